What follows belongs to an exercise in optimizing a design on an open flow for a short achievable clock period and few clock cycles; a production flow would make more cautious choices.
At most, simulation tests tie the RTL to the original design; equivalence was not proved.
The runs stand in the order in which they began. Some may have run side by side, so a run need not build on the results above it, and the first need not be the original design.
Not every run is shown, and edits may drop behaviour that the tests do not exercise.
No functional check of the RTL was part of runs 2 to 4.
Power and IR drop assume default switching activity.

## constraint.sdc

```tcl
create_clock -name core_clock -period 18.0 [get_ports {clk}]
set_input_delay 3.6000 -clock core_clock [delete_from_list [all_inputs] [get_ports {clk}]]
set_output_delay 3.6000 -clock core_clock [all_outputs]
set_load 0.01 [all_outputs]
```

## config.mk

```make
export PLATFORM = sky130hd
export DESIGN_NAME = mips
export DESIGN_NICKNAME = mips
export VERILOG_FILES = /design/flow/design.v
export SDC_FILE = /design/flow/constraint.sdc
export NUM_CORES = 4
export LEC_CHECK = 0
export CAP_MARGIN = 20
export CORE_MARGIN = 2
export CORE_UTILIZATION = 40
export SLEW_MARGIN = 20
```

## run.sh

```bash
#!/bin/bash
# synth_recipe.tcl (not shown) runs the flow's synth.tcl, then flattens the netlist and writes it again
# the make line also repeats each setting of config.mk as NAME=value (left out here)
make -C /OpenROAD-flow-scripts/flow DESIGN_CONFIG=/design/flow/config.mk WORK_HOME=/design/flow/orfs CLKGATE_MAP_FILE= SYNTH_SCRIPT=/design/flow/synth_recipe.tcl finish
```

## design.v

```verilog
module adder(
        input logic a, b, cin,
        output logic s, cout);
    logic p, g;
    assign p = a ^ b;
    assign g = a & b;
    assign s = p ^ cin;
    assign cout = g | (p & cin);
endmodule
module mux2_1(
    input logic s,
    input logic d0, d1,
    output logic y);
    assign y = s ? d1 : d0;
endmodule
module mux4_1(
    input logic [1:0] s,
    input logic d0, d1, d2, d3,
    output logic y);
    logic y0, y1;
    mux2_1 m0(s[0], d0, d1, y0);
    mux2_1 m1(s[0], d2, d3, y1);
    mux2_1 m2(s[1], y0, y1, y);
endmodule
module mux8_1(
    input logic [2:0] s,
    input logic d0, d1, d2, d3, d4, d5, d6, d7,
    output logic y);
    logic y0, y1;
    mux4_1 m0(s[1:0], d0, d1, d2, d3, y0);
    mux4_1 m1(s[1:0], d4, d5, d6, d7, y1);
    mux2_1 m2(s[2], y0, y1, y);
endmodule
module ula(
        input logic [2:0] ULAcontrole,
        input logic a, b,
        input logic cin, addsub, less,
        output logic set, cout,
        output logic ULAsaida
        );
    logic saidaAND, saidaOR, saidaNOR, saidaXOR, saidaADD, saidaSUB, saidaDEF, bAux;
    logic cout0, cout1;
    assign saidaDEF = 1'b0;  
    and ULAand(saidaAND,a,b);                  
    or ULAor(saidaOR,a,b);                     
    nor ULAnor(saidaNOR,a,b);                  
    xor ULAxor(saidaXOR,a,b);                  
	 xor ULAaddsub(bAux, b, addsub);
	 adder ULAadd(.a(a), .b(bAux), .cin(cin), .s(saidaADD), .cout(cout));
    assign set = saidaADD;
	 mux8_1 ULAmux(.s(ULAcontrole), .d0(saidaAND), .d1(saidaOR), .d2(saidaADD), .d3(saidaNOR), .d4(saidaDEF)
		, .d5(saidaXOR), .d6(saidaADD), .d7(less), .y(ULAsaida));
endmodule
module ula32(
    input logic [2:0] ULAcontrole,
    input logic [31:0] SrcA, SrcB,
    output logic [31:0] ULAsaida,
    output logic overflow, zero
    );
    logic [31:0] cout, set;
	 logic addSub;
	 assign addSub = (ULAcontrole == 3'b110 || ULAcontrole == 3'b111) ? 1'b1 : 1'b0;
    ula ula0(.ULAcontrole(ULAcontrole), .a(SrcA[0]), .b(SrcB[0]), .cin(addSub), .addsub(addSub)
		, .less(set[31]), .set(set[0]), .cout(cout[0]), .ULAsaida(ULAsaida[0]));
    genvar j;
    generate
        for (j = 1; j < 32; j++) begin: ula
            ula ula(.ULAcontrole(ULAcontrole), .a(SrcA[j]), .b(SrcB[j]), .cin(cout[j-1]), .addsub(addSub)
					, .less(1'b0), .set(set[j]), .cout(cout[j]), .ULAsaida(ULAsaida[j]));
        end
    endgenerate
    xor of(overflow, cout[31], cout[30]);
    nor z(zero, ULAsaida[31], ULAsaida[30], ULAsaida[29], ULAsaida[28], ULAsaida[27], ULAsaida[26],
        ULAsaida[25], ULAsaida[24], ULAsaida[23], ULAsaida[22], ULAsaida[21], ULAsaida[20], ULAsaida[19],
        ULAsaida[18], ULAsaida[17], ULAsaida[16], ULAsaida[15], ULAsaida[14], ULAsaida[13], ULAsaida[12],
        ULAsaida[11], ULAsaida[10], ULAsaida[9], ULAsaida[8], ULAsaida[7], ULAsaida[6], ULAsaida[5], 
		  ULAsaida[4], ULAsaida[3], ULAsaida[2], ULAsaida[1], ULAsaida[0]);
endmodule
module mux2_5(
    input logic s,
    input logic [4:0] d0, d1,
    output logic [4:0] y);
    assign y = s ? d1 : d0;
endmodule
module mux2_32(
    input logic s,
    input logic [31:0] d0, d1,
    output logic [31:0] y);
    assign y = s ? d1 : d0;
endmodule
module mux4_32(
    input logic [1:0] s,
    input logic [31:0] d0, d1, d2, d3,
    output logic [31:0] y);
    logic [31:0] y0, y1;
    mux2_32 m0(s[0], d0, d1, y0);
    mux2_32 m1(s[0], d2, d3, y1);
    mux2_32 m2(s[1], y0, y1, y);
endmodule
module signext(
    input logic [15:0] a,
    output logic [31:0] y);
    assign y = {{16{a[15]}}, a[15:0]};
endmodule
module sl2(
    input logic [31:0] a,
    output logic [31:0] y);
    assign y = {a[29:0], 2'b00};
endmodule
module flopenr(
    input logic clk_in,
    input logic en,
    input logic rst_in,
    input logic d,
    output logic q);
    always_ff @(posedge clk_in, posedge rst_in)
        if (rst_in) q <= 1'b0;
        else if (en) q <= d;
endmodule
module flopenr32(
    input logic clk_in, en, rst_in,
    input logic [31:0]d,
    output logic [31:0]q
	 );
    genvar j;
    generate for (j = 0; j < 32; j++) begin: registers
        flopenr registers(
                .clk_in(clk_in),
                .en(en),
                .rst_in(rst_in),
                .d(d[j]),
                .q(q[j])
				);
		end
	endgenerate
endmodule
module flopr(
    input logic clk_in, rst_in,
    input logic d,
    output logic q
    );
    always_ff @(posedge clk_in, posedge rst_in)
        if (rst_in) q <= 1'b0;
        else q <= d;
endmodule
module flopr32(
    input logic clk_in, rst_in,
    input logic [31:0] d,
    output logic [31:0] q
    );
    genvar j;
    generate for (j = 0; j < 32; j++) begin: registers
        flopr registers(
            .clk_in(clk_in),
            .rst_in(rst_in),
            .d(d[j]),
            .q(q[j])
				);
		end
	endgenerate
endmodule
module decoder(
    input logic [4:0] a,
    output logic [31:0] y);
    assign y = 32'd1 << a;
endmodule
module flopenr32_regbank(
    input logic clk_in, en, rst_in, regWrite,
    input logic [31:0] d,
    output logic [31:0] q
	 );
    logic write_s;
    assign write_s = regWrite & en;
    flopenr32 register(.clk_in(clk_in), .en(write_s), .rst_in(rst_in), .d(d), .q(q));
endmodule
module mux32_1(
    input logic [31:0][31:0] a,
    input logic [4:0] sel,
    output logic [31:0] y);
always_comb begin
    y = a[sel];
    end
endmodule
module regbank(
	input logic [4:0] a1, a2, a3,
	input logic [31:0] wd3,
	input logic clk, rst, we3,
	output logic [31:0] rd1, rd2
	);
	logic [31:0] decoder_s;
	logic [31:0][31:0] registers_s;
	decoder decoder(a3, decoder_s);
	assign registers_s[0] = 32'd0;  
	genvar j;
	generate for(j = 1; j < 32; j++) begin: registers
			flopenr32_regbank reg32(.clk_in(clk), .en(decoder_s[j]), .rst_in(rst), .regWrite(we3), .d(wd3), .q(registers_s[j]));
		end
	endgenerate
	mux32_1 mux1(.sel(a1), .a(registers_s), .y(rd1));
	mux32_1 mux2(.sel(a2), .a(registers_s), .y(rd2));
endmodule
module datapath(
    input logic clk, reset,
    input logic IorD, RegDst, MemtoReg, IRWrite, WE3, ALUSrcA, Branch, PCWrite,
    input logic [1:0] ALUSrcB, PCSrc,
    input logic [2:0] ALUControl,
    input logic [31:0] RD,
    output logic [31:0] Adr, WD,
    output logic Overflow,
	 output [5:0] Op, Funct
    );
    logic Zero, outputAND_PC, PCEn;
    logic [31:0] inputPC, outputPC, outRegInstr, outRegData, outRegA, outRegB, WD3, RD1, RD2;
    logic [31:0] SrcA, SrcB, SignImm, outShift2, ALUOut, ALUResult;
    logic [31:0] inShift2, outShiftJump, jumpADDR;
    logic [4:0] A3;
    and andPC(outputAND_PC, Zero, Branch);
    or orPC(PCEn, outputAND_PC, PCWrite);
    flopenr32 reg_pc(.clk_in(clk), .en(PCEn), .rst_in(reset), .d(inputPC), .q(outputPC));
	 mux2_32 mux__1(.s(IorD), .d0(outputPC), .d1(ALUOut), .y(Adr));
    flopenr32 reg_instructions(.clk_in(clk), .en(IRWrite), .rst_in(reset), .d(RD), .q(outRegInstr));
    flopr32 reg_data(.clk_in(clk), .rst_in(reset), .d(RD), .q(outRegData));
    mux2_5 mux__2(.s(RegDst), .d0(outRegInstr[20:16]), .d1(outRegInstr[15:11]), .y(A3));
    mux2_32 mux__3(.s(MemtoReg), .d0(ALUOut), .d1(outRegData), .y(WD3));
    regbank register_bank(.a1(outRegInstr[25:21]), .a2(outRegInstr[20:16]), .a3(A3), .wd3(WD3), .clk(clk)
		, .rst(reset), .we3(WE3), .rd1(RD1), .rd2(RD2));
	 flopr32 reg_A(.clk_in(clk), .rst_in(reset), .d(RD1), .q(outRegA));
    flopr32 reg_B(.clk_in(clk), .rst_in(reset), .d(RD2), .q(outRegB));
    mux2_32 mux__4(.s(ALUSrcA), .d0(outputPC), .d1(outRegA), .y(SrcA));
    signext sign_extend(.a(outRegInstr[15:0]), .y(SignImm));
    sl2 shift_2(.a(SignImm), .y(outShift2));
    mux4_32 mux__5(.s(ALUSrcB), .d0(outRegB), .d1(32'd4), .d2(SignImm), .d3(outShift2), .y(SrcB));
    ula32 ula32(.ULAcontrole(ALUControl), .SrcA(SrcA), .SrcB(SrcB), .ULAsaida(ALUResult), .overflow(Overflow), .zero(Zero));
    flopr32 reg_ALUResult(.clk_in(clk), .rst_in(reset), .d(ALUResult), .q(ALUOut));
    assign inShift2[25:0] = outRegInstr[25:0];
    assign inShift2[31:26] = 6'b000000;
    sl2 shift_2_2(.a(inShift2), .y(outShiftJump));
    assign jumpADDR = {outputPC[31:28], outShiftJump[27:0]};
    mux4_32 mux__6(.s(PCSrc), .d0(ALUResult), .d1(ALUOut), .d2(jumpADDR), .d3(32'd0), .y(inputPC));
	 assign WD = outRegB;
	 assign Op = outRegInstr[31:26];
	 assign Funct = outRegInstr[5:0];
endmodule
module ula_decoder(
    input logic [5:0] Funct,
    input logic [1:0] ULAOp,
    output logic [2:0] ULAControle);
    always_comb begin
		case (ULAOp)
			2'b00: begin
				ULAControle = 3'b010;  
			end
			2'b01: begin
				ULAControle = 3'b110;  
			end
			2'b10: begin
				case (Funct)
					6'b100000: begin
						ULAControle = 3'b010;  
					end
					6'b100010: begin
						ULAControle = 3'b110;  
					end
					6'b100100: begin
						ULAControle = 3'b000;  
					end
					6'b100101: begin
						ULAControle = 3'b001;  
					end
					6'b101010: begin
						ULAControle = 3'b111;  
					end
					6'b100111: begin
                        ULAControle = 3'b011;  
                    end
                    6'b100110: begin
                        ULAControle = 3'b101;  
                    end
					default: ULAControle = 3'b010;  
				endcase
			end
			2'b11: begin
				case (Funct)
					6'b100000: begin
						ULAControle = 3'b010;  
					end
					6'b100010: begin
						ULAControle = 3'b110;  
					end
					6'b100100: begin
						ULAControle = 3'b000;  
					end
					6'b100101: begin
						ULAControle = 3'b001;  
					end
					6'b101010: begin
						ULAControle = 3'b111;  
					end
					6'b100111: begin
                        ULAControle = 3'b011;  
                    end
                    6'b100110: begin
                        ULAControle = 3'b101;  
                    end
					default: ULAControle = 3'b010;  
				endcase
			end
			default: ULAControle = 3'b010;  
		endcase
    end
endmodule
module fsm(
    input logic [5:0] Opcode,
    input logic clk, reset,
    output logic MemtoReg, RegDst, IorD, ALUSrcA, IRWrite, MemWrite, PCWrite, Branch, RegWrite,
    output logic [1:0] ULAOp, ALUSrcB, PCSrc);
    typedef enum logic [3:0]{S0,S1,S2,S3,S4,S5,S6,S7,S8,S9,S10,S11} State;
    State current_state, next_state;
    always_ff @(posedge clk, posedge reset) begin
        if(reset)begin
            current_state <= S0;
            end
        else
            current_state <= next_state;
    end
    always_comb begin
        case(current_state)
            S0: begin   
                IorD = 1'b0;
                ALUSrcA = 1'b0;
                ALUSrcB = 2'b01;
                ULAOp = 2'b00;
                PCSrc = 2'b00;
                IRWrite = 1'b1;
                PCWrite = 1'b1;
                MemtoReg = 1'b0;
                RegDst = 1'b0;
                MemWrite = 1'b0;
                Branch = 1'b0;
                RegWrite = 1'b0;
                next_state = S1;
            end
            S1: begin  
                ALUSrcA = 1'b0;
                ALUSrcB = 2'b11;
                ULAOp = 2'b00;
                MemtoReg = 1'b0;
                RegDst = 1'b0;
                MemWrite = 1'b0;
                Branch = 1'b0;
                RegWrite = 1'b0;
                IorD = 1'b0;
                PCSrc = 2'b00;
                IRWrite = 1'b0;
                PCWrite = 1'b0;
                case(Opcode)
                    6'd0: begin
                        next_state = S6;  
                    end
                    6'd35: begin
                        next_state = S2;  
                    end
                    6'd43: begin
                        next_state = S2;  
                    end
                    6'd4: begin
                        next_state = S8;  
                    end
                    6'd8: begin
                        next_state = S9;  
                    end
                    6'd2: begin
                        next_state = S11;  
                    end
                    default: next_state = S0;
                endcase
            end
            S2: begin  
                ALUSrcA = 1'b1;
                ALUSrcB = 2'b10;
                ULAOp = 2'b00;
                MemtoReg = 1'b0;
                RegDst = 1'b0;
                MemWrite = 1'b0;
                Branch = 1'b0;
                RegWrite = 1'b0;
                IorD = 1'b0;
                PCSrc = 2'b00;
                IRWrite = 1'b0;
                PCWrite = 1'b0;
                case(Opcode)
                    6'd35: begin
                        next_state = S3;  
                    end
                    6'd43: begin
                        next_state = S5;  
                    end
                    default: next_state= S0;
                endcase
            end
            S3: begin  
                IorD = 1'b1;
                MemtoReg = 1'b0;
                RegDst = 1'b0;
                MemWrite = 1'b0;
                Branch = 1'b0;
                RegWrite = 1'b0;
                ALUSrcA = 1'b0;
                ALUSrcB = 2'b00;
                ULAOp = 2'b00;
                PCSrc = 2'b00;
                IRWrite = 1'b0;
                PCWrite = 1'b0;
                next_state = S4;
            end
            S4: begin  
                RegDst = 1'b0;
                MemtoReg = 1'b1;
                RegWrite = 1'b1;
                MemWrite = 1'b0;
                Branch = 1'b0;
                IorD = 1'b0;
                ALUSrcA = 1'b0;
                ALUSrcB = 2'b00;
                ULAOp = 2'b00;
                PCSrc = 2'b00;
                IRWrite = 1'b0;
                PCWrite = 1'b0;
                next_state = S0;
            end
            S5: begin  
                IorD = 1'b1;
                MemWrite = 1'b1;
                MemtoReg = 1'b0;
                RegDst = 1'b0;
                Branch = 1'b0;
                RegWrite = 1'b0;
                ALUSrcA = 1'b0;
                ALUSrcB = 2'b00;
                ULAOp = 2'b00;
                PCSrc = 2'b00;
                IRWrite = 1'b0;
                PCWrite = 1'b0;
                next_state = S0;
            end
            S7: begin  
                RegDst   = 1'b1;
                MemtoReg = 1'b0;
                RegWrite = 1'b1;
                MemWrite = 1'b0;
                Branch = 1'b0;
                IorD = 1'b0;
                ALUSrcA = 1'b0;
                ALUSrcB = 2'b00;
                ULAOp = 2'b00;
                PCSrc = 2'b00;
                IRWrite = 1'b0;
                PCWrite = 1'b0;
                next_state = S0;
            end
            S8: begin  
                ALUSrcA = 1'b1;
                ALUSrcB = 2'b00;
                PCSrc = 2'b01;
                ULAOp = 2'b01;
                Branch = 1'b1;
                MemtoReg = 1'b0;
                RegDst = 1'b0;
                MemWrite = 1'b0;
                RegWrite = 1'b0;
                IorD = 1'b0;
                IRWrite = 1'b0;
                PCWrite = 1'b0;
                next_state = S0;
            end
            S10: begin  
                RegDst = 1'b0;
                MemtoReg = 1'b0;
                RegWrite = 1'b1;
                MemWrite = 1'b0;
                Branch = 1'b0;
                IorD = 1'b0;
                ALUSrcA = 1'b0;
                ALUSrcB = 2'b00;
                ULAOp = 2'b00;
                PCSrc = 2'b00;
                IRWrite = 1'b0;
                PCWrite = 1'b0;
                next_state = S0;
            end
            S11: begin  
                PCSrc = 2'b10;
                PCWrite = 1'b1;
                MemtoReg = 1'b0;
                RegDst = 1'b0;
                MemWrite = 1'b0;
                Branch = 1'b0;
                RegWrite = 1'b0;
                IorD = 1'b0;
                ALUSrcA = 1'b0;
                ALUSrcB = 2'b00;
                ULAOp = 2'b00;
                IRWrite = 1'b0;
                next_state = S0;
            end
            S9: begin  
                ALUSrcA = 1'b1;
                ALUSrcB = 2'b10;
                ULAOp = 2'b00;
                MemtoReg = 1'b0;
                RegDst = 1'b0;
                MemWrite = 1'b0;
                Branch = 1'b0;
                RegWrite = 1'b0;
                IorD = 1'b0;
                PCSrc = 2'b00;
                IRWrite = 1'b0;
                PCWrite = 1'b0;
                next_state = S10;
            end
            S6: begin  
                ALUSrcA = 1'b1;
                ALUSrcB = 2'b00;
                MemtoReg = 1'b0;
                RegDst = 1'b0;
                MemWrite = 1'b0;
                Branch = 1'b0;
                RegWrite = 1'b0;
                IorD = 1'b0;
                PCSrc = 2'b00;
                IRWrite = 1'b0;
                PCWrite = 1'b0;
                ULAOp = 2'b10;  
                next_state = S7;
            end
            default: begin
                MemtoReg = 1'b0;
                RegDst = 1'b0;
                MemWrite = 1'b0;
                Branch = 1'b0;
                RegWrite = 1'b0;
                IorD = 1'b0;
                ALUSrcA = 1'b0;
                ALUSrcB = 2'b00;
                ULAOp = 2'b00;
                PCSrc = 2'b00;
                IRWrite = 1'b0;
                PCWrite = 1'b0;
                next_state = S0;
            end
        endcase
    end
endmodule
module controller(
    input logic [5:0] Opcode, Funct,
    input logic clk, reset,
    output logic MemtoReg, RegDst, IorD, ALUSrcA, IRWrite, MemWrite, PCWrite, Branch, RegWrite,
    output logic [1:0] ALUSrcB, PCSrc,
    output logic [2:0] ULAControle
    );
    logic [1:0]ULAOp;
    fsm fsm(.Opcode(Opcode), .clk(clk), .reset(reset), .MemtoReg(MemtoReg), .RegDst(RegDst), .IorD(IorD)
		, .ALUSrcA(ALUSrcA), .IRWrite(IRWrite), .MemWrite(MemWrite), .PCWrite(PCWrite), .Branch(Branch)
		,.RegWrite(RegWrite), .ULAOp(ULAOp), .ALUSrcB(ALUSrcB), .PCSrc(PCSrc));
    ula_decoder ula_decoder(.ULAOp(ULAOp), .Funct(Funct), .ULAControle(ULAControle));
endmodule
module mips(input logic clk,reset,input logic [31:0]rd,output logic [31:0] wd, adr,output logic MemWrite);
logic IorD,MemtoReg,IRWrite,RegWrite,PCWrite,Branch,ALUSrcA,RegDst;
logic [1:0] ALUSrcB,PCSrc;
logic [2:0] ALUControl;
logic [5:0]Opcode,Funct;
datapath datapath(.clk(clk), .reset(reset), .IorD(IorD), .MemtoReg(MemtoReg), .IRWrite(IRWrite)
	, .Branch(Branch), .ALUSrcA(ALUSrcA), .RegDst(RegDst), .ALUSrcB(ALUSrcB), .PCSrc(PCSrc)
	, .ALUControl(ALUControl), .Op(Opcode), .Funct(Funct), .Adr(adr), .WD(wd), .RD(rd), .PCWrite(PCWrite)
	, .WE3(RegWrite));
controller controller(.clk(clk), .reset(reset), .IorD(IorD), .MemtoReg(MemtoReg), .IRWrite(IRWrite)
	, .Branch(Branch), .ALUSrcA(ALUSrcA), .RegDst(RegDst), .ALUSrcB(ALUSrcB), .PCSrc(PCSrc)
	, .ULAControle(ALUControl), .Opcode(Opcode), .Funct(Funct), .MemWrite(MemWrite), .PCWrite(PCWrite)
	, .RegWrite(RegWrite));
endmodule
```

==> summary.txt, run 1 <==
Timing
  • Final hold violations: 0
  • Max-slew violation count: 0
  • RSZ-0062 raised after global routing: no
  • Setup_tns: 0 ns
  • Slew HR: 17.7%
  • Final Skew: 0.0265 ns
  • Final period utilization: 96.3%
  • Fin crit period: 17.34 ns
  • FMAX: 57.7 MHz
  • Worst setup margin: 0.660 ns
  • Worst-margin pin slew: 1.22 ns
  • Setup Viol. Count Final: 0

Critical path
  • WP data required: 18.67 ns
  • Cell mode on critical path: fa_1
  • Critical path class: flop to flop
  • Crit path to: datapath.reg_pc.registers[14].registers.q$_DFFE_PP0P_
  • Critical path arrival: 18.01 ns
  • Startpoint class of the critical path: flop
  • CP peak stage delay: 0.65 ns
  • Critical path's slowest cell: dfrtp_1
  • Critical Path Source: controller.fsm.current_state[3]$_DFF_PP0_
  • RR Startpoint: controller.fsm.current_state[3]$_DFF_PP0_
  • Crit path max fanout: 35
  • Setup crit end kind: flop
  • Worst reg2reg path depth: 46
  • Reg2reg end: datapath.reg_pc.registers[14].registers.q$_DFFE_PP0P_
  • Reg2reg setup slack: 0.66 ns

Floorplan
  • Core Rows: 145
  • Die area: 0.160 sq mm
  • Die X: 400 um
  • # IOs: 99
  • CORE AREA: 0.156 sq mm
  • Die height: 400 um
  • Starting density of the core: 40.2%

Yosys
  • Synth top area share: 47.4%
  • Post-synth EDFFs: 0
  • Commonest cells post-synth: 1188 x dfrtp_1, 689 x nand2_1, 596 x nor2_1, 576 x mux4_2, 554 x o21ai_0
  • YS warnings: 5
  • Syn nets: 5648
  • Netlist cell types: 75
  • Leading register cell type out of synthesis: dfrtp_1
  • Sequential share of the synthesized area: 47.4%
  • Post-synthesis instance total: 5520
  • Syn Std Cell Area: 0.0627 sq mm
  • Post-synth ARST share: 100%
  • Mapped Avg Cell Area: 11.4 sq um
  • Synth Register Bits: 1188
  • Largest cells by area after synthesis: dfrtp_1 47%, mux4_2 21%, o21ai_0 4.4%
  • Area leader, netlist: dfrtp_1
  • Count leader, synth: dfrtp_1

Cells and area
  • Post-route cell area: 0.0700 sq mm
  • Share of cells above drive strength 1: 21.6%
  • Layout Nets: 5439
  • Number of non-filler instances in the completed layout: 7466
  • Core Util, Final: 44.9%
  • Area Overhead vs Synth: 11.6%

Route
  • Antenna viol nets, final: 0
  • Via density: 5.99
  • Drt first-iter violations: 4530
  • Routed WL: 206000 um
  • DR vias: 44.8k
  • TritonRoute pass-1 iters: 8
  • Wire length per cell: 27.6 um
  • DRC: 0

Pwr
  • Lkg Pwr: 30.4 nW
  • VDD IR-drop max: 163 uV
  • PD cells: 205 mW/mm^2

Run
  • Max-cap viol count: 0

GRT
  • First-pass GRT wire length: 306000 um
  • Number of antenna violations at the first check in global routing: 16
  • GRT overflow: 0
  • Largest net degree at the start of global routing: 176
  • GRT Overall Usage: 26.1%
  • Number of global-route vias before repair: 44.4k

Place
  • Post-placement setup slack: 0.816 ns
  • DPL Wire Length: 121000 um
  • Buffers on Ports: 98
  • Placed cell areas: 0.0654 sq mm
  • Inst Count DP: 7234
  • Final Wtd Congestion: 0.960

Outcome
  • Status: no timing/DRC/antenna violations

CTS
  • CTS Root Cell: clkbuf_16
  • H-Tree Depth: 4
  • Longest Clk Path Bufs: 3
  • Worst-path clk slew: 0.06 ns
  • Worst-Skew Late Latency: 0.78 ns
  • Post-CTS Setup Bufs: 0
  • TritonCTS clock tree: yes
  • Num CTS Buffers: 132
  • Total clock sinks: 1188

Hold path
  • Worst hold path type: flop to flop
[stage by stage]
step,total power (W),hold WS [ns]
6_report,0.0144,0.497
5_1_grt,0.0152,0.519
4_1_cts,0.0143,0.500
3_5_place_dp,0.0114,0.485
3_3_place_gp,0.0113,0.473
2_1_floorplan,0.00906,0.460
[layout by cell type (no fill, tap or decap), drive strengths merged, types with 16 or more instances in the layout]
| cell | synthesis | layout |
|---|---|---|
| a21oi | 534 | 534 |
| a22o | 67 | 67 |
| buf | 120 | 114 |
| clkbuf | 435 | 180 |
| clkdlybuf4s50 | 0 | 98 |
| clkinv | 1 | 19 |
| dfrtp | 1188 | 1188 |
| fa | 30 | 30 |
| ha | 64 | 64 |
| inv | 89 | 96 |
| mux2 | 162 | 162 |
| mux2i | 96 | 96 |
| mux4 | 576 | 576 |
| nand2 | 689 | 689 |
| nand3 | 16 | 16 |
| nor2 | 597 | 597 |
| nor3 | 18 | 18 |
| nor3b | 21 | 21 |
| nor4 | 24 | 24 |
| o21ai | 559 | 559 |
| o22ai | 21 | 21 |
| or3 | 21 | 21 |
| xnor2 | 33 | 33 |
[repair_timing]
action                                  CTS  global route
hold buffers                              0             0
endpoints found under the setup margin    0             1
hold endpoints to repair                  0             0
gates resized for setup                   0             1
[layer usage]
metal / GRT usage (%) / up-vias / wire length (um)
met5: 0 / - / 122
met4: 8.89 / 18 / 7100
met3: 5.59 / 409 / 18700
met2: 39.3 / 1854 / 92600
met1: 37.4 / 23000 / 87300
li1: - / 19500 / -
[worst min path at each step]
| stage | slack [ns] | cells past startpoint | endpoint | startpoint |
|---|---|---|---|---|
| 2_1_floorplan | 0.46 | 2 | flop | flop |
| 3_3_place_gp | 0.47 | 2 | flop | flop |
| 3_5_place_dp | 0.49 | 2 | flop | flop |
| 4_1_cts | 0.50 | 2 | flop | flop |
| 5_1_grt | 0.52 | 2 | flop | flop |
| 6_report | 0.50 | 2 | flop | flop |
[worst max-delay path: cells and delay by family (launching register included)]
kind,cells,cell delay [ns]
DFF,1,0.65
AOI/OAI and AO/OA,5,1.52
buffers and inverters,2,0.58
adders and majority gates,30,11.91
xor gates and xnor gates,3,0.63
and+or+nand+nor,6,1.92
[final cells by class]
class / instances / area [sq um]
fillers: 14300 / 86000
multi-input cells: 3687 / 30800
flip-flops and latches: 1188 / 29800
clock buffers: 180 / 3820
well taps: 2058 / 2570
repair buffers: 212 / 1940
clock inverters: 50 / 723
inverters: 90 / 347
diodes: 1 / 2.50
[cells by family (layout without fill, tap and decap cells)]
family | count (synthesis) | count (layout) | share of synthesized area (%)
other | 0 | 1 | 0
buffers and inverters | 645 | 532 | 4.14
AO/OA/AOI/OAI | 1277 | 1277 | 11.2
multiplexers | 834 | 834 | 25.1
AND/OR/NAND/NOR | 1442 | 1442 | 9.37
XOR/XNOR | 40 | 40 | 0.559
flip-flops | 1188 | 1188 | 47.4
adder cells (fa/ha/maj) | 94 | 94 | 2.23
[where the power goes]
group,internal [W],switching (W)
combinational,0.00296,0.00409
clock,0.00170,0.00116
sequential,0.00358,0.000865
Testbench counts, summed over its fixed seeds: cycles 265,263.
==> run 2, diff against run 1 <==
==> design.v (replaced) <==
module mips(input logic clk, reset, input logic [31:0] rd,
            output logic [31:0] wd, adr, output logic MemWrite);
  localparam int NL = 64;            
  localparam int IB = $clog2(NL);    
  localparam int TB = 10 - IB;
  localparam int W = 32;             
  function automatic logic [31:0] add32(input logic [31:0] a, b, input logic ci);
    logic [31:0] p, g, p0, g0;
    p0 = a ^ b;
    g0 = a & b;
    g0[0] = g0[0] | (p0[0] & ci);
    p = p0;
    g = g0;
    for (int d = 1; d < 32; d = d * 2) begin
      for (int i = 31; i >= d; i--) begin
        g[i] = g[i] | (p[i] & g[i - d]);
        p[i] = p[i] & p[i - d];
      end
    end
    add32 = p0 ^ {g[30:0], ci};
  endfunction
  function automatic logic [4:0] f_dst(input logic [31:0] x);
    case (x[31:26])
      6'd0: f_dst = x[15:11];
      6'd8, 6'd35: f_dst = x[20:16];
      default: f_dst = 5'd0;
    endcase
  endfunction
  function automatic logic f_usrs(input logic [31:0] x);
    f_usrs = x[31:26] == 6'd0 || x[31:26] == 6'd8 || x[31:26] == 6'd35 ||
             x[31:26] == 6'd43 || x[31:26] == 6'd4;
  endfunction
  function automatic logic f_usrt(input logic [31:0] x);
    f_usrt = x[31:26] == 6'd0 || x[31:26] == 6'd43 || x[31:26] == 6'd4;
  endfunction
  function automatic logic f_mem(input logic [31:0] x);
    f_mem = x[31:26] == 6'd35 || x[31:26] == 6'd43;
  endfunction
  logic [31:0] adr_q, wd_q;
  logic        mw_q;                 
  logic        pf_q;                 
  logic        ld_q;                 
  logic [4:0]  ldrt_q;
  logic [13:2] pp;                   
  logic [13:2] fpc;                  
  logic [31:0] ir0, ir1;             
  logic        ir0_v, ir1_v;
  logic [13:2] ir_pc;                
  logic        ir_pt;                
  logic        fb_v;                 
  logic [31:0] fb_d;
  logic [13:2] fb_a;
  logic [31:0] rf [1:31];
  logic [31:1] rf_v;                 
  logic [31:0] c_d   [0:NL-1];
  logic [TB-1:0] c_tag [0:NL-1];
  logic [NL-1:0] c_v;
  logic [NL-1:0] c_bp;               
  logic [13:2] c_tgt [0:NL-1];       
  logic [4:0]  c_dst [0:NL-1];
  logic [NL-1:0] c_usrs, c_usrt, c_mem, c_j, c_b;
  assign adr = adr_q;
  assign wd = wd_q;
  assign MemWrite = mw_q;
  logic [5:0]  op0, op1, fn0, fn1;
  logic [4:0]  rs0, rt0, rd0, rs1, rt1, rd1;
  logic [31:0] a0, b0, a1, b1, se0, se1;
  assign op0 = ir0[31:26]; assign rs0 = ir0[25:21]; assign rt0 = ir0[20:16];
  assign rd0 = ir0[15:11]; assign fn0 = ir0[5:0];
  assign op1 = ir1[31:26]; assign rs1 = ir1[25:21]; assign rt1 = ir1[20:16];
  assign rd1 = ir1[15:11]; assign fn1 = ir1[5:0];
  assign se0 = {{16{ir0[15]}}, ir0[15:0]};
  assign se1 = {{16{ir1[15]}}, ir1[15:0]};
  function automatic logic [31:0] rread(input logic [4:0] r);
    rread = (r != 5'd0 && rf_v[r]) ? rf[r] : 32'd0;
  endfunction
  assign a0 = rread(rs0);
  assign b0 = rread(rt0);
  assign a1 = rread(rs1);
  assign b1 = rread(rt1);
  function automatic logic [31:0] alu(input logic [5:0] fn, input logic [31:0] a, b);
    logic sub;
    logic [31:0] sum;
    sub = (fn == 6'h22) || (fn == 6'h2a);
    sum = add32(a, b ^ {32{sub}}, sub);
    case (fn)
      6'h24: alu = a & b;
      6'h25: alu = a | b;
      6'h26: alu = a ^ b;
      6'h27: alu = ~(a | b);
      6'h2a: alu = {31'd0, sum[31]};
      default: alu = sum;
    endcase
  endfunction
  logic stall, ex, ex1;
  assign stall = ld_q && (ldrt_q != 5'd0) &&
                 ((f_usrs(ir0) && rs0 == ldrt_q) || (f_usrt(ir0) && rt0 == ldrt_q) ||
                  (ir1_v && ((f_usrs(ir1) && rs1 == ldrt_q) || (f_usrt(ir1) && rt1 == ldrt_q))));
  assign ex = ir0_v && !stall;
  assign ex1 = ex && ir1_v;
  logic [31:0] ag0, ag1, res0, res1;
  assign ag0 = add32(a0, se0, 1'b0);
  assign ag1 = add32(a1, se1, 1'b0);
  assign res0 = (op0 == 6'd0) ? alu(fn0, a0, b0) : ag0;
  assign res1 = (op1 == 6'd0) ? alu(fn1, a1, b1) : ag1;
  logic [4:0] wa0, wa1;
  logic we0, we1;
  assign wa0 = (op0 == 6'd0) ? rd0 : rt0;
  assign wa1 = (op1 == 6'd0) ? rd1 : rt1;
  assign we0 = ex && (op0 == 6'd0 || op0 == 6'd8) && wa0 != 5'd0;
  assign we1 = ex1 && (op1 == 6'd0 || op1 == 6'd8) && wa1 != 5'd0;
  logic        bsl, isb, tk, e_redir;
  logic [31:0] ba, bb;
  logic [15:0] bimm;
  logic [13:2] bpc, e_tgt;
  assign bsl = ir1_v && op1 == 6'd4;
  assign isb = bsl || op0 == 6'd4;
  assign ba = bsl ? a1 : a0;
  assign bb = bsl ? b1 : b0;
  assign bimm = bsl ? ir1[15:0] : ir0[15:0];
  assign bpc = bsl ? ir_pc + 12'd1 : ir_pc;
  assign tk = ba == bb;
  always_comb begin
    e_redir = 1'b0;
    e_tgt = bpc + 12'd1 + bimm[11:0];
    if (ex && isb && tk != ir_pt) begin
      e_redir = 1'b1;
      if (!tk) e_tgt = bpc + 12'd1;
    end else if (ex && op0 == 6'd2 && !ir_pt) begin
      e_redir = 1'b1;
      e_tgt = ir0[11:0];
    end
  end
  logic msl, e_mem;
  assign msl = ir1_v && f_mem(ir1);
  assign e_mem = ex && (f_mem(ir0) || msl);
  logic [IB-1:0] i0;
  logic [TB-1:0] ft, ft1;
  logic        wrap, hit0, hit1, fbh0, rdh0, f_avail, slot_free, f_take;
  logic [31:0] c_d1 [0:NL-1];
  logic [TB-1:0] c_tag1 [0:NL-1];
  logic [NL-1:0] c_v1, c_bp1, c_usrs1, c_usrt1, c_mem1, c_j1, c_b1;
  logic [13:2] c_tgt1 [0:NL-1];
  logic [4:0]  c_dst1 [0:NL-1];
  always_comb
    for (int k = 0; k < NL; k++) begin
      c_d1[k] = c_d[(k + 1) % NL];
      c_tag1[k] = c_tag[(k + 1) % NL];
      c_tgt1[k] = c_tgt[(k + 1) % NL];
      c_dst1[k] = c_dst[(k + 1) % NL];
      c_v1[k] = c_v[(k + 1) % NL];
      c_bp1[k] = c_bp[(k + 1) % NL];
      c_usrs1[k] = c_usrs[(k + 1) % NL];
      c_usrt1[k] = c_usrt[(k + 1) % NL];
      c_mem1[k] = c_mem[(k + 1) % NL];
      c_j1[k] = c_j[(k + 1) % NL];
      c_b1[k] = c_b[(k + 1) % NL];
    end
  assign i0 = fpc[IB+1:2];
  assign ft = fpc[11:IB+2];
  assign ft1 = ft + 1'b1;
  assign wrap = &i0;
  assign hit0 = fpc[13:12] == 2'b00 && c_v[i0] && c_tag[i0] == ft;
  assign hit1 = fpc[13:12] == 2'b00 && c_v1[i0] &&
                (wrap ? (ft != '1 && c_tag1[i0] == ft1) : c_tag1[i0] == ft);
  assign fbh0 = fb_v && fb_a == fpc;
  assign rdh0 = pf_q && pp == fpc;
  assign f_avail = hit0 | fbh0 | rdh0;
  assign slot_free = !ir0_v || ex;
  assign f_take = f_avail && slot_free && !e_redir;
  logic [31:0] x0, x1;
  assign x0 = hit0 ? c_d[i0] : fbh0 ? fb_d : rd;
  assign x1 = c_d1[i0];
  logic pt0, pt1, raw, pair;
  assign pt0 = c_j[i0] | (c_b[i0] & c_bp[i0]);
  assign pt1 = c_j1[i0] | (c_b1[i0] & c_bp1[i0]);
  assign raw = c_dst[i0] != 5'd0 &&
               ((c_usrs1[i0] && x1[25:21] == c_dst[i0]) || (c_usrt1[i0] && x1[20:16] == c_dst[i0]) ||
                (c_mem[i0] && c_dst1[i0] == c_dst[i0]));    
  assign pair = hit0 && hit1 && !pt0 &&
                (c_b[i0] ? c_j1[i0] : (!(c_mem[i0] && c_mem1[i0]) && !raw));
  logic        f_pt;
  logic [13:2] fpc_n;
  always_comb begin
    f_pt = 1'b0;
    if (e_redir) fpc_n = e_tgt;
    else if (!f_take) fpc_n = fpc;
    else if (pair) begin
      f_pt = c_b1[i0] & c_bp1[i0];
      fpc_n = pt1 ? c_tgt1[i0] : fpc + 12'd2;
    end else if (hit0) begin
      f_pt = pt0;
      fpc_n = pt0 ? c_tgt[i0] : fpc + 12'd1;
    end else fpc_n = fpc + 12'd1;
  end
  logic [11:0] dpp;
  logic behind, far;
  logic [13:2] pp_n;
  assign dpp = pp - fpc;
  assign behind = dpp[11];
  assign far = !behind && dpp >= 12'(W - 1);
  always_comb begin
    if (e_redir) pp_n = e_tgt;
    else if (!f_avail || behind) pp_n = fpc;
    else if (pf_q && !far) pp_n = pp + 12'd1;
    else pp_n = pp;
  end
  always_ff @(posedge clk, posedge reset) begin
    if (reset) begin
      adr_q <= 32'd0;
      mw_q <= 1'b0;
      pf_q <= 1'b1;
      ld_q <= 1'b0;
      pp <= 12'd0;
      fpc <= 12'd0;
      ir0_v <= 1'b0;
      ir1_v <= 1'b0;
      ir_pt <= 1'b0;
      fb_v <= 1'b0;
    end else begin
      fpc <= fpc_n;
      pp <= pp_n;
      if (e_mem) begin
        adr_q <= msl ? ag1 : ag0;
        mw_q <= msl ? op1 == 6'd43 : op0 == 6'd43;
        ld_q <= msl ? op1 == 6'd35 : op0 == 6'd35;
        pf_q <= 1'b0;
      end else begin
        adr_q <= {18'd0, pp_n, 2'b00};
        mw_q <= 1'b0;
        ld_q <= 1'b0;
        pf_q <= 1'b1;
      end
      if (f_take) begin
        ir0_v <= 1'b1;
        ir1_v <= pair;
        ir_pt <= f_pt;
      end else if (ex || e_redir) begin
        ir0_v <= 1'b0;
        ir1_v <= 1'b0;
      end
      fb_v <= pf_q && pp[13:12] == 2'b00;
    end
  end
  always_ff @(posedge clk) begin
    if (e_mem) begin
      ldrt_q <= msl ? rt1 : rt0;
      wd_q <= msl ? b1 : b0;
    end
    if (f_take) begin
      ir0 <= x0;
      ir1 <= x1;
      ir_pc <= fpc;
    end
    fb_d <= rd;
    fb_a <= pp;
  end
  always_ff @(posedge clk, posedge reset) begin
    if (reset) rf_v <= '0;
    else begin
      for (int i = 1; i < 32; i++)
        if ((we1 && wa1 == 5'(i)) || (we0 && wa0 == 5'(i)) || (ld_q && ldrt_q == 5'(i)))
          rf_v[i] <= 1'b1;
    end
  end
  always_ff @(posedge clk) begin
    for (int i = 1; i < 32; i++) begin
      if (we1 && wa1 == 5'(i)) rf[i] <= res1;
      else if (we0 && wa0 == 5'(i)) rf[i] <= res0;
      else if (ld_q && ldrt_q == 5'(i)) rf[i] <= rd;
    end
  end
  logic inval, fill;
  logic [IB-1:0] fi;
  assign fi = fb_a[IB+1:2];
  assign inval = mw_q && adr_q[13:12] == 2'b00;
  assign fill = fb_v && !(c_v[fi] && c_tag[fi] == fb_a[11:IB+2]);
  always_ff @(posedge clk, posedge reset) begin
    if (reset) c_v <= '0;
    else if (inval) c_v <= '0;
    else if (fill) c_v[fi] <= 1'b1;
  end
  always_ff @(posedge clk) begin
    if (fill) begin
      c_d[fi] <= fb_d;
      c_tag[fi] <= fb_a[11:IB+2];
      c_tgt[fi] <= (fb_d[31:26] == 6'd2) ? fb_d[11:0] : fb_a + 12'd1 + fb_d[11:0];
      c_dst[fi] <= f_dst(fb_d);
      c_usrs[fi] <= f_usrs(fb_d);
      c_usrt[fi] <= f_usrt(fb_d);
      c_mem[fi] <= f_mem(fb_d);
      c_j[fi] <= fb_d[31:26] == 6'd2;
      c_b[fi] <= fb_d[31:26] == 6'd4;
    end
    for (int i = 0; i < NL; i++) begin
      if (ex && isb && bpc[IB+1:2] == IB'(i)) c_bp[i] <= tk;
      else if (fill && fi == IB'(i)) c_bp[i] <= fb_d[25:21] == fb_d[20:16];
    end
  end
endmodule
==> flow/run.sh (new file) <==
#!/bin/bash
set -euo pipefail
bash standard.sh SETUP_SLACK_MARGIN=13 finish > flow_standard.log 2>&1
==> standard.sh (new file) <==
#!/bin/bash
# synth_recipe.tcl (not shown) runs the flow's synth.tcl, then flattens the netlist and writes it again
# the make line also repeats each setting of config.mk as NAME=value (left out here)
make -C /OpenROAD-flow-scripts/flow DESIGN_CONFIG=/design/flow/config.mk WORK_HOME=/design/flow/orfs CLKGATE_MAP_FILE= SYNTH_SCRIPT=/design/flow/synth_recipe.tcl "${@:-finish}"
--- a/config.mk
+++ b/config.mk
@@ -7,5 +7,7 @@
 export LEC_CHECK = 0
+export ABC_CLOCK_PERIOD_IN_PS = 3000
 export CAP_MARGIN = 20
 export CORE_MARGIN = 2
-export CORE_UTILIZATION = 40
+export CORE_UTILIZATION = 50
 export SLEW_MARGIN = 20
+export TNS_END_PERCENT = 5
removed: run.sh
==> run 2 against run 1 <==
  * The run now fails in global routing
  * Area after synthesis increased to 4.6 times the previous value
  * Synthesized cell count increased to 4.3 times the previous value
==> summary.txt, run 2 <==
Yosys
  • Syn Std Cell Area: 0.288 sq mm
  • Leading register cell type out of synthesis: edfxtp_1
  • Post-synthesis instance total: 23.5k
  • Syn nets: 23.9k
  • Post-synth ARST share: 3.11%
  • Synth top area share: 50.9%
  • Mapped Avg Cell Area: 12.2 sq um
  • Synth Register Bits: 5083
  • Sequential share of the synthesized area: 52.6%
  • Largest cells by area after synthesis: edfxtp_1 51%, mux4_2 11%, a22oi_1 5.9%
  • Area leader, netlist: edfxtp_1
  • Commonest cells post-synth: 4881 x edfxtp_1, 2260 x a22oi_1, 1866 x nand2_1, 1633 x clkbuf_1, 1373 x mux4_2
  • Count leader, synth: edfxtp_1
  • YS warnings: 38
  • Post-synth EDFFs: 4881
  • Netlist cell types: 126

GRT
  • GRT overflow: 3113
  • Largest net degree at the start of global routing: 191
  • Number of global-route vias before repair: 322k
  • GRT Overall Usage: 88.5%
  • First-pass GRT wire length: 3500000 um

Place
  • Buffers on Ports: 98
  • Final Wtd Congestion: 1.38
  • DPL Wire Length: 1520000 um

Floorplan
  • Die height: 763 um
  • Starting density of the core: 50.2%
  • # IOs: 99
  • Core Rows: 278
  • Die X: 763 um

CTS
  • Total clock sinks: 5083
  • Longest Clk Path Bufs: 4
  • Num CTS Buffers: 552
  • CTS Root Cell: clkbuf_16
  • H-Tree Depth: 6
  • CTS Hold Buffers Added: 0

Outcome
  • Status: aborted with a tool error
  • Error message: [ERROR GRT-0116] Global routing finished with congestion. Check the congestion regions in the DRC Viewer.
  • Fail Step: global routing
## run 2: how the worst max path moves through the flow
stage | from | endpoint
floorplan | ir1[16]$_DFFE_PP_ | rf[5][28]$_DFFE_PP_
global placement | ir1[24]$_DFFE_PP_ | rf[22][31]$_DFFE_PP_
detailed placement | ir0[21]$_DFFE_PP_ | rf[3][30]$_DFFE_PP_
CTS | fpc[3]$_DFFE_PP0P_ | fpc[5]$_DFFE_PP0P_
## run 2: stage by stage
| stage | instances | cell area [sq um] | setup WS, ns | utilization, % | total power (W) |
|---|---|---|---|---|---|
| floorplan | 23500 | 289000 | 12.27 | - | 0.0287 |
| global placement | 30400 | 305000 | 7.47 | 53.2 | 0.0416 |
| detailed placement | 30400 | 305000 | 7.85 | 53.2 | 0.0419 |
| CTS | 31900 | 336000 | 10.87 | 58.6 | 0.0566 |
## run 2: timing repair
action / 4_1_cts
setup endpoints to repair: 6075
gates resized for setup: 1334
pin swaps: 283
cloned: 80
endpoints found under the hold margin: 0
buffers inserted: 419
## run 2: cell families after synthesis
| logic type | synth area share [%] |
|---|---|
| compound gates | 17.2 |
| simple gates | 9.89 |
| flops | 52.6 |
| buf+inv | 3.66 |
| mux | 14.1 |
| xor+xnor | 1.11 |
| fa+ha+maj | 1.44 |
## run 2: power groups by stage
stage               logic (W)  clock network, W  registers [W]
detailed placement     0.0261                 0         0.0158
global placement       0.0259                 0         0.0157
floorplan              0.0133                 0         0.0154
CTS                    0.0291            0.0119         0.0156
## run 2: routing by layer
layer / track usage [%] / GRT overflow
met5: 65.5 / 72
met4: 83.8 / 1122
met3: 83.5 / 395
met1: 90.0 / 333
met2: 95.2 / 1191
==> run 3, diff against run 2 <==
--- a/design.v
+++ b/design.v
@@ -2,6 +2,6 @@
             output logic [31:0] wd, adr, output logic MemWrite);
-  localparam int NL = 64;            
+  localparam int NL = 32;            
   localparam int IB = $clog2(NL);    
   localparam int TB = 10 - IB;
-  localparam int W = 32;             
+  localparam int W = 20;             
   function automatic logic [31:0] add32(input logic [31:0] a, b, input logic ci);
@@ -38,2 +38,11 @@
   endfunction
+  function automatic logic f_pairable(input logic [31:0] p, q);
+    logic [4:0] d;
+    d = f_dst(p);
+    f_pairable = p[31:26] != 6'd2 &&
+                 !(p[31:26] == 6'd4 && q[31:26] == 6'd4) &&
+                 !(f_mem(p) && f_mem(q)) &&
+                 !(d != 5'd0 && ((f_usrs(q) && q[25:21] == d) || (f_usrt(q) && q[20:16] == d))) &&
+                 !(p[31:26] == 6'd35 && d != 5'd0 && f_dst(q) == d);
+  endfunction
   logic [31:0] adr_q, wd_q;
@@ -50,4 +59,8 @@
   logic        fb_v;                 
+  logic        fb_in;                
   logic [31:0] fb_d;
   logic [13:2] fb_a;
+  logic        pv_v;                 
+  logic [31:0] pv_d;
+  logic [13:2] pv_a;
   logic [31:0] rf [1:31];
@@ -59,4 +72,3 @@
   logic [13:2] c_tgt [0:NL-1];       
-  logic [4:0]  c_dst [0:NL-1];
-  logic [NL-1:0] c_usrs, c_usrt, c_mem, c_j, c_b;
+  logic [NL-1:0] c_j, c_b, c_pb;     
   assign adr = adr_q;
@@ -94,3 +106,3 @@
   endfunction
-  logic stall, ex, ex1;
+  logic stall, ex, ex1, kill1;
   assign stall = ld_q && (ldrt_q != 5'd0) &&
@@ -99,3 +111,4 @@
   assign ex = ir0_v && !stall;
-  assign ex1 = ex && ir1_v;
+  assign kill1 = op0 == 6'd4 && a0 == b0;    
+  assign ex1 = ex && ir1_v && !kill1;
   logic [31:0] ag0, ag1, res0, res1;
@@ -135,25 +148,6 @@
   assign msl = ir1_v && f_mem(ir1);
-  assign e_mem = ex && (f_mem(ir0) || msl);
+  assign e_mem = ex && (f_mem(ir0) || (msl && !kill1));
   logic [IB-1:0] i0;
   logic [TB-1:0] ft, ft1;
-  logic        wrap, hit0, hit1, fbh0, rdh0, f_avail, slot_free, f_take;
-  logic [31:0] c_d1 [0:NL-1];
-  logic [TB-1:0] c_tag1 [0:NL-1];
-  logic [NL-1:0] c_v1, c_bp1, c_usrs1, c_usrt1, c_mem1, c_j1, c_b1;
-  logic [13:2] c_tgt1 [0:NL-1];
-  logic [4:0]  c_dst1 [0:NL-1];
-  always_comb
-    for (int k = 0; k < NL; k++) begin
-      c_d1[k] = c_d[(k + 1) % NL];
-      c_tag1[k] = c_tag[(k + 1) % NL];
-      c_tgt1[k] = c_tgt[(k + 1) % NL];
-      c_dst1[k] = c_dst[(k + 1) % NL];
-      c_v1[k] = c_v[(k + 1) % NL];
-      c_bp1[k] = c_bp[(k + 1) % NL];
-      c_usrs1[k] = c_usrs[(k + 1) % NL];
-      c_usrt1[k] = c_usrt[(k + 1) % NL];
-      c_mem1[k] = c_mem[(k + 1) % NL];
-      c_j1[k] = c_j[(k + 1) % NL];
-      c_b1[k] = c_b[(k + 1) % NL];
-    end
+  logic          fca, fca1;
   assign i0 = fpc[IB+1:2];
@@ -161,6 +155,28 @@
   assign ft1 = ft + 1'b1;
-  assign wrap = &i0;
-  assign hit0 = fpc[13:12] == 2'b00 && c_v[i0] && c_tag[i0] == ft;
-  assign hit1 = fpc[13:12] == 2'b00 && c_v1[i0] &&
-                (wrap ? (ft != '1 && c_tag1[i0] == ft1) : c_tag1[i0] == ft);
+  assign fca = fpc[13:12] == 2'b00;
+  assign fca1 = fca && ft != '1;       
+  logic [NL-1:0] h0, h1, h2, j1r, j2r, b1r, bp1r, pb1r;
+  logic [31:0]   d1r  [0:NL-1];
+  logic [13:2]   t1r  [0:NL-1];
+  logic [13:2]   t2r  [0:NL-1];
+  always_comb
+    for (int k = 0; k < NL; k++) begin
+      h0[k] = c_v[k] && c_tag[k] == ft;
+      h1[k] = c_v[(k + 1) % NL] &&
+              ((k + 1 >= NL) ? (fca1 && c_tag[(k + 1) % NL] == ft1) : c_tag[(k + 1) % NL] == ft);
+      h2[k] = c_v[(k + 2) % NL] &&
+              ((k + 2 >= NL) ? (fca1 && c_tag[(k + 2) % NL] == ft1) : c_tag[(k + 2) % NL] == ft);
+      j1r[k] = c_j[(k + 1) % NL];
+      j2r[k] = c_j[(k + 2) % NL];
+      b1r[k] = c_b[(k + 1) % NL];
+      bp1r[k] = c_bp[(k + 1) % NL];
+      pb1r[k] = c_pb[(k + 1) % NL];
+      d1r[k] = c_d[(k + 1) % NL];
+      t1r[k] = c_tgt[(k + 1) % NL];
+      t2r[k] = c_tgt[(k + 2) % NL];
+    end
+  logic hit0, hit1, hit2, fbh0, rdh0, f_avail, slot_free;
+  assign hit0 = fca && h0[i0];
+  assign hit1 = fca && h1[i0];
+  assign hit2 = fca && h2[i0];
   assign fbh0 = fb_v && fb_a == fpc;
@@ -169,14 +185,8 @@
   assign slot_free = !ir0_v || ex;
-  assign f_take = f_avail && slot_free && !e_redir;
-  logic [31:0] x0, x1;
-  assign x0 = hit0 ? c_d[i0] : fbh0 ? fb_d : rd;
-  assign x1 = c_d1[i0];
-  logic pt0, pt1, raw, pair;
+  logic pt0, pt1, pair, fold1, fold2;
   assign pt0 = c_j[i0] | (c_b[i0] & c_bp[i0]);
-  assign pt1 = c_j1[i0] | (c_b1[i0] & c_bp1[i0]);
-  assign raw = c_dst[i0] != 5'd0 &&
-               ((c_usrs1[i0] && x1[25:21] == c_dst[i0]) || (c_usrt1[i0] && x1[20:16] == c_dst[i0]) ||
-                (c_mem[i0] && c_dst1[i0] == c_dst[i0]));    
-  assign pair = hit0 && hit1 && !pt0 &&
-                (c_b[i0] ? c_j1[i0] : (!(c_mem[i0] && c_mem1[i0]) && !raw));
+  assign pt1 = j1r[i0] | (b1r[i0] & bp1r[i0]);
+  assign pair = hit0 && hit1 && pb1r[i0] && !pt0;
+  assign fold1 = hit1 && j1r[i0];      
+  assign fold2 = hit2 && j2r[i0];      
   logic        f_pt;
@@ -186,10 +196,10 @@
     if (e_redir) fpc_n = e_tgt;
-    else if (!f_take) fpc_n = fpc;
+    else if (!(f_avail && slot_free)) fpc_n = fpc;
     else if (pair) begin
-      f_pt = c_b1[i0] & c_bp1[i0];
-      fpc_n = pt1 ? c_tgt1[i0] : fpc + 12'd2;
+      f_pt = b1r[i0] & bp1r[i0];
+      fpc_n = pt1 ? t1r[i0] : fold2 ? t2r[i0] : fpc + 12'd2;
     end else if (hit0) begin
       f_pt = pt0;
-      fpc_n = pt0 ? c_tgt[i0] : fpc + 12'd1;
-    end else fpc_n = fpc + 12'd1;
+      fpc_n = pt0 ? c_tgt[i0] : fold1 ? t1r[i0] : fpc + 12'd1;
+    end else fpc_n = fold1 ? t1r[i0] : fpc + 12'd1;
   end
@@ -219,2 +229,3 @@
       fb_v <= 1'b0;
+      pv_v <= 1'b0;
     end else begin
@@ -233,7 +244,7 @@
       end
-      if (f_take) begin
-        ir0_v <= 1'b1;
-        ir1_v <= pair;
+      if (slot_free) begin
+        ir0_v <= f_avail && !e_redir;
+        ir1_v <= pair && !e_redir;
         ir_pt <= f_pt;
-      end else if (ex || e_redir) begin
+      end else if (e_redir) begin
         ir0_v <= 1'b0;
@@ -242,2 +253,3 @@
       fb_v <= pf_q && pp[13:12] == 2'b00;
+      if (fb_v) pv_v <= 1'b1;
     end
@@ -249,5 +261,5 @@
     end
-    if (f_take) begin
-      ir0 <= x0;
-      ir1 <= x1;
+    if (slot_free) begin
+      ir0 <= hit0 ? c_d[i0] : fbh0 ? fb_d : rd;
+      ir1 <= d1r[i0];
       ir_pc <= fpc;
@@ -256,2 +268,7 @@
     fb_a <= pp;
+    fb_in <= (c_v[pp[IB+1:2]] && c_tag[pp[IB+1:2]] == pp[11:IB+2]) || (fb_v && fb_a == pp);
+    if (fb_v) begin
+      pv_d <= fb_d;
+      pv_a <= fb_a;
+    end
   end
@@ -276,3 +293,3 @@
   assign inval = mw_q && adr_q[13:12] == 2'b00;
-  assign fill = fb_v && !(c_v[fi] && c_tag[fi] == fb_a[11:IB+2]);
+  assign fill = fb_v && !fb_in;
   always_ff @(posedge clk, posedge reset) begin
@@ -287,8 +304,5 @@
       c_tgt[fi] <= (fb_d[31:26] == 6'd2) ? fb_d[11:0] : fb_a + 12'd1 + fb_d[11:0];
-      c_dst[fi] <= f_dst(fb_d);
-      c_usrs[fi] <= f_usrs(fb_d);
-      c_usrt[fi] <= f_usrt(fb_d);
-      c_mem[fi] <= f_mem(fb_d);
       c_j[fi] <= fb_d[31:26] == 6'd2;
       c_b[fi] <= fb_d[31:26] == 6'd4;
+      c_pb[fi] <= pv_v && pv_a + 12'd1 == fb_a && f_pairable(pv_d, fb_d);
     end
--- a/config.mk
+++ b/config.mk
@@ -10,3 +10,4 @@
 export CORE_MARGIN = 2
-export CORE_UTILIZATION = 50
+export CORE_UTILIZATION = 40
+export PLACE_DENSITY = 0.7
 export SLEW_MARGIN = 20
==> run 3 against run 2 <==
  * The flow again stops in global routing
  * Area after synthesis is 34% lower
  * Synthesized cell count decreased by 25%
==> summary.txt, run 3 <==
Outcome
  • Error message: [ERROR GRT-0116] Global routing finished with congestion. Check the congestion regions in the DRC Viewer.
  • Status: aborted with a tool error
  • Fail Step: global routing

Floorplan
  • Die X: 695 um
  • Core Rows: 253
  • Starting density of the core: 40.2%
  • # IOs: 99
  • Die height: 695 um

Yosys
  • Post-synth ARST share: 4.23%
  • Commonest cells post-synth: 2829 x edfxtp_1, 1638 x nand2_1, 1276 x a22oi_1, 1260 x clkbuf_1, 1202 x nor2_1
  • Post-synthesis instance total: 17.7k
  • Leading register cell type out of synthesis: edfxtp_1
  • Area leader, netlist: edfxtp_1
  • Mapped Avg Cell Area: 10.8 sq um
  • Syn nets: 18.1k
  • Syn Std Cell Area: 0.191 sq mm
  • Largest cells by area after synthesis: edfxtp_1 44%, mux4_2 6.8%, a22oi_1 5.0%
  • Sequential share of the synthesized area: 46.6%
  • Synth top area share: 44.4%
  • Synth Register Bits: 3001
  • YS warnings: 37
  • Post-synth EDFFs: 2829
  • Count leader, synth: edfxtp_1
  • Netlist cell types: 115

Place
  • DPL Wire Length: 1120000 um
  • Buffers on Ports: 98
  • Final Wtd Congestion: 1.36

GRT
  • GRT overflow: 3518
  • Number of global-route vias before repair: 223k
  • GRT Overall Usage: 80.7%
  • First-pass GRT wire length: 2590000 um
  • Largest net degree at the start of global routing: 121

CTS
  • Longest Clk Path Bufs: 4
  • Total clock sinks: 3001
  • H-Tree Depth: 5
  • CTS Hold Buffers Added: 0
  • Num CTS Buffers: 347
  • CTS Root Cell: clkbuf_16
run 3: power by group through the flow:
stage / clock, W / combinational [W] / sequential, W
4_1_cts: 0.00732 / 0.0246 / 0.00898
3_5_place_dp: 0 / 0.0215 / 0.00914
3_3_place_gp: 0 / 0.0215 / 0.00913
2_1_floorplan: 0 / 0.0104 / 0.00892
run 3: kinds of logic after synthesis:
kind of cell    after synthesis  synth area share (%)
buf+inv                    2013                  4.24
mux                        1458                  11.6
xor+xnor                    553                  2.55
simple gates               4661                  11.4
fa+ha+maj                   334                  2.21
flops                      3001                  46.6
compound gates             5714                  21.4
run 3: worst min path at each step:
| stage | to | slack, ns | start |
|---|---|---|---|
| floorplan | fb_a[2]$_DFF_P_ | 0.37 | pp[2]$_DFF_PP0_ |
| global placement | pv_v$_DFFE_PP0P_ | 0.46 | pv_v$_DFFE_PP0P_ |
| detailed placement | pv_v$_DFFE_PP0P_ | 0.46 | pv_v$_DFFE_PP0P_ |
| CTS | pv_v$_DFFE_PP0P_ | 0.48 | pv_v$_DFFE_PP0P_ |
run 3: timing repair:
| action | in CTS |
|---|---|
| pin swaps | 221 |
| endpoints found under the setup margin | 2445 |
| cloned | 76 |
| setup buffers | 535 |
| endpoints found under the hold margin | 0 |
| resized for setup | 1584 |
run 3: through the flow:
step                cell area (sq um)  worst slack, ns  std cells  hold WS, ns
CTS                            231000            11.20      24900        0.477
floorplan                      191000            11.48      17700        0.372
global placement               205000             7.58      23600        0.456
detailed placement             205000             7.67      23600        0.461
run 3: metal layers:
metal | GRT overflow | GRT usage [%]
met5 | 77 | 61.3
met2 | 1471 | 88.8
met1 | 510 | 82.1
met4 | 835 | 73.3
met3 | 625 | 74.9
==> run 4, diff against run 3 <==
--- a/design.v
+++ b/design.v
@@ -54,2 +54,3 @@
   logic [13:2] fpc;                  
+  logic [NL-1:0] fs;                 
   logic [31:0] ir0, ir1;             
@@ -58,2 +59,3 @@
   logic        ir_pt;                
+  logic [31:0] rs0o, rt0o, rs1o, rt1o;   
   logic        fb_v;                 
@@ -85,9 +87,10 @@
   assign se1 = {{16{ir1[15]}}, ir1[15:0]};
-  function automatic logic [31:0] rread(input logic [4:0] r);
-    rread = (r != 5'd0 && rf_v[r]) ? rf[r] : 32'd0;
+  function automatic logic [31:0] rread(input logic [31:0] ro);
+    rread = '0;
+    for (int k = 1; k < 32; k++) rread = rread | ({32{ro[k] & rf_v[k]}} & rf[k]);
   endfunction
-  assign a0 = rread(rs0);
-  assign b0 = rread(rt0);
-  assign a1 = rread(rs1);
-  assign b1 = rread(rt1);
+  assign a0 = rread(rs0o);
+  assign b0 = rread(rt0o);
+  assign a1 = rread(rs1o);
+  assign b1 = rread(rt1o);
   function automatic logic [31:0] alu(input logic [5:0] fn, input logic [31:0] a, b);
@@ -177,6 +180,31 @@
     end
+  logic [31:0] cd0, cd1;
+  logic [13:2] t0s, t1s, t2s;
+  logic        h0s, h1s, h2s, j0s, b0s, bp0s, j1s, b1s, bp1s, pb1s, j2s;
+  always_comb begin
+    cd0 = '0; cd1 = '0; t0s = '0; t1s = '0; t2s = '0;
+    {h0s, h1s, h2s, j0s, b0s, bp0s, j1s, b1s, bp1s, pb1s, j2s} = '0;
+    for (int k = 0; k < NL; k++) begin
+      cd0 = cd0 | ({32{fs[k]}} & c_d[k]);
+      cd1 = cd1 | ({32{fs[k]}} & d1r[k]);
+      t0s = t0s | ({12{fs[k]}} & c_tgt[k]);
+      t1s = t1s | ({12{fs[k]}} & t1r[k]);
+      t2s = t2s | ({12{fs[k]}} & t2r[k]);
+      h0s = h0s | (fs[k] & h0[k]);
+      h1s = h1s | (fs[k] & h1[k]);
+      h2s = h2s | (fs[k] & h2[k]);
+      j0s = j0s | (fs[k] & c_j[k]);
+      b0s = b0s | (fs[k] & c_b[k]);
+      bp0s = bp0s | (fs[k] & c_bp[k]);
+      j1s = j1s | (fs[k] & j1r[k]);
+      b1s = b1s | (fs[k] & b1r[k]);
+      bp1s = bp1s | (fs[k] & bp1r[k]);
+      pb1s = pb1s | (fs[k] & pb1r[k]);
+      j2s = j2s | (fs[k] & j2r[k]);
+    end
+  end
   logic hit0, hit1, hit2, fbh0, rdh0, f_avail, slot_free;
-  assign hit0 = fca && h0[i0];
-  assign hit1 = fca && h1[i0];
-  assign hit2 = fca && h2[i0];
+  assign hit0 = fca && h0s;
+  assign hit1 = fca && h1s;
+  assign hit2 = fca && h2s;
   assign fbh0 = fb_v && fb_a == fpc;
@@ -186,20 +214,40 @@
   logic pt0, pt1, pair, fold1, fold2;
-  assign pt0 = c_j[i0] | (c_b[i0] & c_bp[i0]);
-  assign pt1 = j1r[i0] | (b1r[i0] & bp1r[i0]);
-  assign pair = hit0 && hit1 && pb1r[i0] && !pt0;
-  assign fold1 = hit1 && j1r[i0];      
-  assign fold2 = hit2 && j2r[i0];      
+  assign pt0 = j0s | (b0s & bp0s);
+  assign pt1 = j1s | (b1s & bp1s);
+  assign pair = hit0 && hit1 && pb1s && !pt0;
+  assign fold1 = hit1 && j1s;          
+  assign fold2 = hit2 && j2s;          
+  function automatic logic [NL-1:0] dec(input logic [13:2] a);
+    dec = '0;
+    dec[a[IB+1:2]] = 1'b1;
+  endfunction
+  function automatic logic [NL-1:0] rot(input logic [NL-1:0] x, input int n);
+    rot = (x << n) | (x >> (NL - n));
+  endfunction
   logic        f_pt;
   logic [13:2] fpc_n;
+  logic [NL-1:0] fs_n;
   always_comb begin
     f_pt = 1'b0;
-    if (e_redir) fpc_n = e_tgt;
-    else if (!(f_avail && slot_free)) fpc_n = fpc;
-    else if (pair) begin
-      f_pt = b1r[i0] & bp1r[i0];
-      fpc_n = pt1 ? t1r[i0] : fold2 ? t2r[i0] : fpc + 12'd2;
-    end else if (hit0) begin
+    if (e_redir) begin
+      fpc_n = e_tgt; fs_n = dec(e_tgt);
+    end else if (!(f_avail && slot_free)) begin
+      fpc_n = fpc; fs_n = fs;
+    end else if (pair) begin
+      f_pt = b1s & bp1s;
+      if (pt1) begin
+        fpc_n = t1s; fs_n = dec(t1s);
+      end else if (fold2) begin
+        fpc_n = t2s; fs_n = dec(t2s);
+      end else begin
+        fpc_n = fpc + 12'd2; fs_n = rot(fs, 2);
+      end
+    end else if (hit0 && pt0) begin
       f_pt = pt0;
-      fpc_n = pt0 ? c_tgt[i0] : fold1 ? t1r[i0] : fpc + 12'd1;
-    end else fpc_n = fold1 ? t1r[i0] : fpc + 12'd1;
+      fpc_n = t0s; fs_n = dec(t0s);
+    end else if (fold1) begin
+      fpc_n = t1s; fs_n = dec(t1s);
+    end else begin
+      fpc_n = fpc + 12'd1; fs_n = rot(fs, 1);
+    end
   end
@@ -217,2 +265,4 @@
   end
+  logic [31:0] x0;
+  assign x0 = hit0 ? cd0 : fbh0 ? fb_d : rd;
   always_ff @(posedge clk, posedge reset) begin
@@ -225,2 +275,3 @@
       fpc <= 12'd0;
+      fs <= NL'(1);
       ir0_v <= 1'b0;
@@ -232,2 +283,3 @@
       fpc <= fpc_n;
+      fs <= fs_n;
       pp <= pp_n;
@@ -262,4 +314,8 @@
     if (slot_free) begin
-      ir0 <= hit0 ? c_d[i0] : fbh0 ? fb_d : rd;
-      ir1 <= d1r[i0];
+      ir0 <= x0;
+      ir1 <= cd1;
+      rs0o <= 32'(1) << x0[25:21];
+      rt0o <= 32'(1) << x0[20:16];
+      rs1o <= 32'(1) << cd1[25:21];
+      rt1o <= 32'(1) << cd1[20:16];
       ir_pc <= fpc;
==> run 4 against run 3 <==
  * The run again fails in global routing
  * Synthesized cell count up 5.8%
  * Area after synthesis decreased by 1.2%
==> summary.txt, run 4 <==
Yosys
  • Post-synthesis simple-gate area fraction: 15.5%
  • Post-synthesis compound-gate area fraction: 23.9%
  • Netlist cell types: 93
  • Mux contribution to synthesized area: 1.86%
  • Synth top area share: 46.9%
  • Post-synth ARST share: 5.04%
  • Commonest cells post-synth: 2953 x edfxtp_1, 2373 x a22oi_1, 1536 x clkbuf_1, 1286 x nand2_1, 1217 x nor2_1
  • Post-synthesis instance total: 18.8k
  • Post-Synth XOR/XNOR Area: 2.55%
  • Sequential share of the synthesized area: 49.5%
  • Leading register cell type out of synthesis: edfxtp_1
  • Count leader, synth: edfxtp_1
  • Post-synth EDFFs: 2953
  • Largest family of logic cells by synthesized area: compound AO/OA/AOI/OAI gates
  • YS warnings: 5
  • Area leader, netlist: edfxtp_1
  • Mapped Avg Cell Area: 10.1 sq um
  • Largest cells by area after synthesis: edfxtp_1 47%, a22oi_1 9.4%, clkbuf_1 3.1%
  • Syn Std Cell Area: 0.189 sq mm
  • Synth Register Bits: 3157
  • Area share of fa/ha/maj cells after synthesis: 2.07%
  • Syn nets: 19.1k

Floorplan
  • # IOs: 99
  • Core Rows: 252
  • Starting density of the core: 40.1%
  • Die height: 691 um
  • Die X: 691 um

GRT
  • GRT overflow: 2
  • Largest net degree at the start of global routing: 118
  • GRT Overall Usage: 74.1%

CTS
  • CTS Root Cell: clkbuf_16
  • H-Tree Depth: 5
  • Longest Clk Path Bufs: 4
  • Num CTS Buffers: 354
  • Total clock sinks: 3157
  • CTS Hold Buffers Added: 0

Place
  • Buffers on Ports: 98
  • DPL Wire Length: 1100000 um
  • Post-placement setup slack: 8.67 ns
  • Final Wtd Congestion: 1.25

Outcome
  • Status: aborted with a tool error
  • Fail Step: global routing
  • Error message: [ERROR GRT-0232] Routing congestion too high. Check the congestion heatmap in the GUI.
==> run 4: cell types whose count changed after synthesis, sizes merged, moves of 167 or more <==
cell	before	now
nand3	343	905
nand2	1639	1286
mux4	579	60
mux2i	672	198
mux2	207	15
and3	106	749
nand4	240	684
a22oi	1277	2373
a2111oi	40	231
a31oi	328	161
clkbuf	1261	1538
==> run 4: how the worst min path moves through the flow <==
stage,startpoint,endpoint,slack [ns],cells after the start
4_1_cts,fpc[7]$_DFFE_PP0P_,ir_pc[7]$_DFFE_PP_,0.45,0
3_3_place_gp,fpc[7]$_DFFE_PP0P_,ir_pc[7]$_DFFE_PP_,0.44,0
3_5_place_dp,fpc[7]$_DFFE_PP0P_,ir_pc[7]$_DFFE_PP_,0.45,0
2_1_floorplan,pp[2]$_DFF_PP0_,fb_a[2]$_DFF_P_,0.37,0
==> run 4: cells by family after synthesis <==
family,Yosys count
AO/OA/AOI/OAI,6413
AND/OR/NAND/NOR,5841
flip-flops,3157
buffers and inverters,2223
XOR/XNOR,550
adder cells (fa/ha/maj),309
multiplexers,273
==> run 4: timing repair <==
action	in CTS
pin swaps	240
endpoints found under the setup margin	2497
buffers inserted	519
resized for setup	1262
gates cloned	77
==> run 4: routing by layer <==
metal	GRT usage, %	GRT overflow
met5	39.1	2
met4	70.2	0
met3	60.1	0
met2	86.9	0
met1	76.8	0
==> run 4: power groups by stage <==
stage	clock [W]	sequential [W]	combinational [W]
2_1_floorplan	0	0.00934	0.00500
3_3_place_gp	0	0.00977	0.00867
3_5_place_dp	0	0.00977	0.00872
4_1_cts	0.00778	0.00960	0.00915
==> run 4: metrics by stage <==
| stage | std cells | power, W | hold WS, ns | util, % | cell area [sq um] |
|---|---|---|---|---|---|
| 2_1_floorplan | 18800 | 0.0143 | 0.372 | - | 189000 |
| 3_5_place_dp | 24200 | 0.0185 | 0.451 | 42.6 | 201000 |
| 4_1_cts | 25500 | 0.0265 | 0.448 | 47.8 | 225000 |
| 3_3_place_gp | 24200 | 0.0184 | 0.440 | 42.5 | 200000 |
==> run 5, diff against run 4 <==
--- a/design.v
+++ b/design.v
@@ -3,3 +3,3 @@
   localparam int NL = 32;            
-  localparam int IB = $clog2(NL);    
+  localparam int IB = 5;            
   localparam int TB = 10 - IB;
--- a/config.mk
+++ b/config.mk
@@ -7,7 +7,6 @@
 export LEC_CHECK = 0
-export ABC_CLOCK_PERIOD_IN_PS = 3000
 export CAP_MARGIN = 20
 export CORE_MARGIN = 2
-export CORE_UTILIZATION = 40
-export PLACE_DENSITY = 0.7
+export CORE_UTILIZATION = 33
+export PLACE_DENSITY = 0.62
 export SLEW_MARGIN = 20
==> run 5 against run 4 <==
  * Synthesized cell count did not move
  * Area after synthesis did not move
  * The flow again stops in global routing
==> summary.txt, run 5 <==
Outcome
  • Status: aborted with a tool error
  • Fail Step: global routing
  • Error message: [ERROR GRT-0232] Routing congestion too high. Check the congestion heatmap in the GUI.

Floorplan
  • Die X: 761 um
  • Starting density of the core: 33.2%
  • Die height: 761 um
  • Core Rows: 277
  • # IOs: 99

Yosys
  • Syn nets: 19.1k
  • Count leader, synth: edfxtp_1
  • Area share of fa/ha/maj cells after synthesis: 2.07%
  • Synth Register Bits: 3157
  • Syn Std Cell Area: 0.189 sq mm
  • Mapped Avg Cell Area: 10.1 sq um
  • Post-synth EDFFs: 2953
  • Post-Synth XOR/XNOR Area: 2.55%
  • Post-synthesis compound-gate area fraction: 23.9%
  • Area leader, netlist: edfxtp_1
  • Post-synthesis simple-gate area fraction: 15.5%
  • Largest family of logic cells by synthesized area: compound AO/OA/AOI/OAI gates
  • Sequential share of the synthesized area: 49.5%
  • Leading register cell type out of synthesis: edfxtp_1
  • Commonest cells post-synth: 2953 x edfxtp_1, 2373 x a22oi_1, 1536 x clkbuf_1, 1286 x nand2_1, 1217 x nor2_1
  • Netlist cell types: 93
  • Largest cells by area after synthesis: edfxtp_1 47%, a22oi_1 9.4%, clkbuf_1 3.1%
  • Mux contribution to synthesized area: 1.86%
  • Post-synth ARST share: 5.04%
  • Post-synthesis instance total: 18.8k
  • YS warnings: 5
  • Synth top area share: 46.9%

Place
  • Final Wtd Congestion: 1.23
  • DPL Wire Length: 1070000 um
  • Buffers on Ports: 98
  • Inst Count DP: 25.5k

CTS
  • CTS Hold Buffers Added: 0
  • Num CTS Buffers: 370
  • CTS Root Cell: clkbuf_16
  • Longest Clk Path Bufs: 4
  • Total clock sinks: 3157
  • H-Tree Depth: 5

GRT
  • GRT overflow: 1
  • GRT Overall Usage: 59.1%
  • Largest net degree at the start of global routing: 159
run 5: cell counts after synthesis:
Identical to the previous run, type by type.
run 5: metrics by stage:
stage	area (sq um)	worst slack [ns]
after floorplan	189000	12.39
after global placement	202000	8.92
after detailed placement	202000	8.93
after CTS	227000	11.87
run 5: worst max-delay path by stage:
stage	startpoint	end	slack [ns]	depth (start not counted)
2_1_floorplan	reset	adr_q[0]$_DFF_PP0_	12.39	1
3_3_place_gp	rf_v[24]$_DFFE_PP0P_	rf_v[12]$_DFFE_PP0P_	8.92	19
3_5_place_dp	rf_v[24]$_DFFE_PP0P_	rf_v[5]$_DFFE_PP0P_	8.93	19
4_1_cts	rf_v[20]$_DFFE_PP0P_	rf[2][24]$_DFFE_PP_	11.87	29
run 5: logic make-up after synthesis:
family / after synthesis
buffers and inverters: 2223
muxes: 273
adders and majority gates: 309
DFF: 3157
AOI/OAI and AO/OA: 6413
xor gates and xnor gates: 550
and+or+nand+nor: 5841
run 5: timing repair:
item                       in CTS
gates cloned                   59
gates resized for setup      1398
setup buffers                 495
pin swaps                     256
setup endpoints to repair    2375
run 5: power by group through the flow:
stage	clock network, W	logic, W	registers, W
after floorplan	0	0.00500	0.00934
after global placement	0	0.00851	0.00990
after detailed placement	0	0.00854	0.00989
after CTS	0.00808	0.00896	0.00972
run 5: layer usage:
metal	GRT overflow	global-route usage, %
met4	0	54.9
met5	0	25.5
met3	0	46.3
met1	0	61.8
met2	1	71.1
Testbench counts for the RTL of run 5, summed over its fixed seeds: cycles 55,320.
==> run 6, diff against run 5 <==
==> design.v (replaced) <==
module mips(input logic clk, reset, input logic [31:0] rd,
            output logic [31:0] wd, adr, output logic MemWrite);
  localparam int NL = 32;            
  logic [31:0] adr_q, wd_q;
  logic        mw_q;                 
  logic        pf_q;                 
  logic        ld_q;                 
  logic [4:0]  ldrt_q;
  logic [13:2] fpc;                  
  logic [13:2] fpc1;                 
  logic [31:0] ir;                   
  logic        ir_v;
  logic [13:2] ir_pc;
  logic        ir_pt;                
  logic        fill_q;               
  logic [31:0] rf [1:31];
  logic [31:0] c_d   [0:NL-1];
  logic [4:0]  c_tag [0:NL-1];
  logic        c_v   [0:NL-1];
  logic        c_bp  [0:NL-1];       
  assign adr = adr_q;
  assign wd = wd_q;
  assign MemWrite = mw_q;
  logic [5:0]  op, fn;
  logic [4:0]  rs, rt, rdf;
  logic [31:0] a, b, se;
  assign op  = ir[31:26];
  assign rs  = ir[25:21];
  assign rt  = ir[20:16];
  assign rdf = ir[15:11];
  assign fn  = ir[5:0];
  assign se  = {{16{ir[15]}}, ir[15:0]};
  assign a = (rs == 5'd0) ? 32'd0 : rf[rs];
  assign b = (rt == 5'd0) ? 32'd0 : rf[rt];
  logic is_r, is_addi, is_lw, is_sw, is_beq, is_j;
  assign is_r    = op == 6'd0;
  assign is_addi = op == 6'd8;
  assign is_lw   = op == 6'd35;
  assign is_sw   = op == 6'd43;
  assign is_beq  = op == 6'd4;
  assign is_j    = op == 6'd2;
  logic uses_rs, uses_rt, stall, ex;
  assign uses_rs = is_r | is_addi | is_lw | is_sw | is_beq;
  assign uses_rt = is_r | is_sw | is_beq;
  assign stall = ld_q && (ldrt_q != 5'd0) &&
                 ((uses_rs && rs == ldrt_q) || (uses_rt && rt == ldrt_q));
  assign ex = ir_v && !stall;
  logic        sub;
  logic [31:0] sum, agen, rres;
  assign sub  = (fn == 6'h22) || (fn == 6'h2a);
  assign sum  = a + (b ^ {32{sub}}) + {31'd0, sub};
  assign agen = a + se;
  always_comb begin
    case (fn)
      6'h24: rres = a & b;
      6'h25: rres = a | b;
      6'h26: rres = a ^ b;
      6'h27: rres = ~(a | b);
      6'h2a: rres = {31'd0, sum[31]};
      default: rres = sum;
    endcase
  end
  logic        we_a;
  logic [4:0]  wa;
  logic [31:0] wdat;
  assign we_a = ex && ((is_r && rdf != 5'd0) || (is_addi && rt != 5'd0));
  assign wa   = is_r ? rdf : rt;
  assign wdat = is_r ? rres : agen;
  logic        taken, e_redir;
  logic [13:2] e_tgt, btgt;
  assign taken = is_beq && (a == b);
  assign btgt  = ir_pc + 12'd1 + ir[11:0];
  always_comb begin
    e_redir = 1'b0;
    e_tgt = btgt;
    if (ex && is_beq && (taken != ir_pt)) begin
      e_redir = 1'b1;
      e_tgt = taken ? btgt : ir_pc + 12'd1;
    end else if (ex && is_j && !ir_pt) begin
      e_redir = 1'b1;
      e_tgt = ir[11:0];
    end
  end
  logic e_mem;
  assign e_mem = ex && (is_lw || is_sw);
  logic [4:0]  i0, i1;
  logic        ca0, ca1, hit0, hit1;
  logic [31:0] cd0, cd1;
  assign i0  = fpc[6:2];
  assign i1  = fpc1[6:2];
  assign ca0 = fpc[13:12] == 2'b00;
  assign ca1 = fpc1[13:12] == 2'b00;
  assign cd0 = c_d[i0];
  assign cd1 = c_d[i1];
  assign hit0 = ca0 && c_v[i0] && (c_tag[i0] == fpc[11:7]);
  assign hit1 = ca1 && c_v[i1] && (c_tag[i1] == fpc1[11:7]);
  logic        f_avail, f_take, slot_free, p_j, p_b, f_pred, fold;
  logic [31:0] f_ins;
  logic [13:2] f_tgt, fpc_n;
  assign f_avail = pf_q | hit0;
  assign f_ins = hit0 ? cd0 : rd;
  assign slot_free = !ir_v || ex;
  assign f_take = f_avail && slot_free && !e_redir;
  assign p_j = hit0 && cd0[31:26] == 6'd2;
  assign p_b = hit0 && cd0[31:26] == 6'd4 && c_bp[i0];
  assign f_pred = p_j | p_b;
  assign f_tgt = p_j ? cd0[11:0] : fpc1 + cd0[11:0];
  assign fold = hit1 && cd1[31:26] == 6'd2;
  always_comb begin
    if (e_redir) fpc_n = e_tgt;
    else if (f_take) begin
      if (f_pred) fpc_n = f_tgt;
      else if (fold) fpc_n = cd1[11:0];
      else fpc_n = fpc1;
    end else fpc_n = fpc;
  end
  always_ff @(posedge clk, posedge reset) begin
    if (reset) begin
      adr_q <= 32'd0;
      mw_q <= 1'b0;
      pf_q <= 1'b1;
      ld_q <= 1'b0;
      fpc <= 12'd0;
      fpc1 <= 12'd1;
      ir_v <= 1'b0;
      ir_pt <= 1'b0;
      fill_q <= 1'b0;
    end else begin
      fpc <= fpc_n;
      fpc1 <= fpc_n + 12'd1;
      if (e_mem) begin
        adr_q <= agen;
        mw_q <= is_sw;
        ld_q <= is_lw;
        pf_q <= 1'b0;
      end else begin
        adr_q <= {18'd0, fpc_n, 2'b00};
        mw_q <= 1'b0;
        ld_q <= 1'b0;
        pf_q <= 1'b1;
      end
      if (f_take) begin
        ir_v <= 1'b1;
        ir_pt <= f_pred;
      end else if (ex || e_redir) begin
        ir_v <= 1'b0;
      end
      fill_q <= f_take && !hit0 && ca0;
    end
  end
  always_ff @(posedge clk) begin
    if (e_mem) begin
      ldrt_q <= rt;
      wd_q <= b;
    end
    if (f_take) begin
      ir <= f_ins;
      ir_pc <= fpc;
    end
  end
  always_ff @(posedge clk, posedge reset) begin
    if (reset) begin
      for (int i = 1; i < 32; i++) rf[i] <= 32'd0;
    end else begin
      for (int i = 1; i < 32; i++) begin
        if (we_a && wa == 5'(i)) rf[i] <= wdat;
        else if (ld_q && ldrt_q == 5'(i)) rf[i] <= rd;
      end
    end
  end
  logic inval;
  assign inval = mw_q && adr_q[13:12] == 2'b00;
  always_ff @(posedge clk, posedge reset) begin
    if (reset) begin
      for (int i = 0; i < NL; i++) c_v[i] <= 1'b0;
    end else begin
      for (int i = 0; i < NL; i++) begin
        if (inval) c_v[i] <= 1'b0;
        else if (fill_q && ir_pc[6:2] == 5'(i)) c_v[i] <= 1'b1;
      end
    end
  end
  always_ff @(posedge clk) begin
    for (int i = 0; i < NL; i++) begin
      if (fill_q && ir_pc[6:2] == 5'(i)) begin
        c_d[i] <= ir;
        c_tag[i] <= ir_pc[11:7];
      end
      if (ex && is_beq && ir_pc[6:2] == 5'(i)) c_bp[i] <= taken;
      else if (fill_q && ir_pc[6:2] == 5'(i)) c_bp[i] <= (rs == rt);
    end
  end
endmodule
--- a/config.mk
+++ b/config.mk
@@ -8,5 +8,7 @@
 export CAP_MARGIN = 20
+export CELL_PAD_IN_SITES_DETAIL_PLACEMENT = 1
+export CELL_PAD_IN_SITES_GLOBAL_PLACEMENT = 2
 export CORE_MARGIN = 2
-export CORE_UTILIZATION = 33
-export PLACE_DENSITY = 0.62
+export CORE_UTILIZATION = 27
+export PLACE_DENSITY = 0.6
 export SLEW_MARGIN = 20
==> run 6 against run 5 <==
  * Synthesized cell count is 37% lower
  * Area after synthesis is 34% lower
  * The layout now fails its checks (capacitance limit, slew limit)
==> summary.txt, run 6 <==
Route
  • Antenna viol nets, final: 0
  • DR vias: 123k
  • Routed WL: 861000 um
  • Via density: 6.59
  • Wire length per cell: 46.3 um
  • TritonRoute pass-1 iters: 12
  • Drt first-iter violations: 20.6k
  • DRC: 0

Timing
  • FMAX: 154 MHz
  • Setup Viol. Count Final: 0
  • Setup_tns: 0 ns
  • Worst hold margin: 0.498 ns
  • Final Skew: 0.0557 ns
  • Fin crit period: 6.49 ns
  • RSZ-0062 raised after global routing: yes
  • Max-slew violation count: 11
  • Final hold violations: 0
  • Final period utilization: 36.0%
  • Slew HR: -14.0%
  • Worst-margin pin slew: 1.71 ns

GRT
  • First-pass GRT wire length: 1120000 um
  • GRT overflow: 0
  • GRT Overall Usage: 34.8%
  • Number of global-route vias before repair: 118k
  • Number of antenna violations at the first check in global routing: 91
  • Largest net degree at the start of global routing: 140

Yosys
  • Post-synthesis instance total: 11.8k
  • Commonest cells post-synth: 1297 x edfxtp_1, 1233 x a22oi_1, 1084 x dfrtp_1, 1035 x a21oi_1, 899 x clkbuf_1
  • Post-synth ARST share: 45.6%
  • Largest cells by area after synthesis: edfxtp_1 31%, dfrtp_1 22%, a22oi_1 7.4%
  • Post-synth EDFFs: 1297
  • Netlist cell types: 111
  • Syn Std Cell Area: 0.125 sq mm
  • Sequential share of the synthesized area: 53.0%
  • Area leader, netlist: edfxtp_1
  • Synth Register Bits: 2383
  • Leading register cell type out of synthesis: edfxtp_1
  • YS warnings: 38
  • Count leader, synth: edfxtp_1
  • Mapped Avg Cell Area: 10.5 sq um
  • Synth top area share: 31.2%
  • Syn nets: 12.0k

Floorplan
  • CORE AREA: 0.460 sq mm
  • Core Rows: 249
  • # IOs: 99
  • Die area: 0.467 sq mm
  • Die height: 684 um
  • Die X: 684 um
  • Starting density of the core: 27.1%

Critical path
  • Critical path arrival: 7.35 ns
  • Worst reg2reg path depth: 18
  • Reg2reg end: fpc1[12]$_DFF_PP0_
  • RR Startpoint: fpc1[5]$_DFF_PP0_
  • Critical Path Source: fpc1[5]$_DFF_PP0_
  • Critical path class: flop to flop
  • Crit path max fanout: 21
  • Crit path to: fpc1[12]$_DFF_PP0_
  • WP data required: 18.86 ns
  • Startpoint class of the critical path: flop
  • Setup crit end kind: flop
  • Reg2reg setup slack: 11.51 ns

CTS
  • CTS Hold Buffers Added: 0
  • Longest Clk Path Bufs: 4
  • Worst-path clk slew: 0.07 ns
  • H-Tree Depth: 5
  • TritonCTS clock tree: yes
  • Num CTS Buffers: 296
  • Worst-Skew Late Latency: 1.01 ns
  • Total clock sinks: 2383
  • CTS Root Cell: clkbuf_16

Cells and area
  • Core Util, Final: 33.8%
  • Biggest register: c_d
  • Fillers: 50.2k
  • Layout Nets: 12.4k
  • Max reg flops: 1024
  • Most frequent cells in the layout: 1297 x edfxtp_1, 1225 x a22oi_1, 1079 x dfrtp_1
  • Most common cell after layout, fill and taps aside: edfxtp_1
  • Area Overhead vs Synth: 24.5%
  • Biggest regs: c_d (1024), rf (992), c_tag (160)
  • Footprint of the multi-input gates: 0.0587 sq mm
  • Post-route cell area: 0.155 sq mm
  • Share of cells above drive strength 1: 20.8%
  • Register area: 0.0661 sq mm

Place
  • Buffers on Ports: 98
  • Placed cell areas: 0.135 sq mm
  • Final Wtd Congestion: 1.00
  • DPL Wire Length: 522000 um

Pwr
  • Cell-internal power: 0.0141 W
  • VDD IR-drop max: 141 uV
  • Switching fraction of total power: 46.3%
  • Lkg Pwr: 58.4 nW
  • PD cells: 169 mW/mm^2
  • Sequential share of power: 29.2%
  • Net Sw Power: 0.0121 W
  • Comb power frac: 47.5%
  • Clock power frac: 23.3%

Hold path
  • Worst hold path type: flop to flop

Outcome
  • Failed Checks: capacitance limit, slew limit
  • Status: finished with violations

Run
  • Max-cap viol count: 1
==> run 6: cell types whose count changed after synthesis, moves of 213 or more <==
cell,delta
edfxtp_1,-1656
a22oi_1,-1140
dfrtp_1,+927
clkbuf_1,-637
nand3_1,-626
and3_1,-592
nand4_1,-452
nor2_1,-447
nand2_1,-429
nor2b_1,+426
o21ai_0,-343
mux2_2,+284
xor2_1,-249
a221oi_1,-213
==> run 6: repair_timing <==
action	CTS	global route
gates resized for setup	609	522
buffers inserted	231	212
pin swaps	130	162
gates cloned	27	31
endpoints found under the setup margin	2052	2034
==> run 6: area by class of cell <==
class | count | share of cell area (%)
antenna | 46 | 0.0742
clock buffer | 397 | 5.28
clock inverter | 125 | 0.837
inverter | 133 | 0.352
multi-input combinational | 8231 | 37.8
sequential | 2383 | 42.6
tap | 6149 | 4.96
timing repair buffer | 1142 | 8.09
==> run 6: metrics by stage <==
step	setup slack, ns	total power (W)	std cells
floorplan	-0.580	0.0124	11800
global placement	7.45	0.0174	17500
detailed placement	7.44	0.0175	17500
CTS	11.70	0.0245	18300
global route	11.49	0.0267	18600
finish	11.51	0.0262	18600
==> run 6: worst min path at each step <==
stage,to,startpoint,cells after the start
floorplan,ir_pc[3]$_DFFE_PN_,fpc[3]$_DFF_PP0_,0
detailed placement,ir_pc[13]$_DFFE_PN_,fpc[13]$_DFF_PP0_,0
finish,ir_pc[13]$_DFFE_PN_,fpc[13]$_DFF_PP0_,0
global placement,c_v[27]$_DFFE_PP0P_,c_v[27]$_DFFE_PP0P_,1
CTS,ir_pc[13]$_DFFE_PN_,fpc[13]$_DFF_PP0_,0
global route,ir_pc[13]$_DFFE_PN_,fpc[13]$_DFF_PP0_,0
==> run 6: logic make-up (layout without fill, tap and decap cells) <==
| family | count (synthesis) | in the layout | synth area share (%) |
|---|---|---|---|
| AND/OR/NAND/NOR | 3282 | 3285 | 13.1 |
| other | 0 | 46 | 0 |
| multiplexers | 656 | 656 | 5.58 |
| adder cells (fa/ha/maj) | 159 | 159 | 1.58 |
| flip-flops | 2383 | 2383 | 53.0 |
| AO/OA/AOI/OAI | 3994 | 3994 | 21.9 |
| XOR/XNOR | 137 | 137 | 0.968 |
| buffers and inverters | 1228 | 1797 | 3.87 |
==> run 6: routing by layer <==
metal / track usage (%) / up-vias / part of all wire, %
li1: - / 46100 / -
met1: 43.0 / 63700 / 38
met2: 52.7 / 9625 / 43
met3: 9.48 / 3108 / 11
met4: 24.3 / 38 / 8.6
met5: 0 / - / 0.034
==> run 6: worst max-delay path, stage by stage (launching register included) <==
cell and delay (ns):
dfrtp_1 0.45, buf_4 0.33, buf_4 0.44, nand2_1 0.58, nor2_2 0.44, buf_4 0.61
a22o_1 0.23, a211oi_1 0.07, a41oi_1 0.38, xor2_1 0.13, a21oi_1 0.61, nand3_4 0.42
mux2i_1 0.30, a221o_1 0.39, a21oi_4 0.23, ha_4 0.19, inv_6 0.05, nor4_4 0.31
xnor2_1 0.11
==> run 6: power groups by stage <==
stage / clock [W] / combinational [W] / sequential (W)
floorplan: 0 / 0.00520 / 0.00722
finish: 0.00612 / 0.0125 / 0.00766
CTS: 0.00615 / 0.0107 / 0.00757
global route: 0.00634 / 0.0127 / 0.00765
detailed placement: 0 / 0.00979 / 0.00767
global placement: 0 / 0.00967 / 0.00769
Testbench counts for the RTL of run 6, summed over its fixed seeds: cycles 74,699.
==> run 7, diff against run 6 <==
==> flow/run.sh (replaced) <==
#!/bin/bash
set -euo pipefail
bash standard.sh SETUP_SLACK_MARGIN=13 SKIP_GATE_CLONING=1 finish > flow_standard.log 2>&1
--- a/config.mk
+++ b/config.mk
@@ -7,3 +7,3 @@
 export LEC_CHECK = 0
-export CAP_MARGIN = 20
+export CAP_MARGIN = 45
 export CELL_PAD_IN_SITES_DETAIL_PLACEMENT = 1
@@ -13,3 +13,3 @@
 export PLACE_DENSITY = 0.6
-export SLEW_MARGIN = 20
+export SLEW_MARGIN = 45
 export TNS_END_PERCENT = 5
==> run 7 against run 6 <==
  * Fmax is 0.43% higher
  * Cell area is 0.15% lower
  * Via count is 0.42% lower
  * Sequential power hardly changed
  * Now clean on timing, DRC and antenna
  * Largest power group unchanged
==> summary.txt, run 7 <==
Outcome
  • Status: no timing/DRC/antenna violations

Cells and area
  • Area Overhead vs Synth: 24.3%
  • Layout Nets: 12.3k
  • Footprint of the multi-input gates: 0.0584 sq mm
  • Fillers: 50.2k
  • Most frequent cells in the layout: 1297 x edfxtp_1, 1220 x a22oi_1, 1079 x dfrtp_1
  • Register area: 0.0661 sq mm
  • Biggest regs: c_d (1024), rf (992), c_tag (160)
  • Max reg flops: 1024
  • Core Util, Final: 33.7%
  • Post-route cell area: 0.155 sq mm
  • Number of non-filler instances in the completed layout: 18.6k
  • Biggest register: c_d
  • Share of cells above drive strength 1: 20.2%
  • Most common cell after layout, fill and taps aside: edfxtp_1

Critical path
  • Critical path class: flop to flop
  • Reg2reg setup slack: 11.54 ns
  • Critical path arrival: 7.32 ns
  • Crit path max fanout: 18
  • WP data required: 18.86 ns
  • Reg2reg end: fpc1[13]$_DFF_PP0_
  • Worst reg2reg path depth: 24
  • Setup crit end kind: flop
  • RR Startpoint: ir[21]$_DFFE_PN_
  • Startpoint class of the critical path: flop

CTS
  • H-Tree Depth: 5
  • TritonCTS clock tree: yes
  • CTS Root Cell: clkbuf_16
  • Worst-Skew Late Latency: 1.00 ns
  • Num CTS Buffers: 299
  • CTS Hold Buffers Added: 0
  • Total clock sinks: 2383
  • Longest Clk Path Bufs: 4
  • Worst-path clk slew: 0.07 ns

Pwr
  • Net Sw Power: 0.0121 W
  • VDD IR-drop max: 165 uV
  • Cell-internal power: 0.0140 W
  • Comb power frac: 47.0%
  • Clock power frac: 23.6%
  • PD cells: 168 mW/mm^2
  • Total power: 0.0261 W
  • Switching fraction of total power: 46.2%
  • Sequential share of power: 29.3%
  • Lkg Pwr: 58.3 nW

Route
  • Via density: 6.58
  • DR vias: 122k
  • Wire length per cell: 45.9 um
  • TritonRoute pass-1 iters: 10
  • Antenna viol nets, final: 0
  • Routed WL: 853000 um
  • Drt first-iter violations: 20.5k
  • DRC: 0

Yosys
  • Largest cells by area after synthesis: edfxtp_1 31%, dfrtp_1 22%, a22oi_1 7.4%
  • Post-synthesis instance total: 11.8k
  • Netlist cell types: 111
  • Post-synth EDFFs: 1297
  • Syn Std Cell Area: 0.125 sq mm
  • Count leader, synth: edfxtp_1
  • Area leader, netlist: edfxtp_1
  • Leading register cell type out of synthesis: edfxtp_1
  • Post-synth ARST share: 45.6%
  • Mapped Avg Cell Area: 10.5 sq um
  • Sequential share of the synthesized area: 53.0%
  • Synth top area share: 31.2%
  • Synth Register Bits: 2383
  • Commonest cells post-synth: 1297 x edfxtp_1, 1233 x a22oi_1, 1084 x dfrtp_1, 1035 x a21oi_1, 899 x clkbuf_1
  • YS warnings: 38
  • Syn nets: 12.0k

Floorplan
  • # IOs: 99
  • Die area: 0.467 sq mm
  • Die X: 684 um
  • Die height: 684 um
  • Starting density of the core: 27.1%
  • CORE AREA: 0.460 sq mm
  • Core Rows: 249

Place
  • Inst Count DP: 17.6k
  • Placed cell areas: 0.136 sq mm
  • Post-placement setup slack: 8.07 ns
  • Buffers on Ports: 98
  • Final Wtd Congestion: 1.00
  • DPL Wire Length: 528000 um

Timing
  • Final period utilization: 35.9%
  • Fin crit period: 6.46 ns
  • Worst-margin pin slew: 0.946 ns
  • Final hold violations: 0
  • FMAX: 155 MHz
  • Worst setup margin: 11.54 ns
  • RSZ-0062 raised after global routing: yes
  • Max-slew violation count: 0
  • Slew HR: 36.9%
  • Setup Viol. Count Final: 0
  • Final Skew: 0.0418 ns

Hold path
  • Worst Hold End: ir_pc[13]$_DFFE_PN_
  • Min-Delay Path Depth: 0
  • Worst hold path type: flop to flop
  • Min-delay src: fpc[13]$_DFF_PP0_

GRT
  • GRT Overall Usage: 34.7%
  • Largest net degree at the start of global routing: 134
  • First-pass GRT wire length: 1110000 um
  • Number of antenna violations at the first check in global routing: 98
  • Number of global-route vias before repair: 118k
  • GRT overflow: 0

Run
  • Max-cap viol count: 0
[run 7: cell count changes in the layout (fill, tap and decap cells not counted), sizes merged, moves of 2 or more]
cell      previous run  this run
clkinvlp            14        12
inv                130       134
buf               1022      1025
nor2               775       773
diode               46        42
clkbuf             427       402
clkinv              96       107
bufbuf              15         0
[run 7: critical path: stages (launching register included)]
cell and delay, ns:
edfxtp_1 0.45, buf_12 0.19, buf_12 0.16, nand2b_4 0.27
nor2_4 0.17, buf_4 0.41, buf_12 0.32, a22oi_1 0.11
nand3_1 0.11, nor3_1 0.06, a22o_1 0.28, ha_1 0.36
nor4_4 0.50, nand4_1 0.54, nor2_4 0.35, xor2_2 0.11
nand2_2 0.14, nand2_4 0.08, buf_4 0.15, buf_4 0.15
o41ai_1 0.44, or3_4 0.26, nand4_1 0.18, nor4_2 0.36
xnor2_1 0.11
[run 7: worst max path at each step]
stage	start	cells past startpoint	slack (ns)	end
6_report	ir[21]$_DFFE_PN_	24	11.54	fpc1[13]$_DFF_PP0_
5_1_grt	ir[18]$_DFFE_PN_	33	11.55	fpc1[13]$_DFF_PP0_
4_1_cts	ir[20]$_DFFE_PN_	27	11.62	rf[19][28]$_DFFE_PP0P_
3_5_place_dp	ir[17]$_DFFE_PN_	28	8.07	fpc1[13]$_DFF_PP0_
3_3_place_gp	ir[17]$_DFFE_PN_	28	7.45	fpc1[13]$_DFF_PP0_
2_1_floorplan	reset	1	-0.58	adr_q[0]$_DFF_PP0_
[run 7: cells by family after synthesis]
| logic type | synth area share [%] |
|---|---|
| xor+xnor | 0.968 |
| buf+inv | 3.87 |
| simple gates | 13.1 |
| compound gates | 21.9 |
| fa+ha+maj | 1.58 |
| flops | 53.0 |
| mux | 5.58 |
[run 7: layout make-up]
cell class	instances	area share [%]
Inverter	133	0.343
Clock inverter	137	0.801
Multi-Input combinational cell	8228	37.7
Tap cell	6149	4.96
Antenna cell	42	0.0678
Timing Repair Buffer	1102	8.04
Sequential cell	2383	42.7
Clock buffer	398	5.41
[run 7: what timing repair did]
action                                   CTS  global route
gates resized for setup                  620           363
endpoints found under the setup margin  1910          1826
pin swaps                                132           146
setup buffers                            226           184
[run 7: per-layer routing]
layer / up-vias / GRT usage (%) / wire (um)
li1: 46000 / - / -
met1: 63300 / 43.3 / 319000
met2: 9751 / 52.6 / 367000
met3: 2987 / 9.10 / 95700
met4: 38 / 23.6 / 70900
met5: - / 0.0408 / 281
[run 7: power by group through the flow]
stage / Sequential [W] / Combinational [W] / Clock, W
6_report: 0.00766 / 0.0123 / 0.00616
3_5_place_dp: 0.00767 / 0.00993 / 0
4_1_cts: 0.00757 / 0.0107 / 0.00620
3_3_place_gp: 0.00769 / 0.00967 / 0
5_1_grt: 0.00764 / 0.0125 / 0.00640
2_1_floorplan: 0.00722 / 0.00520 / 0
[run 7: through the flow]
| step | hold WS [ns] | setup TNS, ns |
|---|---|---|
| after floorplan | 0.420 | -628.21 |
| after global placement | 0.493 | 0 |
| after detailed placement | 0.487 | 0 |
| after CTS | 0.494 | 0 |
| after global routing | 0.513 | 0 |
| final | 0.492 | 0 |

separate check: timing with driven ports:
The flow's constraints put no driver on any port. The routed layouts listed below were extracted and timed again, unchanged, in two steps.
Step 1 sets driving cells, clkbuf_16 on the clock port and buf_2 on the other inputs (assumed; they add their load-dependent delay and slew).
Step 2, shift: input delay + t, output delay - t, t = (earliest + latest rising clock arrival at the registers) / 2. This alone moves slack from input paths to output paths.
Three values: ideal, step 1, step 2; two values: the first two.
run | t (ns) | setup WS [ns] | worst hold slack (ns) | worst slew at a driven data input, ns | pins driven straight from the clock port
run 1 | 0.851 | 0.660 / 0.660 / 0.660 | 0.497 / 0.497 / 0.497 | 0.11 | 1
run 6 | 1.119 | 11.513 / 11.513 / 10.911 | 0.498 / 0.498 / 0.498 | 0.28 | 1
run 7 | 1.106 | 11.541 / 11.541 / 11.141 | 0.492 / 0.492 / 0.492 | 0.25 | 1
For run 6, which loses most, drivers alone change the setup slack by 0.000 ns; drivers and shift together by -0.602 ns. The worst setup slack also covers recovery checks on asynchronous resets.
